Context: an optimization exercise on an open-source flow, tuned for small area and a short achievable clock period. The choices shown serve that exercise and are no tape-out recipe. Only simulation tests tie the RTL to the original design; equivalence was not proved. Runs are listed by start time; runs that overlapped did not see each other's results, and the first one shown may already differ from the original design. The series may have gaps, and a smaller design here may also do less where the tests do not look.

==> flow/config.mk <==
export PLATFORM = sky130hd
export DESIGN_NAME = riscv32_cpu
export DESIGN_NICKNAME = riscv32_cpu
export VERILOG_FILES = /design/flow/design.v
export SDC_FILE = /design/flow/constraint.sdc
export NUM_CORES = 4
export LEC_CHECK = 0
export CAP_MARGIN = 20
export CORE_MARGIN = 2
export CORE_UTILIZATION = 30
export SLEW_MARGIN = 20
==> flow/constraint.sdc <==
create_clock -name core_clock -period 220.0 [get_ports {iCLK}]
set_input_delay 44.0000 -clock core_clock [delete_from_list [all_inputs] [get_ports {iCLK}]]
set_output_delay 44.0000 -clock core_clock [all_outputs]
set_load 0.01 [all_outputs]
==> flow/design.v <==
module x_register_file (
    input           iCLK,
    input           iRST,
    input   [4:0]   iRD,
    input   [4:0]   iRS1,
    input   [4:0]   iRS2,
    input   [4:0]   iRS3,
    output  [31:0]  oALU_IN1,
    output  [31:0]  oALU_IN2,
    output  [31:0]  oALU_IN3,
    input   [31:0]  iALU_OUT
);
    integer i;
    reg [31:0] regfile [0:31];
    assign oALU_IN1 = regfile[iRS1];
    assign oALU_IN2 = regfile[iRS2];
    assign oALU_IN3 = regfile[iRS3];
    always @(posedge iCLK) begin
        if (iRST) begin
            for (i = 0; i < 32; i = i + 1) begin
                regfile[i] <= 32'b0;
            end
        end else if (iRD != 5'b00000) begin
            regfile[iRD] <= iALU_OUT;
        end
    end
endmodule
module instruction_mux(
    input           iCLK,
    input   [6:0]   OPCODE,
    input   [15:0]  iIR_C,
    input   [31:0]  iIR,
    input   [4:0]   iRD_R, iRD_I, iRD_S, iRD_U, iRD_J, iRD_M, iRD_A, iRD_F,
    input   [4:0]   iRS1_R, iRS1_I, iRS1_S, iRS1_B, iRS1_M, iRS1_A, iRS1_F,
    input   [4:0]   iRS2_R, iRS2_I, iRS2_S, iRS2_B, iRS2_M, iRS2_A,
    output  [31:0]  oALU_IN1_R, oALU_IN1_I, oALU_IN1_S, oALU_IN1_B, oALU_IN1_M, oALU_IN1_A, oALU_IN1_F, 
    output  [31:0]  oALU_IN2_R, oALU_IN2_I, oALU_IN2_S, oALU_IN2_B, oALU_IN2_M, oALU_IN2_A,
    input   [31:0]  iALU_OUT_R, iALU_OUT_I, iALU_OUT_S, iALU_OUT_U, iALU_OUT_J, iALU_OUT_M, iALU_OUT_A, iALU_OUT_F,
    input   [4:0]   iRD_CR, iRD_CI, iRD_CIW, iRD_CL, iRD_CS, iRD_CB, iRD_CJ,
    input   [4:0]   iRS1_CR, iRS1_CI, iRS1_CSS, iRS1_CS, 
    input   [4:0]   iRS2_CR, iRS2_CI, iRS2_CSS, iRS2_CS,
    input   [4:0]   iRS_CIW, iRS_CL, iRS_CB,
    output  [31:0]  oALU_IN1_CR, oALU_IN1_CI, oALU_IN1_CSS, oALU_IN1_CS, 
    output  [31:0]  oALU_IN2_CR, oALU_IN2_CI, oALU_IN2_CSS, oALU_IN2_CS, 
    output  [31:0]  oALU_IN_CIW, oALU_IN_CL, oALU_IN_CB, 
    input   [31:0]  iALU_OUT_CR, iALU_OUT_CI, iALU_OUT_CIW, iALU_OUT_CL, 
    input   [31:0]  iALU_OUT_CS, iALU_OUT_CB, iALU_OUT_CJ,
    output  [4:0]   oRD, oRS1, oRS2,
    input   [31:0]  iALU_IN1, iALU_IN2,
    output  [31:0]  oALU_OUT
);
    function opcode_r_m;
        input [31:0] iIR;
        begin
            opcode_r_m = 1'b0;
            if ((iIR[14:12] == 3'h0 && iIR[31:25] == 7'h01) ||
                (iIR[14:12] == 3'h1 && iIR[31:25] == 7'h01) ||
                (iIR[14:12] == 3'h2 && iIR[31:25] == 7'h01) ||
                (iIR[14:12] == 3'h3 && iIR[31:25] == 7'h01) ||
                (iIR[14:12] == 3'h4 && iIR[31:25] == 7'h01) ||
                (iIR[14:12] == 3'h5 && iIR[31:25] == 7'h01) ||
                (iIR[14:12] == 3'h6 && iIR[31:25] == 7'h01) ||
                (iIR[14:12] == 3'h7 && iIR[31:25] == 7'h01))
            begin
                opcode_r_m = 1'b1;
            end
        end
    endfunction
    function [2:0] c_mux;
        input [15:0] iIR;
        begin
            c_mux = 3'b000;
            case (iIR[1:0])
                2'b00: begin
                    case (iIR[15:13])
                        3'b010: c_mux = 3'b100;
                        3'b110: c_mux = 3'b101;
                        3'b000: c_mux = 3'b011;
                        default: ;
                    endcase
                end
                2'b01: begin
                    case (iIR[15:13])
                        3'b101, 3'b001: c_mux = 3'b111;
                        3'b110, 3'b111: c_mux = 3'b110;
                        3'b010, 3'b011, 3'b000: c_mux = 3'b001;
                        default: ;
                    endcase
                    casez (iIR[15:10])
                        6'b100?00, 6'b100?01, 6'b100?10: c_mux = 3'b110;
                        default: ;
                    endcase
                    casez ({iIR[15:10], iIR[6:5]})
                        8'b10001111, 8'b10001110, 8'b10001101, 8'b10001100: c_mux = 3'b101;
                        default: ;
                    endcase
                end
                2'b10: begin
                    case (iIR[15:13])
                        3'b010, 3'b000: c_mux = 3'b001;
                        3'b110: c_mux = 3'b010;
                        default: ;
                    endcase
                    case (iIR[15:12])
                        4'b1000, 4'b1001: c_mux = 3'b000;
                        default: ;
                    endcase
                end
                default: ;
            endcase
        end
    endfunction
    wire   OPCODE_R_M;
    assign OPCODE_R_M = opcode_r_m(iIR);
    wire    [6:0]  OFFSET7;
    assign OFFSET7      = iIR[31:25];
    wire [2:0]  C_MUX;
    assign C_MUX = c_mux(iIR_C);
    assign oRD          =   (iIR[1:0] == 2'b11) ? 
                                ((OPCODE == 7'b0110011) ? 
                                    ((OPCODE_R_M == 1'b0) ? iRD_R                                                        : 
                                     (OPCODE_R_M == 1'b1) ? iRD_M                                                        :
                                     5'h0)                                                                               :
                                 (OPCODE == 7'b0010011) || (OPCODE == 7'b0000011) || (OPCODE == 7'b1100111) ? iRD_I      :
                                 (OPCODE == 7'b0100011) ? iRD_S                                                          :
                                 (OPCODE == 7'b0110111) || (OPCODE == 7'b0010111) ? iRD_U                                :
                                 (OPCODE == 7'b1101111) ? iRD_J                                                          :
                                 (OPCODE == 7'b0101111) ? iRD_A                                                          :
                                 (OPCODE == 7'b1010011) && ((OFFSET7 == 7'b1100000)   || 
                                                            (OFFSET7 == 7'b1110000)   || 
                                                            (OFFSET7 == 7'b1010000))   ? iRD_F                           :  
                                 5'h0)                                                                                   :
                            (iIR_C[1:0] != 2'b11) ?
                                ((C_MUX == 3'b000) ? iRD_CR                                                              :
                                 (C_MUX == 3'b001) ? iRD_CI                                                              :
                                 (C_MUX == 3'b011) ? iRD_CIW                                                             :
                                 (C_MUX == 3'b100) ? iRD_CL                                                              :
                                 (C_MUX == 3'b101) ? iRD_CS                                                              :
                                 (C_MUX == 3'b110) ? iRD_CB                                                              :
                                 (C_MUX == 3'b111) ? iRD_CJ                                                              :
                                 5'h0)                                                                                   :
                            5'h0;
    assign oRS1         =   (iIR[1:0] == 2'b11) ?
                                ((OPCODE == 7'b0110011) ?
                                    ((OPCODE_R_M == 1'b0) ? iRS1_R                                                      : 
                                     (OPCODE_R_M == 1'b1) ? iRS1_M                                                      :
                                     5'h0)                                                                              :
                                 (OPCODE == 7'b0010011) || (OPCODE == 7'b0000011) || (OPCODE == 7'b1100111) ? iRS1_I    :
                                 (OPCODE == 7'b0100011) ? iRS1_S                                                        :
                                 (OPCODE == 7'b1100011) ? iRS1_B                                                        :
                                 (OPCODE == 7'b0101111) ? iRS1_A                                                        :
                                 ((OPCODE == 7'b0000111) || 
                                  (OPCODE == 7'b0100111) || 
                                  ((OPCODE == 7'b1010011) && ((OFFSET7 == 7'b1101000)      || 
                                                              (OFFSET7 == 7'b1111000))))    ? iRS1_F                    :
                                 5'h0)                                                                                  :
                            (iIR_C[1:0] != 2'b11) ?
                                ((C_MUX == 3'b000) ? iRS1_CR                                                            :
                                 (C_MUX == 3'b001) ? iRS1_CI                                                            :
                                 (C_MUX == 3'b010) ? iRS1_CSS                                                           :
                                 (C_MUX == 3'b011) ? iRS_CIW                                                            :
                                 (C_MUX == 3'b100) ? iRS_CL                                                             :
                                 (C_MUX == 3'b101) ? iRS1_CS                                                            :
                                 (C_MUX == 3'b110) ? iRS_CB                                                             :
                                 5'h0)                                                                                  :
                            5'h0;
    assign oRS2         =   (iIR[1:0] == 2'b11) ?
                                ((OPCODE == 7'b0110011) ? 
                                    ((OPCODE_R_M == 1'b0) ? iRS2_R                                                      : 
                                     (OPCODE_R_M == 1'b1) ? iRS2_M                                                      :
                                     5'h0)                                                                              :
                                 (OPCODE == 7'b0010011) || (OPCODE == 7'b0000011) || (OPCODE == 7'b1100111) ? iRS2_I    :
                                 (OPCODE == 7'b0100011) ? iRS2_S                                                        :
                                 (OPCODE == 7'b1100011) ? iRS2_B                                                        :
                                 (OPCODE == 7'b0101111) ? iRS2_A                                                        :
                                 5'h0)                                                                                  :
                            (iIR_C[1:0] != 2'b11) ?
                                ((C_MUX == 3'b000) ? iRS2_CR                                                            :
                                 (C_MUX == 3'b001) ? iRS2_CI                                                            :
                                 (C_MUX == 3'b010) ? iRS2_CSS                                                           :
                                 (C_MUX == 3'b101) ? iRS2_CS                                                            :
                                 5'h0)                                                                                  :
                            5'h0;
    assign oALU_OUT     =   (iIR[1:0] == 2'b11) ?
                                ((OPCODE == 7'b0110011) ?
                                    ((OPCODE_R_M == 1'b0) ? iALU_OUT_R                                                   : 
                                     (OPCODE_R_M == 1'b1) ? iALU_OUT_M                                                   : 
                                     5'h0)                                                                               :
                                 (OPCODE == 7'b0010011) || (OPCODE == 7'b0000011) || (OPCODE == 7'b1100111) ? iALU_OUT_I :
                                 (OPCODE == 7'b0100011) ? iALU_OUT_S                                                     :
                                 (OPCODE == 7'b0110111) || (OPCODE == 7'b0010111) ? iALU_OUT_U                           :
                                 (OPCODE == 7'b1101111) ? iALU_OUT_J                                                     :
                                 (OPCODE == 7'b0101111) ? iALU_OUT_A                                                     :
                                 (OPCODE == 7'b1010011) && ((OFFSET7 == 7'b1100000)   || 
                                                            (OFFSET7 == 7'b1110000)   || 
                                                            (OFFSET7 == 7'b1010000))   ? iALU_OUT_F                      :
                                 5'h0)                                                                                   :   
                            (iIR_C[1:0] != 2'b11) ?
                                ((C_MUX == 3'b000) ? iALU_OUT_CR                                                         :
                                 (C_MUX == 3'b001) ? iALU_OUT_CI                                                         :
                                 (C_MUX == 3'b011) ? iALU_OUT_CIW                                                        :
                                 (C_MUX == 3'b100) ? iALU_OUT_CL                                                         :
                                 (C_MUX == 3'b101) ? iALU_OUT_CS                                                         :
                                 (C_MUX == 3'b110) ? iALU_OUT_CB                                                         :
                                 (C_MUX == 3'b111) ? iALU_OUT_CJ                                                         :
                                 5'h0)                                                                                   :
                            5'h0;                     
    assign oALU_IN1_R   =   ((iIR[1:0] == 2'b11) && ((OPCODE == 7'b0110011) && (OPCODE_R_M == 1'b0))) ? iALU_IN1 : 32'h0;
    assign oALU_IN1_I   =   ((iIR[1:0] == 2'b11) && ((OPCODE == 7'b0010011) || (OPCODE == 7'b0000011) || (OPCODE == 7'b1100111))) ? iALU_IN1 : 32'h0;
    assign oALU_IN1_S   =   ((iIR[1:0] == 2'b11) && (OPCODE == 7'b0100011)) ? iALU_IN1 : 32'h0;
    assign oALU_IN1_B   =   ((iIR[1:0] == 2'b11) && (OPCODE == 7'b1100011)) ? iALU_IN1 : 32'h0;
    assign oALU_IN1_M   =   ((iIR[1:0] == 2'b11) && ((OPCODE == 7'b0110011) && (OPCODE_R_M == 1'b1))) ? iALU_IN1 : 32'h0;
    assign oALU_IN1_A   =   ((iIR[1:0] == 2'b11) && (OPCODE == 7'b0101111)) ? iALU_IN1 : 32'h0;
    assign oALU_IN1_F   =   ((OPCODE == 7'b0000111) || 
                             (OPCODE == 7'b0100111) || 
                             ((OPCODE == 7'b1010011) && ((OFFSET7 == 7'b1101000)      || 
                                                         (OFFSET7 == 7'b1111000))))    ? iALU_IN1 : 32'h0;
    assign oALU_IN2_R   =   ((iIR[1:0] == 2'b11) && ((OPCODE == 7'b0110011) && (OPCODE_R_M == 1'b0))) ? iALU_IN2 : 32'h0;
    assign oALU_IN2_I   =   ((iIR[1:0] == 2'b11) && ((OPCODE == 7'b0010011) || (OPCODE == 7'b0000011) || (OPCODE == 7'b1100111))) ? iALU_IN2 : 32'h0;
    assign oALU_IN2_S   =   ((iIR[1:0] == 2'b11) && (OPCODE == 7'b0100011)) ? iALU_IN2 : 32'h0;
    assign oALU_IN2_B   =   ((iIR[1:0] == 2'b11) && (OPCODE == 7'b1100011)) ? iALU_IN2 : 32'h0;
    assign oALU_IN2_M   =   ((iIR[1:0] == 2'b11) && ((OPCODE == 7'b0110011) && (OPCODE_R_M == 1'b1))) ? iALU_IN2 : 32'h0;
    assign oALU_IN2_A   =   ((iIR[1:0] == 2'b11) && (OPCODE == 7'b0101111)) ? iALU_IN2 : 32'h0;
    assign oALU_IN1_CR  =   ((iIR_C[1:0] != 2'b11) && (C_MUX == 3'b000)) ? iALU_IN1 : 32'h0;
    assign oALU_IN1_CI  =   ((iIR_C[1:0] != 2'b11) && (C_MUX == 3'b001)) ? iALU_IN1 : 32'h0;
    assign oALU_IN1_CSS =   ((iIR_C[1:0] != 2'b11) && (C_MUX == 3'b010)) ? iALU_IN1 : 32'h0;
    assign oALU_IN1_CS  =   ((iIR_C[1:0] != 2'b11) && (C_MUX == 3'b101)) ? iALU_IN1 : 32'h0;
    assign oALU_IN2_CR  =   ((iIR_C[1:0] != 2'b11) && (C_MUX == 3'b000)) ? iALU_IN2 : 32'h0;
    assign oALU_IN2_CI  =   ((iIR_C[1:0] != 2'b11) && (C_MUX == 3'b001)) ? iALU_IN2 : 32'h0;
    assign oALU_IN2_CSS =   ((iIR_C[1:0] != 2'b11) && (C_MUX == 3'b010)) ? iALU_IN2 : 32'h0;
    assign oALU_IN2_CS  =   ((iIR_C[1:0] != 2'b11) && (C_MUX == 3'b101)) ? iALU_IN2 : 32'h0;
    assign oALU_IN_CIW  =   ((iIR_C[1:0] != 2'b11) && (C_MUX == 3'b011)) ? iALU_IN1 : 32'h0;
    assign oALU_IN_CL   =   ((iIR_C[1:0] != 2'b11) && (C_MUX == 3'b100)) ? iALU_IN1 : 32'h0;
    assign oALU_IN_CB   =   ((iIR_C[1:0] != 2'b11) && (C_MUX == 3'b110)) ? iALU_IN1 : 32'h0;
endmodule
module instruction_r (
    input           iCLK,
    input   [31:0]  iIR,
    input   [31:0]  iALU_IN1,
    input   [31:0]  iALU_IN2,
    output  [4:0]   oRD,
    output  [4:0]   oRS1,
    output  [4:0]   oRS2,
    output  [31:0]  oALU_OUT
);
    wire    [2:0]   func3;
    wire    [6:0]   func7;
    wire    [9:0]   func37;
    wire    [31:0]  alu_in1, alu_in2, alu_out;
    assign oRD      = iIR[11:7];
    assign oRS1     = iIR[19:15];
    assign oRS2     = iIR[24:20];
    assign func3    = iIR[14:12];
    assign func7    = iIR[31:25];
    assign alu_in1  = iALU_IN1;
    assign alu_in2  = iALU_IN2;
    assign func37   = {func3, func7};
    assign alu_out  = (func37 == {3'h0, 7'h00}) ? alu_in1 + alu_in2                             :        
                      (func37 == {3'h0, 7'h20}) ? alu_in1 - alu_in2                             :        
                      (func37 == {3'h4, 7'h00}) ? alu_in1 ^ alu_in2                             :        
                      (func37 == {3'h6, 7'h00}) ? alu_in1 | alu_in2                             :        
                      (func37 == {3'h7, 7'h00}) ? alu_in1 & alu_in2                             :        
                      (func37 == {3'h1, 7'h00}) ? alu_in1 << alu_in2                            :        
                      (func37 == {3'h5, 7'h00}) ? alu_in1 >> alu_in2                            :        
                      (func37 == {3'h5, 7'h20}) ? alu_in1 >>> alu_in2                           :        
                      (func37 == {3'h2, 7'h00}) ? $signed(alu_in1) < $signed(alu_in2) ? 1 : 0   :        
                      (func37 == {3'h3, 7'h00}) ? alu_in1 < alu_in2 ? 1 : 0                     :        
                      32'h00000000;
    assign oALU_OUT = alu_out;
endmodule
module instruction_i (
    input           iCLK,
    input   [31:0]  iIR,
    input   [31:0]  iREG_OUT1,
    input   [31:0]  iREG_OUT2,
    input   [7:0]   iPC,
    output          oRAM_CE,
    output          oRAM_RD,
    output          oRAM_WR,
    output  [7:0]   oRAM_ADDR,
    input   [31:0]  iRAM_DATA,
    output  [4:0]   oRD,
    output  [4:0]   oRS1,
    output  [4:0]   oRS2,
    output  [31:0]  oREG_IN,
    output  [31:0]  oPC
);
    wire    [2:0]   func3;
    wire    [6:0]   opcode;
    wire    [11:0]  imm;
    wire    [31:0]  alu_in1, alu_in2, alu_out;
    wire    [31:0]  ram_address, ram_data;
    wire    [7:0]   ram_data_byte;
    wire    [15:0]  ram_data_half;
    assign opcode       = iIR[6:0];
    assign oRD          = iIR[11:7];
    assign oRS1         = iIR[19:15];
    assign oRS2         = 5'h00;
    assign imm          = iIR[31:20];
    assign func3        = iIR[14:12];
    assign alu_in1      = iREG_OUT1;
    assign alu_in2      = imm;
    assign ram_address  = alu_in1 + alu_in2;
    assign oRAM_ADDR    = ram_address >> 2;
    assign ram_data     = iRAM_DATA;
    assign ram_data_byte    = (ram_address[1:0] == 2'b00) ? ram_data[7:0]   :
                              (ram_address[1:0] == 2'b01) ? ram_data[15:8]  :
                              (ram_address[1:0] == 2'b10) ? ram_data[23:16] :
                              (ram_address[1:0] == 2'b11) ? ram_data[31:24] :
                              8'h00;
    assign ram_data_half    = (ram_address[1] == 1'b0) ? ram_data[15:0]  :
                              (ram_address[1] == 1'b1) ? ram_data[31:16] :
                              16'h0000;
    assign alu_out  = (opcode == 7'b0010011) ?                                                    
                        ((func3 == 3'h0) ? alu_in1 + alu_in2                                    :        
                         (func3 == 3'h4) ? alu_in1 ^ alu_in2                                    :        
                         (func3 == 3'h6) ? alu_in1 | alu_in2                                    :        
                         (func3 == 3'h7) ? alu_in1 & alu_in2                                    :        
                         (func3 == 3'h1) ? alu_in1 << alu_in2[4:0]                              :        
                         (func3 == 3'h5 && alu_in2[11:5] == 7'h00) ? alu_in1 >> alu_in2[4:0]    :        
                         (func3 == 3'h5 && alu_in2[11:5] == 7'h20) ? alu_in1 >>> alu_in2[4:0]   :        
                         (func3 == 3'h2) ? ($signed(alu_in1) < $signed(alu_in2[4:0]) ? 1 : 0)   :        
                         (func3 == 3'h3) ? (alu_in1 < alu_in2[4:0] ? 1 : 0)                     :        
                         32'h00000000) :
                     (opcode == 7'b0000011) ?                                                    
                        ((func3 == 3'h0) ? $signed(ram_data_byte)                               :        
                         (func3 == 3'h1) ? $signed(ram_data_half)                               :        
                         (func3 == 3'h2) ? ram_data                                             :        
                         (func3 == 3'h4) ? ram_data_byte                                        :        
                         (func3 == 3'h5) ? ram_data_half                                        :        
                         32'h00000000) :
                     (opcode == 7'b1100111) ?                                                    
                        ((func3 == 3'h0) ? alu_in1 + alu_in2 : 32'h00000000) :
                         32'h00000000;
    assign oREG_IN  = (opcode == 7'b1100111 && func3 == 3'h0) ? iPC + 4 : alu_out;
    assign oPC      = (opcode == 7'b1100111 && func3 == 3'h0) ? alu_in1 + alu_in2 : 32'h00000000;
    assign oRAM_CE  = (opcode == 7'b0000011) ? 1'b1 : 1'b0;
    assign oRAM_RD  = (opcode == 7'b0000011) ? 1'b1 : 1'b0;
    assign oRAM_WR  = 1'b0;
endmodule
module instruction_s (
    input           iCLK,
    input   [31:0]  iIR,
    input   [31:0]  iREG_OUT1,
    input   [31:0]  iREG_OUT2,
    output  [4:0]   oRD,
    output  [4:0]   oRS1,
    output  [4:0]   oRS2,
    output  [31:0]  oREG_IN,
    output          oRAM_CE,
    output          oRAM_RD,
    output          oRAM_WR,
    output  [7:0]   oRAM_ADDR,
    input   [31:0]  iRAM_DATA,
    output  [31:0]  oRAM_DATA
);
    wire    [2:0]   func3;
    wire    [11:0]  imm;
    wire    [31:0]  alu_in1, alu_in2, alu_out, ram_address, ram_data_rd;
    wire    [31:0]  ram_data_byte_wr, ram_data_half_wr, ram_data_word_wr;
    wire    [15:0]  ram_data_half;
    wire            ram_wr;
    assign oRD          = 5'h00;
    assign oRS1         = iIR[19:15];
    assign oRS2         = iIR[24:20];
    assign imm          = {iIR[31:25], iIR[11:7]};
    assign func3        = iIR[14:12];
    assign alu_in1      = iREG_OUT1;
    assign alu_in2      = iREG_OUT2;
    assign oRAM_WR      = 1'b1;
    assign oRAM_CE      = 1'b1;
    assign oRAM_RD      = 1'b1;
    assign ram_address  = alu_in1 + imm;
    assign oRAM_ADDR    = ram_address >> 2;
    assign ram_data_rd  = iRAM_DATA;
    assign ram_data_byte_wr = (ram_address[1:0] == 2'b00) ? (alu_in2[7:0]           | (ram_data_rd & 32'hffffff00)) :
                              (ram_address[1:0] == 2'b01) ? ((alu_in2[7:0] << 8)    | (ram_data_rd & 32'hffff00ff)) :
                              (ram_address[1:0] == 2'b10) ? ((alu_in2[7:0] << 16)   | (ram_data_rd & 32'hff00ffff)) :
                              (ram_address[1:0] == 2'b11) ? ((alu_in2[7:0] << 24)   | (ram_data_rd & 32'h00ffffff)) :
                              32'h00;
    assign ram_data_half_wr = (ram_address[1] == 1'b0) ? ((alu_in2[15:0])           | (ram_data_rd & 32'hffff0000)) :
                              (ram_address[1] == 1'b1) ? ((alu_in2[15:0] << 16)     | (ram_data_rd & 32'h0000ffff)) :
                              32'h00;
    assign ram_data_word_wr = alu_in2;
    assign oRAM_DATA    = (func3 == 3'h0) ? ram_data_byte_wr :        
                          (func3 == 3'h1) ? ram_data_half_wr :        
                          (func3 == 3'h2) ? ram_data_word_wr :        
                          32'h00000000;
    assign oREG_IN      = 32'h00;
endmodule
module instruction_b (
    input           iCLK,
    input   [31:0]  iIR,
    input   [7:0]   iPC,
    input   [31:0]  iREG_OUT1,
    input   [31:0]  iREG_OUT2,
    output  [4:0]   oRS1,
    output  [4:0]   oRS2,
    output  [31:0]  oPCBR
);
	wire    [2:0]   func3;
	wire    [31:0]  alu_in1, alu_in2, alu_out;
    wire signed	[31:0] imm;
	assign func3    = iIR[14:12];
	assign oRS1     = iIR[19:15];
	assign oRS2     = iIR[24:20];
	assign imm      = {{19{iIR[31]}}, iIR[31], iIR[7], iIR[30:25], iIR[11:8], 1'b0};
	assign alu_in1  = iREG_OUT1;
	assign alu_in2  = iREG_OUT2;
    assign alu_out  = (func3 == 3'h0) ? (alu_in1 == alu_in2 ? iPC + imm : iPC + 4) :         
                      (func3 == 3'h1) ? (alu_in1 != alu_in2 ? iPC + imm : iPC + 4) :         
                      (func3 == 3'h4) ? (alu_in1 <  alu_in2 ? iPC + imm : iPC + 4) :         
                      (func3 == 3'h5) ? (alu_in1 >= alu_in2 ? iPC + imm : iPC + 4) :         
                      (func3 == 3'h6) ? (alu_in1 <  alu_in2 ? iPC + imm : iPC + 4) :         
                      (func3 == 3'h7) ? (alu_in1 >= alu_in2 ? iPC + imm : iPC + 4) :         
                      32'h0;
	assign oPCBR    = alu_out;
endmodule
module instruction_u (
    input           iCLK,
    input   [31:0]  iIR,
    input   [7:0]   iPC,
    output  [4:0]   oRD,
    output  [31:0]  oREG_IN
);
    wire    [6:0]   opcode;
    wire    [19:0]  imm;
    wire    [31:0]  alu_out;
    assign opcode   = iIR[6:0];
    assign oRD      = iIR[11:7];
    assign imm      = iIR[31:12];
    assign alu_out  = (opcode == {7'b0110111}) ? imm << 12    :           
                      (opcode == {7'h17}) ? iPC + (imm << 12) :           
                      32'h0;
    assign oREG_IN  = alu_out;
endmodule
module instruction_j (
    input           iCLK,
    input   [31:0]  iIR,
    input   [7:0]   iPC,
    output  [4:0]   oRD,
    output  [31:0]  oREG_IN,
    output  [31:0]  oPCBR
);
    wire        [6:0]   opcode;
    wire        [31:0]  imm;
    wire        [31:0]  jump;
    assign opcode   = iIR[6:0];
    assign oRD      = iIR[11:7];
    assign imm      = {{11{iIR[31]}}, iIR[31], iIR[19:12], iIR[20], iIR[30:21], 1'b0};
    assign oREG_IN  = iPC + 4;
    assign oPCBR    = iPC+ imm;
endmodule
module rv32m_multiply (
    input           iCLK,
    input   [31:0]  iIR,
    input   [31:0]  iALU_IN1,
    input   [31:0]  iALU_IN2,
    output  [4:0]   oRD,
    output  [4:0]   oRS1,
    output  [4:0]   oRS2,
    output  [31:0]  oALU_OUT
);
    wire    [2:0]   func3;
    wire    [6:0]   func7;
    wire    [9:0]   func37;
    wire    [31:0]  alu_in1, alu_in2, alu_out;
    wire    [63:0]  mul_res;
    assign oRD      = iIR[11:7];
    assign oRS1     = iIR[19:15];
    assign oRS2     = iIR[24:20];
    assign func3    = iIR[14:12];
    assign func7    = iIR[31:25];
    assign alu_in1  = iALU_IN1;
    assign alu_in2  = iALU_IN2;
    assign mul_res  = alu_in1 * alu_in2;
    wire    [31:0]  div_res, rem_res;
    assign div_res  = (alu_in2 == 32'h0) ? 32'hffffffff : alu_in1 / alu_in2;
    assign rem_res  = (alu_in2 == 32'h0) ? alu_in1      : alu_in1 % alu_in2;
    assign func37   = {func3, func7};
    assign alu_out  = (func37 == {3'h0, 7'h01}) ? mul_res[31:0]         :            
                      (func37 == {3'h1, 7'h01}) ? mul_res[63:32]        :            
                      (func37 == {3'h2, 7'h01}) ? mul_res[63:32]        :            
                      (func37 == {3'h3, 7'h01}) ? mul_res[63:32]        :            
                      (func37 == {3'h4, 7'h01}) ? div_res               :            
                      (func37 == {3'h5, 7'h01}) ? div_res               :            
                      (func37 == {3'h6, 7'h01}) ? rem_res               :            
                      (func37 == {3'h7, 7'h01}) ? rem_res               :            
                      32'h00000000;
    assign oALU_OUT = alu_out;
endmodule
module instruction_cr (
    input           iCLK,
    input   [15:0]  iIR,
    input   [7:0]   iPC,
    input   [31:0]  iRS1, iRS2,   
    output  [31:0]  oALU_OUT,
    output  [4:0]   oRS1, oRS2,
    output  [4:0]   oRD,
    output  [31:0]  oPC
);
    wire    [2:0]   FUNC4;
    assign oRD      = ((FUNC4 == 4'b1001) && (oRS1 != 5'b00000) && (oRS2 == 5'b00000)) ? 5'h1 : iIR[11:7];
    assign oRS1     = iIR[11:7];
    assign oRS2     = iIR[6:2];
    assign FUNC4    = iIR[15:12];
    assign oALU_OUT     = ((FUNC4 == 4'b1001) && (oRS1 != 5'b00000) && (oRS2 == 5'b00000)) ? iPC + 2        :        
                          ((FUNC4 == 4'b1000) && (oRD != 5'b00000)  && (oRS2 != 5'b00000)) ? iRS2           :        
                          ((FUNC4 == 4'b1001) && (oRD != 5'b00000)  && (oRS2 != 5'b00000)) ? iRS1 + iRS2    :        
                          32'h0;
    assign oPC          = ((FUNC4 == 4'b1000) && (oRS1 != 5'b00000) && (oRS2 == 5'b00000))                  ||       
                          ((FUNC4 == 4'b1001) && (oRS1 != 5'b00000) && (oRS2 == 5'b00000))                  ?        
                          iRS1 : 32'h0;
endmodule
module instruction_ci (
    input           iCLK,
    input   [15:0]  iIR,
    input   [31:0]  iRS1, iRS2,
    output  [4:0]   oRD, oRS1, oRS2,
    output  [31:0]  oALU_OUT,
    output          oRAM_CE,
    output          oRAM_RD,
    output          oRAM_WR,
    output  [7:0]   oRAM_ADDR,
    input   [31:0]  iRAM_DATA
);
    wire    [1:0]   OP;
    wire    [2:0]   FUNC3;
    wire    [31:0]  RAM_ADDR, RAM_DATA;
    assign oRD          = iIR[11:7];
    assign oRS1         = iIR[11:7];
    assign oRS2         = 5'h2;
    assign OP           = iIR[1:0];
    assign FUNC3        = iIR[15:13];
    assign RAM_ADDR     = iRS2 + {iIR[3:2], iIR[12], iIR[6:4], 2'b00};
    assign oRAM_ADDR    = RAM_ADDR >> 2;
    assign RAM_DATA     = iRAM_DATA;
    assign oRAM_CE      = 1'b1;
    assign oRAM_RD      = 1'b1;
    assign oRAM_WR      = 1'b0;
    assign oALU_OUT = ((OP == 2'b10) && (FUNC3 == 3'b010) && (oRD != 5'h0))                     
                            ? RAM_DATA                                                                                              :    
                      ((OP == 2'b01) && (FUNC3 == 3'b010) && (oRD != 5'h0))                     
                            ? {{26{iIR[12]}}, {iIR[12], iIR[6:2]}}                                                                  :    
                      ((OP == 2'b01) && (FUNC3 == 3'b011) && (oRD != 5'h0) && (oRD != 5'h2) && ({iIR[12], iIR[6:2]} != 6'h0))    
                            ? {{18{iIR[12]}}, iIR[12], iIR[6:2], 12'h0}                                                             :    
                      ((OP == 2'b01) && (FUNC3 == 3'b000) && (oRD != 5'h0) && ({iIR[12], iIR[6:2]} != 6'h0))    
                            ? iRS1 + {{26{iIR[12]}}, iIR[12], iIR[6:2]}                                                             :    
                      ((OP == 2'b01) && (FUNC3 == 3'b011) && (oRD != 5'h2) && ({iIR[12], iIR[4:3], iIR[5], iIR[2], iIR[4]} != 6'h0))                     
                            ? iRS1 + ({{26{iIR[12]}}, iIR[12], iIR[4:3], iIR[5], iIR[2], iIR[4]} * 16)                              :    
                      ((OP == 2'b10) && (FUNC3 == 3'b000) && (oRD != 5'h0))                                      
                            ? iRS1 << {iIR[12], iIR[6:2]}                                                                           :    
                      32'h0;
endmodule
module instruction_css (
    input           iCLK,
    input   [15:0]  iIR,
    input   [31:0]  iRS1, iRS2,
    output  [4:0]   oRS1, oRS2,
    output          oRAM_CE,
    output          oRAM_RD,
    output          oRAM_WR,
    output  [7:0]   oRAM_ADDR,
    output  [31:0]  oRAM_DATA
);
    wire    [1:0]   OP;
    wire    [2:0]   FUNC3;
    wire    [5:0]   IMM;
    wire    [31:0]  RAM_ADDR, RAM_DATA;
    assign OP           = iIR[1:0];
    assign oRS1         = 5'h2;
    assign oRS2         = iIR[6:2];
    assign IMM          = {iIR[8:7], iIR[12:9], 2'b00};
    assign FUNC3        = iIR[15:13];
    assign RAM_ADDR     = iRS1 + IMM;
    assign oRAM_ADDR    = RAM_ADDR >> 2;
    assign oRAM_CE      = 1'b1;
    assign oRAM_RD      = 1'b0;
    assign oRAM_WR      = 1'b1;
    assign oRAM_DATA    = ((OP == 2'b10) && (FUNC3 == 3'b110)) ? iRS2 :          
                          32'h0;
endmodule
module instruction_ciw (
    input           iCLK,
    input   [15:0]  iIR,
    input   [31:0]  iRS,
    output  [4:0]   oRS, oRD,
    output  [31:0]  oALU_OUT
);
    wire    [1:0]   OP;
    wire    [2:0]   FUNC3;
    wire    [9:0]   IMM;
    wire    [31:0]  RAM_ADDR, RAM_DATA;
    assign OP           = iIR[1:0];
    assign oRS          = 5'h2;
    assign oRD          = 5'h8 + iIR[4:2];
    assign IMM          = {iIR[10:7], iIR[12:11], iIR[5], iIR[4], 2'b00};
    assign FUNC3        = iIR[15:13];
    assign oALU_OUT     = ((OP == 2'b0) && (FUNC3 == 3'b000) && (IMM != 6'h0)) ? iRS + IMM :             
                          32'h0;
endmodule
module instruction_cl (
    input           iCLK,
    input   [15:0]  iIR,
    input   [31:0]  iRS,
    output  [4:0]   oRS, oRD,
    output  [31:0]  oALU_OUT,
    output          oRAM_CE,
    output          oRAM_RD,
    output          oRAM_WR,
    output  [7:0]   oRAM_ADDR,
    input   [31:0]  iRAM_DATA
);
    wire    [1:0]   OP;
    wire    [2:0]   FUNC3;
    wire    [9:0]   IMM;
    wire    [31:0]  RAM_ADDR, RAM_DATA;
    assign OP           = iIR[1:0];
    assign oRS          = 5'h8 + iIR[9:7];
    assign oRD          = 5'h8 + iIR[4:2];
    assign IMM          = {iIR[5], iIR[12:10], iIR[6], 2'b00};
    assign FUNC3        = iIR[15:13];
    assign RAM_ADDR     = iRS + IMM;
    assign oRAM_ADDR    = RAM_ADDR >> 2;
    assign RAM_DATA     = iRAM_DATA;
    assign oRAM_CE      = 1'b1;
    assign oRAM_RD      = 1'b1;
    assign oRAM_WR      = 1'b0;
    assign oALU_OUT     = ((OP == 2'b00) && (FUNC3 == 3'b010)) ? RAM_DATA :          
                          32'h0;
endmodule
module instruction_cs (
    input           iCLK,
    input   [15:0]  iIR,
    input   [31:0]  iRS1, iRS2,
    output  [4:0]   oRS1, oRS2, oRD,
    output  [31:0]  oALU_OUT,
    output          oRAM_CE,
    output          oRAM_RD,
    output          oRAM_WR,
    output  [7:0]   oRAM_ADDR,
    output  [31:0]  oRAM_DATA
);
    wire    [1:0]   OP;
    wire    [2:0]   FUNC3;
    wire    [5:0]   IMM;
    wire    [7:0]   FUNC8;
    wire    [31:0]  RAM_ADDR, RAM_DATA;
    assign OP           = iIR[1:0];
    assign oRD          = 5'h8 + iIR[9:7];
    assign oRS1         = 5'h8 + iIR[9:7];
    assign oRS2         = 5'h8 + iIR[4:2];
    assign IMM          = {iIR[5], iIR[12:10], iIR[6], 2'b00};
    assign FUNC3        = iIR[15:13];
    assign FUNC8        = {iIR[15:10], iIR[6:5]};
    assign RAM_ADDR     = iRS1 + IMM;
    assign oRAM_ADDR    = RAM_ADDR >> 2;
    assign oRAM_CE      = 1'b1;
    assign oRAM_RD      = 1'b0;
    assign oRAM_WR      = 1'b1;
    assign oALU_OUT     = ((OP == 2'b01) && (FUNC8 == 8'b10001111)) ? iRS1 & iRS2 :          
                          ((OP == 2'b01) && (FUNC8 == 8'b10001110)) ? iRS1 | iRS2 :          
                          ((OP == 2'b01) && (FUNC8 == 8'b10001101)) ? iRS1 ^ iRS2 :          
                          ((OP == 2'b01) && (FUNC8 == 8'b10001100)) ? iRS1 - iRS2 :          
                          32'h0; 
    assign oRAM_DATA    = ((OP == 2'b00) && (FUNC3 == 3'b110)) ? iRS2 :                      
                          32'h0;
endmodule
module instruction_cb (
    input           iCLK,
    input   [15:0]  iIR,
    input   [7:0]   iPC,
    input   [31:0]  iRS,
    output  [4:0]   oRD, oRS,
    output  [31:0]  oALU_OUT,
    output  [31:0]  oPC
);
    wire    [1:0]   OP;
    wire    [2:0]   FUNC3;
    wire    [4:0]   FUNC5;
    wire    [5:0]   IMM;
    wire    [7:0]   OFFSET;
    assign oRD          = 5'h8 + iIR[9:7];
    assign oRS          = 5'h8 + iIR[9:7];
    assign IMM          = {iIR[12], iIR[6:2]};
    assign OP           = iIR[1:0];
    assign FUNC3        = iIR[15:13];
    assign FUNC5        = {iIR[15:13], iIR[11:10]};
    assign oALU_OUT = ((OP == 2'b01) && (FUNC5 == 5'b10000) && (IMM[5] != 0)) ? iRS >> IMM   :            
                      ((OP == 2'b01) && (FUNC5 == 5'b10001) && (IMM[5] != 0)) ? iRS >>> IMM  :            
                      ((OP == 2'b01) && (FUNC5 == 5'b10010)) ? iRS & {{26{IMM[5]}}, IMM}     :            
                      32'h0;                      
    assign oPC      = ((OP == 2'b01) && (FUNC3 == 3'b110) && (iRS == 0))
                            ? iPC + OFFSET                                                   :            
                      ((OP == 2'b01) && (FUNC3 == 3'b111) && (iRS != 0))
                            ? iPC + OFFSET                                                   :            
                      32'h0;
endmodule
module instruction_cj (
    input           iCLK,
    input   [15:0]  iIR,
    input   [7:0]   iPC,
    output  [4:0]   oRD,
    output  [31:0]  oALU_OUT, oPC
);
    wire    [1:0]   OP;
    wire    [2:0]   FUNC3;
    wire    [10:0]  OFFSET;
    assign oRD          = 5'h1;
    assign OFFSET       = {iIR[5:3], iIR[11], iIR[2], iIR[7], iIR[6], iIR[10:9], iIR[8], iIR[12]};
    assign OP           = iIR[1:0];
    assign FUNC3        = iIR[15:13];
    assign oALU_OUT = ((OP == 2'b01) && (FUNC3 == 3'b001)) ? iPC + 2                    :            
                      32'h0;
    assign oPC      = ((OP == 2'b01) && (FUNC3 == 3'b101)) ? iPC + OFFSET               :            
                      ((OP == 2'b01) && (FUNC3 == 3'b001)) ? iPC + OFFSET               :            
                      32'h0;
endmodule
module alu (
    input           iCLK,
    input           iRST,
    input   [6:0]   OPCODE,
    input   [7:0]   PC,
    input   [15:0]  IR_C,
    input   [31:0]  IR,
    input   [31:0]  X_ALU_IN1, X_ALU_IN2,
    input   [31:0]  F_ALU_IN1, F_ALU_IN2, F_ALU_IN3,
    output  [31:0]  X_ALU_OUT, F_ALU_OUT,
    output  [31:0]  BR_B, BR_J, BR_I, BR_CR, BR_CB, BR_CJ,
    output  [4:0]   X_RD, X_RS1, X_RS2,
    output  [4:0]   F_RD, F_RS1, F_RS2, F_RS3,
    output          RAM_CE_I, RAM_RD_I, RAM_WR_I,
    output          RAM_CE_S, RAM_RD_S, RAM_WR_S,
    output          RAM_CE_A, RAM_RD_A, RAM_WR_A,
    output          RAM_CE_F, RAM_RD_F, RAM_WR_F,
    output          RAM_CE_CI, RAM_RD_CI, RAM_WR_CI,
    output          RAM_CE_CSS, RAM_RD_CSS, RAM_WR_CSS,
    output          RAM_CE_CL, RAM_RD_CL, RAM_WR_CL,
    output          RAM_CE_CS, RAM_RD_CS, RAM_WR_CS,
    output  [7:0]   RAM_ADDR_I, RAM_ADDR_S, RAM_ADDR_A, RAM_ADDR_F, RAM_ADDR_CI, RAM_ADDR_CSS, RAM_ADDR_CL, RAM_ADDR_CS,
    output  [31:0]  RAM_DATA_WR_I, RAM_DATA_WR_S, RAM_DATA_WR_A, RAM_DATA_WR_F, RAM_DATA_WR_CSS, RAM_DATA_WR_CS, oRAM_DATA,
    input   [31:0]  RAM_DATA_RD_I, RAM_DATA_RD_S, RAM_DATA_RD_A, RAM_DATA_RD_F, RAM_DATA_RD_CI, RAM_DATA_RD_CL
);
    function opcode_r_m;
        input [31:0] iIR;
        begin
            opcode_r_m = 1'b0;
            if ((iIR[14:12] == 3'h0 && iIR[31:25] == 7'h01) ||
                (iIR[14:12] == 3'h1 && iIR[31:25] == 7'h01) ||
                (iIR[14:12] == 3'h2 && iIR[31:25] == 7'h01) ||
                (iIR[14:12] == 3'h3 && iIR[31:25] == 7'h01) ||
                (iIR[14:12] == 3'h4 && iIR[31:25] == 7'h01) ||
                (iIR[14:12] == 3'h5 && iIR[31:25] == 7'h01) ||
                (iIR[14:12] == 3'h6 && iIR[31:25] == 7'h01) ||
                (iIR[14:12] == 3'h7 && iIR[31:25] == 7'h01))
            begin
                opcode_r_m = 1'b1;
            end
        end
    endfunction
    function [2:0] c_mux;
        input [15:0] iIR;
        begin
            c_mux = 3'b000;
            case (iIR[1:0])
                2'b00: begin
                    case (iIR[15:13])
                        3'b010: c_mux = 3'b100;
                        3'b110: c_mux = 3'b101;
                        3'b000: c_mux = 3'b011;
                        default: ;
                    endcase
                end
                2'b01: begin
                    case (iIR[15:13])
                        3'b101, 3'b001: c_mux = 3'b111;
                        3'b110, 3'b111: c_mux = 3'b110;
                        3'b010, 3'b011, 3'b000: c_mux = 3'b001;
                        default: ;
                    endcase
                    casez (iIR[15:10])
                        6'b100?00, 6'b100?01, 6'b100?10: c_mux = 3'b110;
                        default: ;
                    endcase
                    casez ({iIR[15:10], iIR[6:5]})
                        8'b10001111, 8'b10001110, 8'b10001101, 8'b10001100: c_mux = 3'b101;
                        default: ;
                    endcase
                end
                2'b10: begin
                    case (iIR[15:13])
                        3'b010, 3'b000: c_mux = 3'b001;
                        3'b110: c_mux = 3'b010;
                        default: ;
                    endcase
                    case (iIR[15:12])
                        4'b1000, 4'b1001: c_mux = 3'b000;
                        default: ;
                    endcase
                end
                default: ;
            endcase
        end
    endfunction
    wire    [4:0]   RD, RS1, RS2, RS3;                                    
    wire    [31:0]  ALU_IN1, ALU_IN2, ALU_IN3, ALU_OUT;
    wire    [4:0]   RD_R, RS1_R, RS2_R;                              
    wire    [31:0]  ALU_IN1_R, ALU_IN2_R, ALU_OUT_R;
    wire    [4:0]   RD_I, RS1_I, RS2_I;                              
    wire    [31:0]  ALU_IN1_I, ALU_IN2_I, ALU_OUT_I;
    wire    [4:0]   RD_S, RS1_S, RS2_S;                              
    wire    [31:0]  ALU_IN1_S, ALU_IN2_S, ALU_OUT_S;
    wire    [4:0]   RS1_B, RS2_B;                                    
    wire    [31:0]  ALU_IN1_B, ALU_IN2_B;
    wire    [4:0]   RD_U, RD_J;                                      
    wire    [31:0]  ALU_OUT_U, ALU_OUT_J;
    wire    [4:0]   RD_M, RS1_M, RS2_M;                              
    wire    [31:0]  ALU_IN1_M, ALU_IN2_M, ALU_OUT_M;
    wire    [4:0]   RD_A, RS1_A, RS2_A;                              
    wire    [31:0]  ALU_IN1_A, ALU_IN2_A, ALU_OUT_A;
    wire    [4:0]   RD_F, RS1_F;                                     
    wire    [31:0]  ALU_IN1_F, ALU_OUT_F;
    wire    [4:0]   RD_CR, RS1_CR, RS2_CR;                           
    wire    [31:0]  ALU_IN1_CR, ALU_IN2_CR, ALU_OUT_CR;
    wire    [4:0]   RD_CI, RS1_CI, RS2_CI;                           
    wire    [31:0]  ALU_IN1_CI, ALU_IN2_CI, ALU_OUT_CI;
    wire    [4:0]   RS1_CSS, RS2_CSS;                                
    wire    [31:0]  ALU_IN1_CSS, ALU_IN2_CSS;
    wire    [4:0]   RD_CIW, RS_CIW;                                  
    wire    [31:0]  ALU_IN_CIW, ALU_OUT_CIW;
    wire    [4:0]   RD_CL, RS_CL;                                    
    wire    [31:0]  ALU_IN_CL, ALU_OUT_CL;
    wire    [4:0]   RD_CS, RS1_CS, RS2_CS;                           
    wire    [31:0]  ALU_IN1_CS, ALU_IN2_CS, ALU_OUT_CS;
    wire    [4:0]   RD_CB, RS_CB;                                    
    wire    [31:0]  ALU_IN_CB, ALU_OUT_CB;
    wire    [4:0]   RD_CJ;                                           
    wire    [31:0]  ALU_OUT_CJ;
    wire [2:0]  C_MUX;
    assign C_MUX = c_mux(IR_C);
    instruction_mux u1 (
        .iCLK(iCLK),
        .iIR_C(IR_C), .iIR(IR), .OPCODE(OPCODE),
        .iRD_R(RD_R), .iRD_I(RD_I), .iRD_S(RD_S), .iRD_U(RD_U), .iRD_J(RD_J),
        .iRD_M(RD_M), .iRD_A(RD_A), .iRD_F(RD_F),
        .iRS1_R(RS1_R), .iRS1_I(RS1_I), .iRS1_S(RS1_S), .iRS1_B(RS1_B), 
        .iRS1_M(RS1_M), .iRS1_A(RS1_A), .iRS1_F(RS1_F),
        .iRS2_R(RS2_R), .iRS2_I(RS2_I), .iRS2_S(RS2_S), .iRS2_B(RS2_B),
        .iRS2_M(RS2_M), .iRS2_A(RS2_A),
        .oALU_IN1_R(ALU_IN1_R), .oALU_IN1_I(ALU_IN1_I), .oALU_IN1_S(ALU_IN1_S), .oALU_IN1_B(ALU_IN1_B),
        .oALU_IN1_M(ALU_IN1_M), .oALU_IN1_A(ALU_IN1_A), .oALU_IN1_F(ALU_IN1_F),
        .oALU_IN2_R(ALU_IN2_R), .oALU_IN2_I(ALU_IN2_I), .oALU_IN2_S(ALU_IN2_S), .oALU_IN2_B(ALU_IN2_B), 
        .oALU_IN2_M(ALU_IN2_M), .oALU_IN2_A(ALU_IN2_A),
        .iALU_OUT_R(ALU_OUT_R), .iALU_OUT_I(ALU_OUT_I), .iALU_OUT_S(ALU_OUT_S), .iALU_OUT_U(ALU_OUT_U), .iALU_OUT_J(ALU_OUT_J),
        .iALU_OUT_M(ALU_OUT_M), .iALU_OUT_A(ALU_OUT_A), .iALU_OUT_F(ALU_OUT_F),
        .iRD_CR(RD_CR), .iRD_CI(RD_CI), .iRD_CIW(RD_CIW), .iRD_CL(RD_CL), 
        .iRD_CS(RD_CS), .iRD_CB(RD_CB), .iRD_CJ(RD_CJ),
        .iRS1_CR(RS1_CR), .iRS1_CI(RS1_CI), .iRS1_CSS(RS1_CSS), .iRS1_CS(RS1_CS), 
        .iRS2_CR(RS2_CR), .iRS2_CI(RS2_CI), .iRS2_CSS(RS2_CSS), .iRS2_CS(RS2_CS),
        .iRS_CIW(RS_CIW), .iRS_CL(RS_CL), .iRS_CB(RS_CB),
        .oALU_IN1_CR(ALU_IN1_CR), .oALU_IN1_CI(ALU_IN1_CI), .oALU_IN1_CSS(ALU_IN1_CSS), .oALU_IN1_CS(ALU_IN1_CS), 
        .oALU_IN2_CR(ALU_IN2_CR), .oALU_IN2_CI(ALU_IN2_CI), .oALU_IN2_CSS(ALU_IN2_CSS), .oALU_IN2_CS(ALU_IN2_CS), 
        .oALU_IN_CIW(ALU_IN_CIW), .oALU_IN_CL(ALU_IN_CL), .oALU_IN_CB(ALU_IN_CB), 
        .iALU_OUT_CR(ALU_OUT_CR), .iALU_OUT_CI(ALU_OUT_CI), .iALU_OUT_CIW(ALU_OUT_CIW), .iALU_OUT_CL(ALU_OUT_CL), 
        .iALU_OUT_CS(ALU_OUT_CS), .iALU_OUT_CB(ALU_OUT_CB), .iALU_OUT_CJ(ALU_OUT_CJ),
        .oRD(X_RD), .oRS1(X_RS1), .oRS2(X_RS2),
        .iALU_IN1(X_ALU_IN1), .iALU_IN2(X_ALU_IN2),
        .oALU_OUT(X_ALU_OUT)
    );
    instruction_r u2 (
        .iCLK(iCLK), .iIR(IR),
        .iALU_IN1(ALU_IN1_R), .iALU_IN2(ALU_IN2_R),
        .oRD(RD_R), .oRS1(RS1_R), .oRS2(RS2_R),
        .oALU_OUT(ALU_OUT_R)
    );
    instruction_i u3 (
        .iCLK(iCLK), .iIR(IR),
        .oRAM_CE(RAM_CE_I), .oRAM_RD(RAM_RD_I), .oRAM_WR(RAM_WR_I), 
        .oRAM_ADDR(RAM_ADDR_I), .iRAM_DATA(RAM_DATA_RD_I),
        .iREG_OUT1(ALU_IN1_I), .iREG_OUT2(ALU_IN2_I),
        .oRD(RD_I), .oRS1(RS1_I), .oRS2(RS2_I),
        .oREG_IN(ALU_OUT_I),
        .iPC(PC), .oPC(BR_I)
    );
    instruction_s u4 (
        .iCLK(iCLK), .iIR(IR),
        .iREG_OUT1(ALU_IN1_S), .iREG_OUT2(ALU_IN2_S),
        .oRD(RD_S), .oRS1(RS1_S), .oRS2(RS2_S),
        .oREG_IN(ALU_OUT_S),
        .oRAM_CE(RAM_CE_S), .oRAM_RD(RAM_RD_S), .oRAM_WR(RAM_WR_S), 
        .oRAM_ADDR(RAM_ADDR_S), .iRAM_DATA(RAM_DATA_RD_S),
        .oRAM_DATA(RAM_DATA_WR_S)        
    );
    instruction_b u5 (
        .iCLK(iCLK), .iIR(IR), .iPC(PC),
        .iREG_OUT1(ALU_IN1_B), .iREG_OUT2(ALU_IN2_B),
        .oRS1(RS1_B), .oRS2(RS2_B),
        .oPCBR(BR_B)
    );
    instruction_u u7 (
        .iCLK(iCLK), .iIR(IR),
        .iPC(PC),
        .oRD(RD_U), .oREG_IN(ALU_OUT_U)
    );
    instruction_j u8 (
        .iCLK(iCLK), .iIR(IR),
        .iPC(PC),
        .oRD(RD_J), .oREG_IN(ALU_OUT_J),
        .oPCBR(BR_J)
    );
    rv32m_multiply u9 (
        .iCLK(iCLK), .iIR(IR),
        .iALU_IN1(ALU_IN1_M), .iALU_IN2(ALU_IN2_M),
        .oRD(RD_M), .oRS1(RS1_M), .oRS2(RS2_M),
        .oALU_OUT(ALU_OUT_M)
    );
    assign RD_A = 5'h0;  assign RS1_A = 5'h0;  assign RS2_A = 5'h0;  assign ALU_OUT_A = 32'h0;
    assign RAM_CE_A = 1'b0;  assign RAM_RD_A = 1'b0;  assign RAM_WR_A = 1'b0;
    assign RAM_ADDR_A = 8'h0;  assign RAM_DATA_WR_A = 32'h0;
    assign F_RD = 5'h0;  assign F_RS1 = 5'h0;  assign F_RS2 = 5'h0;  assign F_RS3 = 5'h0;  assign F_ALU_OUT = 32'h0;
    assign RD_F = 5'h0;  assign RS1_F = 5'h0;  assign ALU_OUT_F = 32'h0;
    assign RAM_CE_F = 1'b0;  assign RAM_RD_F = 1'b0;  assign RAM_WR_F = 1'b0;
    assign RAM_ADDR_F = 8'h0;  assign RAM_DATA_WR_F = 32'h0;
    instruction_cr u12 (
        .iCLK(iCLK), .iIR(IR_C),
        .iPC(PC),
        .oRS1(RS1_CR), .oRS2(RS2_CR),
        .oRD(RD_CR),
        .iRS1(ALU_IN1_CR), .iRS2(ALU_IN2_CR),   
        .oALU_OUT(ALU_OUT_CR),
        .oPC(BR_CR)
    );
    instruction_ci u13 (
        .iCLK(iCLK), .iIR(IR_C),
        .iRS1(ALU_IN1_CI), .iRS2(ALU_IN2_CI),
        .oRD(RD_CI), .oRS1(RS1_CI), .oRS2(RS2_CI),
        .oALU_OUT(ALU_OUT_CI),
        .oRAM_CE(RAM_CE_CI), .oRAM_RD(RAM_RD_CI), .oRAM_WR(RAM_WR_CI),
        .oRAM_ADDR(RAM_ADDR_CI), .iRAM_DATA(RAM_DATA_RD_CI)
    );
    instruction_css u14 (
        .iCLK(iCLK), .iIR(IR_C),
        .iRS1(ALU_IN1_CSS), .iRS2(ALU_IN2_CSS),
        .oRS1(RS1_CSS), .oRS2(RS2_CSS),
        .oRAM_CE(RAM_CE_CSS), .oRAM_RD(RAM_RD_CSS), .oRAM_WR(RAM_WR_CSS),
        .oRAM_ADDR(RAM_ADDR_CSS), .oRAM_DATA(RAM_DATA_WR_CSS)
    );
    instruction_ciw u15 (
        .iCLK(iCLK), .iIR(IR_C),
        .oRS(RS_CIW), .oRD(RD_CIW),
        .iRS(ALU_IN_CIW),
        .oALU_OUT(ALU_OUT_CIW)
    );
    instruction_cl u16 (
        .iCLK(iCLK), .iIR(IR_C),
        .oRS(RS_CL), .oRD(RD_CL),
        .iRS(ALU_IN_CL),
        .oALU_OUT(ALU_OUT_CL),
        .oRAM_CE(RAM_CE_CL), .oRAM_RD(RAM_RD_CL), .oRAM_WR(RAM_WR_CL),
        .oRAM_ADDR(RAM_ADDR_CL), .iRAM_DATA(RAM_DATA_RD_CL)
    );
    instruction_cs u17 (
        .iCLK(iCLK), .iIR(IR_C),
        .iRS1(ALU_IN1_CS), .iRS2(ALU_IN2_CS),
        .oRS1(RS1_CS), .oRS2(RS2_CS), .oRD(RD_CS),
        .oALU_OUT(ALU_OUT_CS),
        .oRAM_CE(RAM_CE_CS), .oRAM_RD(RAM_RD_CS), .oRAM_WR(RAM_WR_CS),
        .oRAM_ADDR(RAM_ADDR_CS), .oRAM_DATA(RAM_DATA_WR_CS)
    );
    instruction_cb u18 (
        .iCLK(iCLK), .iIR(IR_C),
        .iPC(PC),
        .iRS(ALU_IN_CB),
        .oRD(RD_CB), .oRS(RS_CB),
        .oALU_OUT(ALU_OUT_CB),
        .oPC(BR_CB)
    );
    instruction_cj u19 (
        .iCLK(iCLK), .iIR(IR_C),
        .iPC(PC),
        .oRD(RD_CJ),
        .oALU_OUT(ALU_OUT_CJ), .oPC(BR_CJ)
    );
    assign oRAM_DATA    = (IR[1:0] == 2'b11) ?
                            ((OPCODE == 7'b0100011) ? RAM_DATA_WR_S :
                             (OPCODE == 7'b0101111) ? RAM_DATA_WR_A :
                             (OPCODE == 7'b0100111) ? RAM_DATA_WR_F :
                             32'h0)                                 :
                          (IR_C[1:0] != 2'b11) ?
							((C_MUX == 3'b010) ? RAM_DATA_WR_CSS	:
                             (C_MUX == 3'b101) ? RAM_DATA_WR_CS     :
					   		 32'h0) 								:
						  32'h0;
endmodule
module ram_mux (
	input			iCLK,
    input   [6:0]   OPCODE,    
	input   [15:0]  iIR_C,
    input   [31:0]  iIR,
	input 			iRAM_CE_I, iRAM_RD_I, iRAM_WR_I,
	input 	[7:0]	iRAM_ADDR_I, 
	input 	[31:0]  iRAM_DATA_WR_I,
	output	[31:0]	oRAM_DATA_RD_I,
	input 			iRAM_CE_S, iRAM_RD_S, iRAM_WR_S,
	input 	[7:0]	iRAM_ADDR_S, 
	input 	[31:0]  iRAM_DATA_WR_S,
	output	[31:0]	oRAM_DATA_RD_S,
	input 			iRAM_CE_A, iRAM_RD_A, iRAM_WR_A,
	input 	[7:0]	iRAM_ADDR_A, 
	input 	[31:0]  iRAM_DATA_WR_A,
	output	[31:0]	oRAM_DATA_RD_A,
	input 			iRAM_CE_F, iRAM_RD_F, iRAM_WR_F,
	input 	[7:0]	iRAM_ADDR_F, 
	input 	[31:0]  iRAM_DATA_WR_F,
	output	[31:0]	oRAM_DATA_RD_F,
	input 			iRAM_CE_CI, iRAM_RD_CI, iRAM_WR_CI,
	input 	[7:0]	iRAM_ADDR_CI,
	output	[31:0]	oRAM_DATA_RD_CI,
	input 			iRAM_CE_CSS, iRAM_RD_CSS, iRAM_WR_CSS,
	input 	[7:0]	iRAM_ADDR_CSS, 
	input 	[31:0]  iRAM_DATA_WR_CSS,
	input 			iRAM_CE_CL, iRAM_RD_CL, iRAM_WR_CL,
	input 	[7:0]	iRAM_ADDR_CL,
	output	[31:0]	oRAM_DATA_RD_CL,
	input 			iRAM_CE_CS, iRAM_RD_CS, iRAM_WR_CS,
	input 	[7:0]	iRAM_ADDR_CS, 
	input 	[31:0]  iRAM_DATA_WR_CS,
	output			oRAM_CE, oRAM_RD, oRAM_WR,
	output	[7:0]	oRAM_ADDR, 
	output	[31:0] 	oRAM_DATA_WR,
	input	[31:0]	iRAM_DATA_RD
);
    function opcode_r_m;
        input [31:0] iIR;
        begin
            opcode_r_m = 1'b0;
            if ((iIR[14:12] == 3'h0 && iIR[31:25] == 7'h01) ||
                (iIR[14:12] == 3'h1 && iIR[31:25] == 7'h01) ||
                (iIR[14:12] == 3'h2 && iIR[31:25] == 7'h01) ||
                (iIR[14:12] == 3'h3 && iIR[31:25] == 7'h01) ||
                (iIR[14:12] == 3'h4 && iIR[31:25] == 7'h01) ||
                (iIR[14:12] == 3'h5 && iIR[31:25] == 7'h01) ||
                (iIR[14:12] == 3'h6 && iIR[31:25] == 7'h01) ||
                (iIR[14:12] == 3'h7 && iIR[31:25] == 7'h01))
            begin
                opcode_r_m = 1'b1;
            end
        end
    endfunction
    function [2:0] c_mux;
        input [15:0] iIR;
        begin
            c_mux = 3'b000;
            case (iIR[1:0])
                2'b00: begin
                    case (iIR[15:13])
                        3'b010: c_mux = 3'b100;
                        3'b110: c_mux = 3'b101;
                        3'b000: c_mux = 3'b011;
                        default: ;
                    endcase
                end
                2'b01: begin
                    case (iIR[15:13])
                        3'b101, 3'b001: c_mux = 3'b111;
                        3'b110, 3'b111: c_mux = 3'b110;
                        3'b010, 3'b011, 3'b000: c_mux = 3'b001;
                        default: ;
                    endcase
                    casez (iIR[15:10])
                        6'b100?00, 6'b100?01, 6'b100?10: c_mux = 3'b110;
                        default: ;
                    endcase
                    casez ({iIR[15:10], iIR[6:5]})
                        8'b10001111, 8'b10001110, 8'b10001101, 8'b10001100: c_mux = 3'b101;
                        default: ;
                    endcase
                end
                2'b10: begin
                    case (iIR[15:13])
                        3'b010, 3'b000: c_mux = 3'b001;
                        3'b110: c_mux = 3'b010;
                        default: ;
                    endcase
                    case (iIR[15:12])
                        4'b1000, 4'b1001: c_mux = 3'b000;
                        default: ;
                    endcase
                end
                default: ;
            endcase
        end
    endfunction
    wire [2:0]  C_MUX;
    assign C_MUX = c_mux(iIR_C);
	assign oRAM_CE 			= (iIR[1:0] == 2'b11) ? 
							  	((OPCODE == 7'b0000011) ? iRAM_CE_I       							:
					             (OPCODE == 7'b0100011) ? iRAM_CE_S       							:
							     (OPCODE == 7'b0101111) ? iRAM_CE_A       							:
							     (OPCODE == 7'b0000111) || (OPCODE == 7'b0100111) ? iRAM_CE_F 		:
					   		     1'b0) 																: 
							  (iIR_C[1:0] != 2'b11) ?
							  	((C_MUX == 3'b001) ? iRAM_CE_CI										:
								 (C_MUX == 3'b010) ? iRAM_CE_CSS									:
								 (C_MUX == 3'b100) ? iRAM_CE_CL                                     :
                                 (C_MUX == 3'b101) ? iRAM_CE_CS                                     :
					   		     1'b0) 								  								:
							  1'b0;  
	assign oRAM_RD 			= (iIR[1:0] == 2'b11) ? 
							  	((OPCODE == 7'b0000011) ? iRAM_RD_I       							:
					             (OPCODE == 7'b0100011) ? iRAM_RD_S       							:
							     (OPCODE == 7'b0101111) ? iRAM_RD_A       							:
							     (OPCODE == 7'b0000111) || (OPCODE == 7'b0100111) ? iRAM_RD_F 		:
					   		     1'b0) 																: 
							  (iIR_C[1:0] != 2'b11) ?
							  	((C_MUX == 3'b001) ? iRAM_RD_CI										:
								 (C_MUX == 3'b010) ? iRAM_RD_CSS									:
								 (C_MUX == 3'b100) ? iRAM_RD_CL                                     :
                                 (C_MUX == 3'b101) ? iRAM_RD_CS                                     :
					   		     1'b0) 								  								:
							  1'b0;    
	assign oRAM_WR 			= (iIR[1:0] == 2'b11) ? 
							  	((OPCODE == 7'b0000011) ? iRAM_WR_I       							:
					             (OPCODE == 7'b0100011) ? iRAM_WR_S       							:
							     (OPCODE == 7'b0101111) ? iRAM_WR_A       							:
							     (OPCODE == 7'b0000111) || (OPCODE == 7'b0100111) ? iRAM_WR_F 		:
					   		     1'b0) 																: 
							  (iIR_C[1:0] != 2'b11) ?
							  	((C_MUX == 3'b001) ? iRAM_WR_CI										:
								 (C_MUX == 3'b010) ? iRAM_WR_CSS									:
								 (C_MUX == 3'b100) ? iRAM_WR_CL                                     :
                                 (C_MUX == 3'b101) ? iRAM_WR_CS                                     :
					   		     1'b0) 								  								:
							  1'b0;  
	assign oRAM_ADDR 		= (iIR[1:0] == 2'b11) ? 
							  	((OPCODE == 7'b0000011) ? iRAM_ADDR_I       					   	:
					             (OPCODE == 7'b0100011) ? iRAM_ADDR_S       					   	:
							     (OPCODE == 7'b0101111) ? iRAM_ADDR_A       					   	:
							     (OPCODE == 7'b0000111) || (OPCODE == 7'b0100111) ? iRAM_ADDR_F    	:
					   		     8'h0) 																: 
							  (iIR_C[1:0] != 2'b11) ?
							  	((C_MUX == 3'b001) ? iRAM_ADDR_CI								    :
								 (C_MUX == 3'b010) ? iRAM_ADDR_CSS									:
								 (C_MUX == 3'b100) ? iRAM_ADDR_CL                                   :
                                 (C_MUX == 3'b101) ? iRAM_ADDR_CS                                   :
					   		     8'h0) 								  								:
							  8'h0;     
	assign oRAM_DATA_WR 	= (iIR[1:0] == 2'b11) ? 
							  	((OPCODE == 7'b0100011) ? iRAM_DATA_WR_S  							: 
							     (OPCODE == 7'b0101111) ? iRAM_DATA_WR_A  							: 
							     (OPCODE == 7'b0100111) ? iRAM_DATA_WR_F 							:
					   		     32'h0) 															: 
							  (iIR_C[1:0] != 2'b11) ?
							  	((C_MUX == 3'b010) ? iRAM_DATA_WR_CSS								:
                                 (C_MUX == 3'b101) ? iRAM_DATA_WR_CS                                :
					   		     32'h0) 								  							:
							  32'h0;
	assign oRAM_DATA_RD_I	= ((iIR[1:0] == 2'b11) && (OPCODE == 7'b0000011)) ? iRAM_DATA_RD : 32'h0;
	assign oRAM_DATA_RD_S	= ((iIR[1:0] == 2'b11) && (OPCODE == 7'b0100011)) ? iRAM_DATA_RD : 32'h0;
	assign oRAM_DATA_RD_A	= ((iIR[1:0] == 2'b11) && (OPCODE == 7'b0101111)) ? iRAM_DATA_RD : 32'h0;
	assign oRAM_DATA_RD_F	= ((iIR[1:0] == 2'b11) && (OPCODE == 7'b0000111)) || (OPCODE == 7'b0100111) ? iRAM_DATA_RD : 32'h0;
	assign oRAM_DATA_RD_CI	= ((iIR_C[1:0] != 2'b11) && (C_MUX == 3'b001)) ? iRAM_DATA_RD : 32'h0;
	assign oRAM_DATA_RD_CL	= ((iIR_C[1:0] != 2'b11) && (C_MUX == 3'b100)) ? iRAM_DATA_RD : 32'h0;
endmodule
module riscv32_cpu (
    input           iRST,
    input           iCLK,
    output          oROM_CE, oROM_RD,
    output  [7:0]   oROM_ADDR,
    input   [31:0]  iROM_DATA,
    output          oRAM_CE, oRAM_RD, oRAM_WR,
    output  [31:0]  oRAM_DATA,
    output  [7:0]   oRAM_ADDR,
    input   [31:0]  iRAM_DATA,
    input   [1:0]   iMODE,
    input   [7:0]   iSW,
    output  [31:0]  oREG32
);
    reg     [7:0]   PC;
    reg             C_BUFFER;
    wire    [4:0]   X_RD, X_RS1, X_RS2, X_RS3;                       
    assign X_RS3 = 5'h0;
    wire    [31:0]  X_ALU_IN1, X_ALU_IN2, X_ALU_IN3, X_ALU_OUT;
    wire    [4:0]   F_RD, F_RS1, F_RS2, F_RS3;                       
    wire    [31:0]  F_ALU_IN1, F_ALU_IN2, F_ALU_IN3, F_ALU_OUT;
    wire    [31:0]  BR_B, BR_J, BR_I;
    wire            ROM_CE, ROM_RD;
    wire    [1:0]   OP;
    wire    [6:0]   OPCODE;
    wire    [15:0]  IR_C;
    wire    [31:0]  CURRENT_INSTRUCTION, IR, BR;
    assign ROM_CE = 1;
    assign ROM_RD = 1;
    assign oROM_CE = ROM_CE;
    assign oROM_RD = ROM_RD;
    assign oROM_ADDR            = (PC >> 2);
    assign CURRENT_INSTRUCTION  = iROM_DATA;
    assign IR                   = (CURRENT_INSTRUCTION[1:0] == 2'b11) ? CURRENT_INSTRUCTION                         : 32'h0;
    assign OPCODE               = (CURRENT_INSTRUCTION[1:0] == 2'b11) ? IR[6:0]                                     : 6'h0;
    assign IR_C                 = (CURRENT_INSTRUCTION[1:0] != 2'b11) ? 
                                  (C_BUFFER ? CURRENT_INSTRUCTION[31:16] : CURRENT_INSTRUCTION[15:0])               : 16'h0;
    assign OP                   = (CURRENT_INSTRUCTION[1:0] != 2'b11) ? IR_C[1:0]                                   : 2'b11;
    wire            RAM_CE_I, RAM_RD_I, RAM_WR_I;            
    wire    [31:0]  RAM_DATA_WR_I, RAM_DATA_RD_I;
    wire    [7:0]   RAM_ADDR_I;
    wire            RAM_CE_S, RAM_RD_S, RAM_WR_S;            
    wire    [31:0]  RAM_DATA_WR_S, RAM_DATA_RD_S;
    wire    [7:0]   RAM_ADDR_S;
    wire            RAM_CE_A, RAM_RD_A, RAM_WR_A;            
    wire    [31:0]  RAM_DATA_WR_A, RAM_DATA_RD_A;
    wire    [7:0]   RAM_ADDR_A;
    wire            RAM_CE_F, RAM_RD_F, RAM_WR_F;            
    wire    [31:0]  RAM_DATA_WR_F, RAM_DATA_RD_F;
    wire    [7:0]   RAM_ADDR_F;
    wire            RAM_CE_CI, RAM_RD_CI, RAM_WR_CI;         
    wire    [31:0]  RAM_DATA_RD_CI;
    wire    [7:0]   RAM_ADDR_CI;
    wire            RAM_CE_CSS, RAM_RD_CSS, RAM_WR_CSS;      
    wire    [31:0]  RAM_DATA_WR_CSS;
    wire    [7:0]   RAM_ADDR_CSS;
    wire            RAM_CE_CL, RAM_RD_CL, RAM_WR_CL;         
    wire    [31:0]  RAM_DATA_RD_CL;
    wire    [7:0]   RAM_ADDR_CL;
    wire            RAM_CE_CS, RAM_RD_CS, RAM_WR_CS;         
    wire    [31:0]  RAM_DATA_WR_CS;
    wire    [7:0]   RAM_ADDR_CS;
    x_register_file u1 (
        .iCLK(iCLK), .iRST(iRST),
        .iRD(X_RD), .iRS1(X_RS1), .iRS2(X_RS2), .iRS3(X_RS3),
        .oALU_IN1(X_ALU_IN1), .oALU_IN2(X_ALU_IN2), .oALU_IN3(X_ALU_IN3), .iALU_OUT(X_ALU_OUT)
    );
    assign F_ALU_IN1 = 32'h0;
    assign F_ALU_IN2 = 32'h0;
    assign F_ALU_IN3 = 32'h0;
    alu u3 (
        .iCLK(iCLK), .iRST(iRST), 
        .PC(PC), .OPCODE(OPCODE), .IR_C(IR_C), .IR(IR),
        .X_ALU_IN1(X_ALU_IN1), .X_ALU_IN2(X_ALU_IN2), .X_ALU_OUT(X_ALU_OUT), 
        .F_ALU_IN1(F_ALU_IN1), .F_ALU_IN2(F_ALU_IN2), .F_ALU_IN3(F_ALU_IN3), .F_ALU_OUT(F_ALU_OUT), 
        .BR_B(BR_B), .BR_J(BR_J), .BR_I(BR_I),
        .X_RD(X_RD), .X_RS1(X_RS1), .X_RS2(X_RS2),
        .F_RD(F_RD), .F_RS1(F_RS1), .F_RS2(F_RS2), .F_RS3(F_RS3),
        .RAM_CE_I(RAM_CE_I), .RAM_RD_I(RAM_RD_I), .RAM_WR_I(RAM_WR_I),
        .RAM_ADDR_I(RAM_ADDR_I), .RAM_DATA_WR_I(RAM_DATA_WR_I),
        .RAM_CE_S(RAM_CE_S), .RAM_RD_S(RAM_RD_S), .RAM_WR_S(RAM_WR_S),
        .RAM_ADDR_S(RAM_ADDR_S), .RAM_DATA_WR_S(RAM_DATA_WR_S),
        .RAM_CE_A(RAM_CE_A), .RAM_RD_A(RAM_RD_A), .RAM_WR_A(RAM_WR_A),
        .RAM_ADDR_A(RAM_ADDR_A), .RAM_DATA_WR_A(RAM_DATA_WR_A),
        .RAM_CE_F(RAM_CE_F), .RAM_RD_F(RAM_RD_F), .RAM_WR_F(RAM_WR_F),
        .RAM_ADDR_F(RAM_ADDR_F), .RAM_DATA_WR_F(RAM_DATA_WR_F),
        .RAM_CE_CI(RAM_CE_CI), .RAM_RD_CI(RAM_RD_CI), .RAM_WR_CI(RAM_WR_CI),
        .RAM_ADDR_CI(RAM_ADDR_CI),
        .RAM_CE_CSS(RAM_CE_CSS), .RAM_RD_CSS(RAM_RD_CSS), .RAM_WR_CSS(RAM_WR_CSS),
        .RAM_ADDR_CSS(RAM_ADDR_CSS), .RAM_DATA_WR_CSS(RAM_DATA_WR_CSS),
        .RAM_CE_CL(RAM_CE_CL), .RAM_RD_CL(RAM_RD_CL), .RAM_WR_CL(RAM_WR_CL),
        .RAM_ADDR_CL(RAM_ADDR_CL),
        .RAM_CE_CS(RAM_CE_CS), .RAM_RD_CS(RAM_RD_CS), .RAM_WR_CS(RAM_WR_CS),
        .RAM_ADDR_CS(RAM_ADDR_CS), .RAM_DATA_WR_CS(RAM_DATA_WR_CS),
        .RAM_DATA_RD_I(iRAM_DATA), .RAM_DATA_RD_S(iRAM_DATA), .RAM_DATA_RD_A(iRAM_DATA), .RAM_DATA_RD_F(iRAM_DATA),
        .RAM_DATA_RD_CI(iRAM_DATA), .RAM_DATA_RD_CL(iRAM_DATA),
        .oRAM_DATA()
    );
    ram_mux u4 (
        .iCLK(iCLK), .OPCODE(OPCODE),
        .iIR_C(IR_C), .iIR(IR),   
        .iRAM_CE_I(RAM_CE_I), .iRAM_RD_I(RAM_RD_I), .iRAM_WR_I(RAM_WR_I),
        .iRAM_ADDR_I(RAM_ADDR_I), .iRAM_DATA_WR_I(RAM_DATA_WR_I),
        .oRAM_DATA_RD_I(RAM_DATA_RD_I),
        .iRAM_CE_S(RAM_CE_S), .iRAM_RD_S(RAM_RD_S), .iRAM_WR_S(RAM_WR_S),
        .iRAM_ADDR_S(RAM_ADDR_S), .iRAM_DATA_WR_S(RAM_DATA_WR_S),
        .oRAM_DATA_RD_S(RAM_DATA_RD_S),
        .iRAM_CE_A(RAM_CE_A), .iRAM_RD_A(RAM_RD_A), .iRAM_WR_A(RAM_WR_A),
        .iRAM_ADDR_A(RAM_ADDR_A), .iRAM_DATA_WR_A(RAM_DATA_WR_A),
        .oRAM_DATA_RD_A(RAM_DATA_RD_A),
        .iRAM_CE_F(RAM_CE_F), .iRAM_RD_F(RAM_RD_F), .iRAM_WR_F(RAM_WR_F),
        .iRAM_ADDR_F(RAM_ADDR_F), .iRAM_DATA_WR_F(RAM_DATA_WR_F),
        .oRAM_DATA_RD_F(RAM_DATA_RD_F),
        .iRAM_CE_CI(RAM_CE_CI), .iRAM_RD_CI(RAM_RD_CI), .iRAM_WR_CI(RAM_WR_CI),
        .iRAM_ADDR_CI(RAM_ADDR_CI), .oRAM_DATA_RD_CI(RAM_DATA_RD_CI),
        .iRAM_CE_CSS(RAM_CE_CSS), .iRAM_RD_CSS(RAM_RD_CSS), .iRAM_WR_CSS(RAM_WR_CSS),
        .iRAM_ADDR_CSS(RAM_ADDR_CSS), .iRAM_DATA_WR_CSS(RAM_DATA_WR_CSS),
        .iRAM_CE_CL(RAM_CE_CL), .iRAM_RD_CL(RAM_RD_CL), .iRAM_WR_CL(RAM_WR_CL),
        .iRAM_ADDR_CL(RAM_ADDR_CL), .oRAM_DATA_RD_CL(RAM_DATA_RD_CL),
        .iRAM_CE_CS(RAM_CE_CS), .iRAM_RD_CS(RAM_RD_CS), .iRAM_WR_CS(RAM_WR_CS),
        .iRAM_ADDR_CS(RAM_ADDR_CS), .iRAM_DATA_WR_CS(RAM_DATA_WR_CS),
        .oRAM_CE(oRAM_CE), .oRAM_RD(oRAM_RD), .oRAM_WR(oRAM_WR),
        .oRAM_ADDR(oRAM_ADDR), .oRAM_DATA_WR(oRAM_DATA),
        .iRAM_DATA_RD(iRAM_DATA)
    );
    always @(posedge iCLK or posedge iRST) begin
        if (iRST) begin
            PC          <= 8'b0;
            C_BUFFER    <= 1'b0;
        end else begin
            if (CURRENT_INSTRUCTION[1:0] != 2'b11)
                C_BUFFER <= ~C_BUFFER;
            else
                C_BUFFER <= 1'b0;
            PC  <= (OPCODE == 7'b1100011)                ? (BR_B) :
                   (OPCODE == 7'b1101111)                ? (BR_J) :
                   (OPCODE == 7'b1100111)                ? (BR_I) :
                   (CURRENT_INSTRUCTION[1:0] == 2'b11)   ? PC + 4 :
                   (CURRENT_INSTRUCTION[1:0] != 2'b11)   ? PC + 2 :
                   0;
        end
    end
    assign oREG32 = X_ALU_OUT;
endmodule
==> flow/run.sh <==
#!/bin/bash
# synth_recipe.tcl (not shown) runs the flow's synth.tcl, then flattens the netlist and writes it again
# the make line also repeats each setting of config.mk as NAME=value (left out here)
make -C /OpenROAD-flow-scripts/flow DESIGN_CONFIG=/design/flow/config.mk WORK_HOME=/design/flow/orfs CLKGATE_MAP_FILE= SYNTH_SCRIPT=/design/flow/synth_recipe.tcl finish
==> results_dict.tcl, run 1 <==
set metrics [dict create \
    syn2layout_area_growth_pct 10.0 \
    fin_ws_ns 6.85 \
    synthesis.area_mm2 0.150 \
    finish.net_count 20900 \
    detailroute.via_count 159000 \
    cts.clk_slew.worst_paths_ns 0.08 \
    rsz0062_at_grt "no" \
    met3WireLength_mm 112 \
    rrSetupSlack_ns 95.06 \
    critical-path-slowest-cell "sky130_fd_sc_hd__o41ai_1" \
    drcViolationCount 0 \
    top_cells_by_area_synth "sky130_fd_sc_hd__edfxtp_1 (21%), sky130_fd_sc_hd__fa_1 (12%), sky130_fd_sc_hd__ha_1 (9.7%), sky130_fd_sc_hd__nand2_1 (8.2%), sky130_fd_sc_hd__nor2_1 (4.5%)" \
    grt_remaining_overflow 0 \
    final-instance-count-excl-fill 25600 \
    initialDrtViolationCount 24600 \
    crit_arrival_ns 169.15 \
    yosys_warnings 5 \
    leading_cell_types_by_count_after_synthesis "sky130_fd_sc_hd__nand2_1 (3281), sky130_fd_sc_hd__nor2_1 (1802), sky130_fd_sc_hd__inv_1 (1508), sky130_fd_sc_hd__ha_1 (1157), sky130_fd_sc_hd__a21oi_1 (1033)" \
    synth.yosys.seq_area_share_pct 20.7 \
    hold-path-endpoint "C_BUFFER$_DFF_PP0_" \
    nFillCells 53000 \
    max_slew.worst_pin.slew_ns 1.34 \
    timing.critical_path.buf_inv 35 \
    floorplan.initialDensity_pct 30.1 \
    syn_inst 19200 \
    hold_violations 0 \
    ys.flop_type "sky130_fd_sc_hd__edfxtp_1" \
    path_delay_family "compound AO/OA/AOI/OAI gates" \
    antenna_found_initial 106 \
    timing.final.max_slew_violations 0 \
    antenna_violating_nets_post_route 0 \
    gp_routability_congestion 1.06 \
    totalNegativeSetupSlack_ns 0 \
    avgRoutedWirePerCell_um 33.9 \
    worstPathRequired_ns 176.00 \
    route.layer.met1.wl_mm 317 \
    synth.lib_cells_used.distinct 130 \
    skew_ns 0.0783 \
    drtPass1Iterations 10 \
    postSynthRegisterBits 1033 \
    post_cts_hold_buffer_count 0 \
    category_of_the_critical_setup_timing_path "input port to output port" \
    relSlewSlack_pct 10.4 \
    clk_root_buffer_cell "sky130_fd_sc_hd__clkbuf_16" \
    port_buffers 146 \
    chipHeight_um 711 \
    synth-edff-count 1024 \
    die_w_um 711 \
    grt_start_max_net_pins 146 \
    highest_metal_used "met5" \
    min_path_cells 1 \
    worstSkewPairLatency_ns 0.92 \
    cts.sink_count 1033 \
    cap_violations 0 \
    wl_met2_mm 359 \
    final_hpwl_from_detailed_placement_mm 626 \
    period_needed_ns 213.15 \
    synthDominantAreaCellType "sky130_fd_sc_hd__edfxtp_1" \
    status "timing/DRC/antenna clean" \
    timing.rr.start "C_BUFFER$_DFF_PP0_" \
    htree_levels 3 \
    final-setup-viol-count 0 \
    design.portCount 161 \
    post-synth-top-area-fraction_pct 20.5 \
    worst_setup_path_end_kind "output port" \
    worstRegToRegCells 478 \
    cts_max_path_buffers 4 \
    grt_pass1_vias 149000 \
    clock.fmax_mhz 4.69 \
    dominant_cell_by_count_in_the_synthesized_netlist "sky130_fd_sc_hd__nand2_1" \
    ys_async_sr_fraction_pct 0.871 \
    critPathMaxStageDelay_ns 1.08 \
    grt.total_usage_pct 32.8 \
    timing.hold.ws_ns 0.586 \
    worst_hold_startpoint "C_BUFFER$_DFF_PP0_" \
    min_period_over_period_pct 96.9 \
    grt_pass1_wl_mm 1190 \
    cpMostUsedCell "sky130_fd_sc_hd__o21a_1" \
    start_kind "input port" \
    numCtsBuffers 115 \
    cts_tree "yes" \
    detail_route.vias_per_cell 6.24 \
    floorplan.core_area_mm2 0.498 \
    worst-path-max-fanout 113 \
    place.detailed.instances 25300 \
    drt_wl_total_mm 867 \
    hold_path.class "register to register" \
    dp_slack_ns 6.34 \
    worstReg2RegEnd "u1.regfile[31][30]$_SDFFCE_PN0P_" \
    die_area_mm2 0.506 \
    syn-mean-instance-area_um2 7.83 \
    core.rowCount 259 \
    fraction_of_final_layout_cells_with_drive_strength_greater_than_1_pct 8.19 \
]
## kinds of logic after synthesis
family / after synthesis / synth area share (%)
fa+ha+maj: 2072 / 21.8
xor+xnor: 489 / 2.86
other cells: 2 / 0.00501
compound gates: 4459 / 19.9
simple gates: 7687 / 23.1
mux: 500 / 3.86
buf+inv: 2910 / 7.78
flops: 1033 / 20.7
## flip-flops by register name (all words and copies together), names as in the netlist
signal	cells
PC	8
u1.regfile	1024
C_BUFFER	1
## layer usage
metal | global-route usage, % | vias to the layer above
met2 | 48.1 | 12200
met1 | 40.6 | 77900
met3 | 9.57 | 3023
met4 | 24.6 | 52
met5 | 0 | -
li1 | - | 66300
## how the worst max path moves through the flow
stage | start | to | slack (ns) | cells past startpoint
6_report | iROM_DATA[1] | oREG32[8] | 6.85 | 478
4_1_cts | iROM_DATA[1] | oREG32[8] | 5.89 | 476
3_5_place_dp | iROM_DATA[1] | oREG32[8] | 6.34 | 476
3_3_place_gp | iROM_DATA[1] | oREG32[8] | 6.99 | 476
2_1_floorplan | iROM_DATA[1] | oREG32[4] | 34.30 | 500
## cell type report
class                   instances  area, um^2  share of cell area [%]
diodes                         70         175                   0.106
clock buffers                 130        2930                    1.78
clock inverters                75         702                   0.425
inverters                    1521        5720                    3.47
multi-input cells           15200      109000                    66.3
flip-flops and latches       1033       31000                    18.8
well taps                    6655        8330                    5.05
repair buffers                840        6850                    4.15
## layout by cell type (no fill, tap or decap), types with 59 or more instances in the layout
cell type	count
sky130_fd_sc_hd__a211oi_1	291
sky130_fd_sc_hd__a21o_1	214
sky130_fd_sc_hd__a21oi_1	1024
sky130_fd_sc_hd__a221oi_1	97
sky130_fd_sc_hd__a22oi_1	95
sky130_fd_sc_hd__a311oi_1	212
sky130_fd_sc_hd__a31oi_1	200
sky130_fd_sc_hd__and2_1	153
sky130_fd_sc_hd__and3_1	509
sky130_fd_sc_hd__buf_4	674
sky130_fd_sc_hd__clkbuf_16	115
sky130_fd_sc_hd__clkdlybuf4s50_1	145
sky130_fd_sc_hd__diode_2	70
sky130_fd_sc_hd__edfxtp_1	1024
sky130_fd_sc_hd__fa_1	909
sky130_fd_sc_hd__ha_1	1157
sky130_fd_sc_hd__inv_1	1493
sky130_fd_sc_hd__mux2_2	144
sky130_fd_sc_hd__mux2i_1	298
sky130_fd_sc_hd__nand2_1	3204
sky130_fd_sc_hd__nand2b_1	120
sky130_fd_sc_hd__nand3_1	486
sky130_fd_sc_hd__nand4_1	114
sky130_fd_sc_hd__nor2_1	1774
sky130_fd_sc_hd__nor2b_1	351
sky130_fd_sc_hd__nor3_1	399
sky130_fd_sc_hd__o211ai_1	213
sky130_fd_sc_hd__o21a_1	229
sky130_fd_sc_hd__o21ai_0	862
sky130_fd_sc_hd__o21bai_1	104
sky130_fd_sc_hd__o22ai_1	92
sky130_fd_sc_hd__o311ai_0	71
sky130_fd_sc_hd__o31ai_1	59
sky130_fd_sc_hd__or2_2	76
sky130_fd_sc_hd__or3_1	144
sky130_fd_sc_hd__xnor2_1	319
sky130_fd_sc_hd__xor2_1	169
## repair_timing
item	4_1_cts	5_1_grt
setup buffers	0	1
setup endpoints to repair	0	32
resized for setup	0	28
## through the flow
stage / instance area [um^2] / util, %
6_report: 165000 / 33.1
4_1_cts: 165000 / 33.1
3_3_place_gp: 161000 / 32.3
2_1_floorplan: 150000 / -
3_5_place_dp: 161000 / 32.3
5_1_grt: 165000 / 33.1
Power of run 1 is not shown: default switching activity piles up to over one toggle a cycle in this logic, so the estimate is an artifact.
## Run 2: large edit since run 1, in outline
flow/design.v: 1308 -> 2173 lines; modules unchanged: 0
  x_register_file: edited, 27 -> 29 lines
  rv32m_multiply: edited, 38 -> 14 lines
  divu: new, 45 lines
  mulu: new, 1890 lines, shown in part
  riscv32_cpu: edited, 144 -> 195 lines
  removed: instruction_mux, instruction_r, instruction_i, instruction_s, instruction_b, instruction_u, instruction_j, instruction_cr, instruction_ci, instruction_css, instruction_ciw, instruction_cl, instruction_cs, instruction_cb, instruction_cj, alu, ram_mux
==> module x_register_file as of run 2 <==
module x_register_file (
    input           iCLK,
    input           iRST,
    input   [4:0]   iRD,
    input   [4:0]   iRS1,
    input   [4:0]   iRS2,
    input   [31:0]  iWD,
    output  [31:0]  oRS1,
    output  [31:0]  oRS2
);
    wire    [31:0]  wd = iRST ? 32'h0 : iWD;
    wire    [31:0]  rd1 [0:31];
    wire    [31:0]  rd2 [0:31];
    assign rd1[0] = 32'h0;
    assign rd2[0] = 32'h0;
    genvar i;
    generate
        for (i = 1; i < 32; i = i + 1) begin : x
            reg [31:0] q;
            always @(posedge iCLK)
                if (iRST || (iRD == i))
                    q <= wd;
            assign rd1[i] = rd1[i-1] | ({32{iRS1 == i}} & q);
            assign rd2[i] = rd2[i-1] | ({32{iRS2 == i}} & q);
        end
    endgenerate
    assign oRS1 = rd1[31];
    assign oRS2 = rd2[31];
endmodule
==> module rv32m_multiply as of run 2 <==
module rv32m_multiply (
    input   [2:0]   iF3,
    input   [31:0]  iA,
    input   [31:0]  iB,
    output  [31:0]  oOUT
);
    wire    [63:0]  prod;
    wire    [31:0]  q, r;
    mulu u_mul (.iA(iA), .iB(iB), .oP(prod));
    divu u_div (.iA(iA), .iB(iB), .oQ(q), .oR(r));
    assign oOUT = (iF3 == 3'h0) ? prod[31:0]  :
                  (iF3[2] == 1'b0) ? prod[63:32] :
                  (iF3[1] == 1'b0) ? q : r;
endmodule
==> module divu as of run 2 <==
module divu (
    input   [31:0]  iA,
    input   [31:0]  iB,
    output  [31:0]  oQ,
    output  [31:0]  oR
);
    wire    [33:0]  b3 = {2'b00, iB} + {1'b0, iB, 1'b0};
    wire    [31:0]  rem [0:16];
    assign rem[0] = 32'h0;
    genvar j;
    generate
        for (j = 0; j < 16; j = j + 1) begin : d
            localparam W = 2*j + 2;
            wire [W-1:0] x;
            if (j == 0) begin : x0
                assign x = iA[31:30];
            end else begin : xn
                assign x = {rem[j][W-3:0], iA[31-2*j:30-2*j]};
            end
            wire [W:0] d1 = {1'b0, x} - {1'b0, iB[W-1:0]};
            wire [W:0] d2 = {1'b0, x} - {1'b0, iB[W-2:0], 1'b0};
            wire [W:0] d3 = {1'b0, x} - {1'b0, b3[W-1:0]};
            wire hz1, hz2, hz3;
            if (j == 15) begin : h1
                assign hz1 = 1'b1;
            end else begin : hn
                assign hz1 = ~|iB[31:W];
            end
            assign hz2 = ~|iB[31:W-1];
            assign hz3 = ~|b3[33:W];
            wire ge1 = hz1 & ~d1[W];
            wire ge2 = hz2 & ~d2[W];
            wire ge3 = hz3 & ~d3[W];
            assign oQ[31-2*j] = ge2;
            assign oQ[30-2*j] = ge3 | (ge1 & ~ge2);
            wire [W-1:0] rn = ge3 ? d3[W-1:0] : ge2 ? d2[W-1:0] : ge1 ? d1[W-1:0] : x;
            if (j == 15) begin : r1
                assign rem[j+1] = rn;
            end else begin : rr
                assign rem[j+1] = {{(32-W){1'b0}}, rn};
            end
        end
    endgenerate
    assign oR = rem[16];
endmodule
==> module mulu as of run 2, first 37 of 1890 lines <==
module mulu (
    input   [31:0]  iA,
    input   [31:0]  iB,
    output  [63:0]  oP
);
    wire one0 = iB[0] ^ 1'b0;
    wire two0 = (iB[1] & ~iB[0] & ~1'b0) | (~iB[1] & iB[0] & 1'b0);
    wire neg0 = iB[1] & ~(iB[0] & 1'b0);
    wire [32:0] ax0 = {1'b0, iA} ^ {33{neg0}};
    wire pp0_0 = (one0 & ax0[0]) | (two0 & neg0);
    wire pp0_1 = (one0 & ax0[1]) | (two0 & ax0[0]);
    wire pp0_2 = (one0 & ax0[2]) | (two0 & ax0[1]);
    wire pp0_3 = (one0 & ax0[3]) | (two0 & ax0[2]);
    wire pp0_4 = (one0 & ax0[4]) | (two0 & ax0[3]);
    wire pp0_5 = (one0 & ax0[5]) | (two0 & ax0[4]);
    wire pp0_6 = (one0 & ax0[6]) | (two0 & ax0[5]);
    wire pp0_7 = (one0 & ax0[7]) | (two0 & ax0[6]);
    wire pp0_8 = (one0 & ax0[8]) | (two0 & ax0[7]);
    wire pp0_9 = (one0 & ax0[9]) | (two0 & ax0[8]);
    wire pp0_10 = (one0 & ax0[10]) | (two0 & ax0[9]);
    wire pp0_11 = (one0 & ax0[11]) | (two0 & ax0[10]);
    wire pp0_12 = (one0 & ax0[12]) | (two0 & ax0[11]);
    wire pp0_13 = (one0 & ax0[13]) | (two0 & ax0[12]);
    wire pp0_14 = (one0 & ax0[14]) | (two0 & ax0[13]);
    wire pp0_15 = (one0 & ax0[15]) | (two0 & ax0[14]);
    wire pp0_16 = (one0 & ax0[16]) | (two0 & ax0[15]);
    wire pp0_17 = (one0 & ax0[17]) | (two0 & ax0[16]);
    wire pp0_18 = (one0 & ax0[18]) | (two0 & ax0[17]);
    wire pp0_19 = (one0 & ax0[19]) | (two0 & ax0[18]);
    wire pp0_20 = (one0 & ax0[20]) | (two0 & ax0[19]);
    wire pp0_21 = (one0 & ax0[21]) | (two0 & ax0[20]);
    wire pp0_22 = (one0 & ax0[22]) | (two0 & ax0[21]);
    wire pp0_23 = (one0 & ax0[23]) | (two0 & ax0[22]);
    wire pp0_24 = (one0 & ax0[24]) | (two0 & ax0[23]);
    wire pp0_25 = (one0 & ax0[25]) | (two0 & ax0[24]);
    wire pp0_26 = (one0 & ax0[26]) | (two0 & ax0[25]);
    wire pp0_27 = (one0 & ax0[27]) | (two0 & ax0[26]);
==> module riscv32_cpu as of run 2 <==
module riscv32_cpu (
    input           iRST,
    input           iCLK,
    output          oROM_CE, oROM_RD,
    output  [7:0]   oROM_ADDR,
    input   [31:0]  iROM_DATA,
    output          oRAM_CE, oRAM_RD, oRAM_WR,
    output  [31:0]  oRAM_DATA,
    output  [7:0]   oRAM_ADDR,
    input   [31:0]  iRAM_DATA,
    input   [1:0]   iMODE,
    input   [7:0]   iSW,
    output  [31:0]  oREG32
);
    reg     [7:0]   PC;
    reg             C_BUFFER;
    assign oROM_CE   = 1'b1;
    assign oROM_RD   = 1'b1;
    assign oROM_ADDR = {2'b00, PC[7:2]};
    wire    [31:0]  I    = iROM_DATA;
    wire            is32 = I[1] & I[0];
    wire    [6:0]   opc  = I[6:0];
    wire    [2:0]   f3   = I[14:12];
    wire    [6:0]   f7   = I[31:25];
    wire            oR   = is32 & (opc[6:2] == 5'b01100);
    wire            isM  = oR & (f7 == 7'b0000001);
    wire            isR  = oR & ~isM;
    wire            isIA = is32 & (opc[6:2] == 5'b00100);
    wire            isLD = is32 & (opc[6:2] == 5'b00000);
    wire            isJR = is32 & (opc[6:2] == 5'b11001);
    wire            isS  = is32 & (opc[6:2] == 5'b01000);
    wire            isLU = is32 & (opc[6:2] == 5'b01101);
    wire            isAU = is32 & (opc[6:2] == 5'b00101);
    wire            isJ  = is32 & (opc[6:2] == 5'b11011);
    wire            isB  = is32 & (opc[6:2] == 5'b11000);
    wire    [15:0]  h    = C_BUFFER ? I[31:16] : I[15:0];
    wire            cv   = ~is32 & ~(h[1] & h[0]);
    wire    [2:0]   cf3  = h[15:13];
    wire            q0   = cv & (h[1:0] == 2'b00);
    wire            q1   = cv & (h[1:0] == 2'b01);
    wire            q2   = cv & (h[1:0] == 2'b10);
    wire            cCL  = q0 & (cf3 == 3'b010);
    wire            cSW  = q0 & (cf3 == 3'b110);
    wire            cIW  = q0 & (cf3 == 3'b000);
    wire            cJ   = q1 & (cf3[1:0] == 2'b01);
    wire            c100 = q1 & (cf3 == 3'b100);
    wire            cB   = (q1 & (cf3[2:1] == 2'b11)) | (c100 & (h[11:10] != 2'b11));
    wire            cSA  = c100 & (h[11:10] == 2'b11) & ~h[12];
    wire            cI1  = q1 & ((cf3 == 3'b000) | (cf3 == 3'b010) | (cf3 == 3'b011));
    wire            cI2  = q2 & ((cf3 == 3'b000) | (cf3 == 3'b010));
    wire            cI   = cI1 | cI2;
    wire            cSS  = q2 & (cf3 == 3'b110);
    wire            cS   = cSW | cSA;
    wire            cR   = cv & ~(cCL | cS | cIW | cJ | cB | cI | cSS);
    wire    [4:0]   hrd  = h[11:7];
    wire    [4:0]   hp97 = {2'b01, h[9:7]};
    wire    [4:0]   hp42 = {2'b01, h[4:2]};
    wire    [4:0]   rs1  = is32            ? I[19:15] :
                           (cR | cI)       ? hrd      :
                           (cSS | cIW)     ? 5'd2     : hp97;
    wire    [4:0]   rs2  = is32            ? I[24:20] :
                           cI              ? 5'd2     :
                           cSS             ? h[6:2]   : hp42;
    wire    [4:0]   rd   = (isR | isM | isIA | isLD | isJR | isLU | isAU | isJ) ? I[11:7] :
                           (cR | cI)       ? hrd      :
                           (cIW | cCL)     ? hp42     :
                           (cS | cB)       ? hp97     :
                           cJ              ? 5'd1     : 5'd0;
    wire    [31:0]  rA, rB, wval;
    x_register_file u_rf (
        .iCLK(iCLK), .iRST(iRST),
        .iRD(rd), .iRS1(rs1), .iRS2(rs2),
        .iWD(wval),
        .oRS1(rA), .oRS2(rB)
    );
    wire    [11:0]  immI  = I[31:20];
    wire    [31:0]  imm6s = {{26{h[12]}}, h[12], h[6:2]};
    wire    [9:0]   immIW = {h[10:7], h[12:11], h[5], h[4], 2'b00};
    wire            iaSlt = isIA & (f3[2:1] == 2'b01);
    wire            sub   = (isR & ((f7[5] & (f3 == 3'h0)) | (f3[2:1] == 2'b01))) | isB | iaSlt | (cSA & (h[6:5] == 2'b00));
    wire    [31:0]  bop   = (isR | isB | cSA) ? rB :
                            iaSlt           ? {{27{~f3[0] & I[24]}}, I[24:20]} :
                            isIA | isJR     ? {20'h0, immI} :
                            cIW             ? {22'h0, immIW} : imm6s;
    wire    [32:0]  sum   = {1'b0, rA} + {1'b0, bop ^ {32{sub}}} + {32'h0, sub};
    wire            ltu   = ~sum[32];
    wire            lts   = (rA[31] ^ bop[31]) ? rA[31] : sum[31];
    wire            slt   = f3[0] ? ltu : lts;
    wire            eq    = (sum[31:0] == 32'h0);
    wire            shl   = (isR | isIA) ? ~f3[2] : 1'b1;
    wire    [5:0]   shamt = isR  ? {|rB[31:5], rB[4:0]} :
                            isIA ? {1'b0, I[24:20]}     : {h[12], h[6:2]};
    wire    [31:0]  rArev, shres, shrev;
    genvar gi;
    generate
        for (gi = 0; gi < 32; gi = gi + 1) begin : rv
            assign rArev[gi] = rA[31-gi];
            assign shrev[gi] = shres[31-gi];
        end
    endgenerate
    wire    [31:0]  shin  = shl ? rArev : rA;
    assign shres = shamt[5] ? 32'h0 : (shin >> shamt[4:0]);
    wire    [31:0]  shout = shl ? shrev : shres;
    wire    [31:0]  mout;
    rv32m_multiply u_m (.iF3(f3), .iA(rA), .iB(rB), .oOUT(mout));
    wire    [9:0]   abase = cI ? rB[9:0] : rA[9:0];
    wire    [9:0]   aoff  = isLD ? immI[9:0] :
                            isS  ? {I[29:25], I[11:7]} :
                            cI   ? {2'b00, h[3:2], h[12], h[6:4], 2'b00} :
                            cSS  ? {4'b0000, h[12:9], 2'b00} :
                            cCL  ? {3'b000, h[5], h[12:10], h[6], 2'b00} :
                                   {4'b0000, h[12:10], h[6], 2'b00};
    wire    [9:0]   addr  = abase + aoff;
    assign oRAM_ADDR = addr[9:2];
    assign oRAM_CE   = isLD | isS | cI | cSS | cCL | cS;
    assign oRAM_RD   = isLD | isS | cI | cCL;
    assign oRAM_WR   = isS | cSS | cS;
    wire    [31:0]  M     = iRAM_DATA;
    wire    [7:0]   lbyte = addr[1] ? (addr[0] ? M[31:24] : M[23:16]) : (addr[0] ? M[15:8] : M[7:0]);
    wire    [15:0]  lhalf = addr[1] ? M[31:16] : M[15:0];
    wire    [31:0]  ldval = (f3[1:0] == 2'b00) ? {24'h0, lbyte} :
                            (f3[1:0] == 2'b01) ? {16'h0, lhalf} :
                            (f3 == 3'h2)       ? M : 32'h0;
    wire    [31:0]  sbyte = {addr[1:0] == 2'b11 ? rB[7:0] : M[31:24],
                             addr[1:0] == 2'b10 ? rB[7:0] : M[23:16],
                             addr[1:0] == 2'b01 ? rB[7:0] : M[15:8],
                             addr[1:0] == 2'b00 ? rB[7:0] : M[7:0]};
    wire    [31:0]  shalf = addr[1] ? {rB[15:0], M[15:0]} : {M[31:16], rB[15:0]};
    assign oRAM_DATA = isS ? ((f3 == 3'h0) ? sbyte :
                              (f3 == 3'h1) ? shalf :
                              (f3 == 3'h2) ? rB : 32'h0) :
                       (cSS | cSW) ? rB : 32'h0;
    wire    [8:0]   pc4   = {1'b0, PC} + 9'd4;
    wire    [8:0]   pc2   = {1'b0, PC} + 9'd2;
    wire    [31:0]  rres  = (f3 == 3'h0) ? ((f7 == 7'h00 || f7 == 7'h20) ? sum[31:0] : 32'h0) :
                            (f7 != 7'h00) ? ((f3 == 3'h5 && f7 == 7'h20) ? shout : 32'h0) :
                            (f3 == 3'h4) ? (rA ^ rB) :
                            (f3 == 3'h6) ? (rA | rB) :
                            (f3 == 3'h7) ? (rA & rB) :
                            (f3[2:1] == 2'b01) ? {31'h0, slt} : shout;
    wire    [31:0]  iimm  = {20'h0, immI};
    wire    [31:0]  iares = (f3 == 3'h0) ? sum[31:0] :
                            (f3 == 3'h4) ? (rA ^ iimm) :
                            (f3 == 3'h6) ? (rA | iimm) :
                            (f3 == 3'h7) ? (rA & iimm) :
                            (f3 == 3'h1) ? shout :
                            (f3 == 3'h5) ? (((I[31:25] == 7'h00) || (I[31:25] == 7'h20)) ? shout : 32'h0) :
                            {31'h0, slt};
    wire            hrdz  = (hrd == 5'd0);
    wire    [5:0]   imm6  = {h[12], h[6:2]};
    wire    [31:0]  cires = (q2 & (cf3 == 3'b010) & ~hrdz) ? M :
                            (q1 & (cf3 == 3'b010) & ~hrdz) ? imm6s :
                            (q1 & (cf3 == 3'b011) & ~hrdz & (hrd != 5'd2) & (imm6 != 6'h0)) ? {imm6s[19:0], 12'h0} :
                            (q1 & (cf3 == 3'b000) & ~hrdz & (imm6 != 6'h0)) ? sum[31:0] :
                            (q1 & (cf3 == 3'b011) & hrdz & ({h[12], h[4:3], h[5], h[2], h[4]} != 6'h0)) ?
                                {{22{h[12]}}, h[12], h[4:3], h[5], h[2], h[4], 4'h0} :
                            (q2 & (cf3 == 3'b000) & ~hrdz) ? shout : 32'h0;
    wire    [31:0]  csres = (h[6:5] == 2'b11) ? (rA & rB) :
                            (h[6:5] == 2'b10) ? (rA | rB) :
                            (h[6:5] == 2'b01) ? (rA ^ rB) : sum[31:0];
    wire    [31:0]  other = isR  ? rres :
                            isIA ? iares :
                            isLD ? ldval :
                            isJR ? ((f3 == 3'h0) ? {23'h0, pc4} : 32'h0) :
                            isLU ? {I[31:12], 12'h0} :
                            isAU ? {I[31:12], 4'h0, PC} :
                            isJ  ? {23'h0, pc4} :
                            cI   ? cires :
                            cIW  ? ((immIW != 10'h0) ? sum[31:0] : 32'h0) :
                            cCL  ? M :
                            cSA  ? csres :
                            (cB & (cf3 == 3'b100) & (h[11:10] == 2'b10)) ? (rA & imm6s) :
                            (cJ & ~cf3[2]) ? {23'h0, pc2} : 32'h0;
    assign wval   = isM ? mout : other;
    assign oREG32 = wval;
    wire            btake = (f3 == 3'h0) ? eq :
                            (f3 == 3'h1) ? ~eq :
                            f3[0] ? ~ltu : ltu;
    wire    [7:0]   pcb   = (f3[2:1] == 2'b01) ? 8'h0 :
                            btake ? (PC + {I[27:25], I[11:8], 1'b0}) : pc4[7:0];
    wire    [7:0]   pcj   = PC + {I[27:21], 1'b0};
    wire    [7:0]   pcn   = isB  ? pcb :
                            isJ  ? pcj :
                            isJR ? ((f3 == 3'h0) ? sum[7:0] : 8'h0) :
                            is32 ? pc4[7:0] : pc2[7:0];
    always @(posedge iCLK or posedge iRST) begin
        if (iRST) begin
            PC          <= 8'b0;
            C_BUFFER    <= 1'b0;
        end else begin
            C_BUFFER    <= ~is32 & ~C_BUFFER;
            PC          <= pcn;
        end
    end
endmodule
--- a/flow/config.mk
+++ b/flow/config.mk
@@ -5,7 +5,9 @@
 export SDC_FILE = /design/flow/constraint.sdc
 export NUM_CORES = 4
 export LEC_CHECK = 0
+export ABC_AREA = 1
 export CAP_MARGIN = 20
 export CORE_MARGIN = 2
-export CORE_UTILIZATION = 30
+export CORE_UTILIZATION = 50
+export PLACE_DENSITY = 0.6
 export SLEW_MARGIN = 20
==> run 2 against run 1 <==
Synthesized area down 18%. Register-to-register slack improved by 47 ns. Cell count down 25%. Die area shrank 50%. Worst setup slack improved by 48 ns. Non-clock buffer count fell by 169. Critical path depth down 99. Fmax up 29%. Synthesized cell count down 18%. Clock-buffer cell count decreased by 26. Wire length decreased by 20%. Sequential cell count shrank 32. Critical path type unchanged. Critical endpoint is now oREG32[20]. Largest cell class unchanged.
==> results_dict.tcl, run 2 <==
set metrics [dict create \
    cts_tree "yes" \
    post_cts_hold_buffer_count 0 \
    worstRegToRegCells 371 \
    final_core_utilization_pct 54.8 \
    final-setup-viol-count 0 \
    finish.net_count 17600 \
    grt_pass1_wl_mm 946 \
    synth.yosys.seq_area_share_pct 24.3 \
    hold_violations 0 \
    ys_async_sr_fraction_pct 0.899 \
    clk_root_buffer_cell "sky130_fd_sc_hd__clkbuf_16" \
    timing.final.max_slew_violations 0 \
    totalNegativeSetupSlack_ns 0 \
    htree_levels 3 \
    syn_inst 15800 \
    critPathMaxStageDelay_ns 0.81 \
    yosys_warnings 3 \
    min_path_cells 2 \
    mostFrequentLayoutCells "sky130_fd_sc_hd__nand2_1 (3006), sky130_fd_sc_hd__inv_1 (1869), sky130_fd_sc_hd__a21oi_1 (1111)" \
    grt_pass1_vias 122000 \
    max_flop_register "u_rf.x.q" \
    drcViolationCount 0 \
    nFillCells 24100 \
    ys.flop_type "sky130_fd_sc_hd__edfxtp_1" \
    worst_setup_path_end_kind "output port" \
    post-synth-top-area-fraction_pct 24.1 \
    critical-path-slowest-cell "sky130_fd_sc_hd__o21ai_2" \
    drt_wl_total_mm 697 \
    worstSkewPairLatency_ns 0.77 \
    cts.sink_count 1001 \
    status "timing/DRC/antenna clean" \
    hold-path-endpoint "PC[0]$_DFFE_PP0P_" \
    max_ffs_per_register 992 \
    rsz0062_at_grt "no" \
    drtPass1Iterations 7 \
    worst_hold_startpoint "PC[0]$_DFFE_PP0P_" \
    post_cts_resized 0 \
    max_slew.worst_pin.slew_ns 1.35 \
    cts.clk_slew.worst_paths_ns 0.09 \
    category_of_the_critical_setup_timing_path "input port to output port" \
    final_hpwl_from_detailed_placement_mm 497 \
    cts_max_path_buffers 3 \
    crit_arrival_ns 121.05 \
    skew_ns 0.0846 \
    timing.rr.start "C_BUFFER$_DFF_PP0_" \
    synth-edff-count 992 \
    core.rowCount 182 \
    avgRoutedWirePerCell_um 36.2 \
    worst-path-max-fanout 40 \
    dominant_cell_by_count_in_the_synthesized_netlist "sky130_fd_sc_hd__nand2_1" \
    area.sequential_mm2 0.0300 \
    floorplan.core_area_mm2 0.246 \
    clock.fmax_mhz 6.06 \
    cap_violations 0 \
    numCtsBuffers 89 \
    die_w_um 501 \
    top_cells_by_area_synth "sky130_fd_sc_hd__edfxtp_1 (24%), sky130_fd_sc_hd__ha_1 (11%), sky130_fd_sc_hd__fa_1 (9.4%), sky130_fd_sc_hd__nand2_1 (9.2%), sky130_fd_sc_hd__inv_1 (5.7%)" \
    start_kind "input port" \
    chipHeight_um 501 \
    final-instance-count-excl-fill 19300 \
    timing.critical_path.buf_inv 55 \
    floorplan.initialDensity_pct 50.3 \
    cts_setup_buffers 0 \
    port_buffers 146 \
    worstPathRequired_ns 176.00 \
    antenna_violating_nets_post_route 0 \
    design.portCount 161 \
    gp_routability_congestion 1.10 \
    syn2layout_area_growth_pct 8.95 \
    syn-mean-instance-area_um2 7.82 \
    detail_route.vias_per_cell 6.88 \
    commonest_non_fill_non_tap_cell_in_the_layout "sky130_fd_sc_hd__nand2_1" \
    place.detailed.instances 19000 \
    worstReg2RegEnd "u_rf.x[2].q[9]$_DFFE_PP_" \
    leading_cell_types_by_count_after_synthesis "sky130_fd_sc_hd__nand2_1 (3030), sky130_fd_sc_hd__inv_1 (1891), sky130_fd_sc_hd__a21oi_1 (1126), sky130_fd_sc_hd__o21ai_0 (1121), sky130_fd_sc_hd__ha_1 (1077)" \
    grt_remaining_overflow 0 \
    die_area_mm2 0.251 \
    grt.total_usage_pct 53.8 \
    path_delay_family "compound AO/OA/AOI/OAI gates" \
    grt_start_max_net_pins 66 \
    period_needed_ns 165.05 \
    multi_input_comb_area_mm2 0.0845 \
    min_period_over_period_pct 75.0 \
    postSynthRegisterBits 1001 \
    synth.lib_cells_used.distinct 90 \
    cpMostUsedCell "sky130_fd_sc_hd__nand2_1" \
    synthesis.area_mm2 0.123 \
    synthDominantAreaCellType "sky130_fd_sc_hd__edfxtp_1" \
    antenna_found_initial 104 \
    top_regs "u_rf.x.q x992, PC x8, C_BUFFER x1" \
    initialDrtViolationCount 22100 \
    relSlewSlack_pct 9.55 \
    detailroute.via_count 132000 \
    fraction_of_final_layout_cells_with_drive_strength_greater_than_1_pct 7.38 \
    rrSetupSlack_ns 142.36 \
    hold_path.class "register to register" \
]
run 2: logic make-up (layout without fill, tap and decap cells):
family	count (synthesis)	after routing	share of synthesized area [%]
AO/OA/AOI/OAI	4348	4348	21.5
XOR/XNOR	1165	1165	8.26
adder cells (fa/ha/maj)	1655	1655	20.3
buffers and inverters	2668	2826	8.43
flip-flops	1001	1001	24.3
multiplexers	25	25	0.203
other	2	101	0.00608
AND/OR/NAND/NOR	4918	4918	17.0
run 2: worst max path at each step:
stage | start | end | slack (ns) | depth (start not counted)
after global routing | iROM_DATA[14] | oREG32[20] | 49.99 | 377
after floorplan | iROM_DATA[1] | oREG32[10] | 81.26 | 366
final | iROM_DATA[14] | oREG32[20] | 54.95 | 379
after detailed placement | iROM_DATA[14] | oREG32[20] | 57.53 | 374
after global placement | iROM_DATA[1] | oREG32[20] | 57.88 | 371
after CTS | iROM_DATA[1] | oREG32[20] | 57.30 | 374
run 2: cell type report:
class / instances / area share, %
timing repair buffer: 671 / 4.02
multi-input combinational: 12100 / 62.8
tap: 3220 / 2.99
inverter: 1992 / 5.57
antenna: 97 / 0.180
clock inverter: 59 / 0.415
sequential: 1001 / 22.3
clock buffer: 104 / 1.70
run 2: through the flow:
| step | hold slack (ns) | setup slack (ns) | instance area (um^2) |
|---|---|---|---|
| 2_1_floorplan | 0.537 | 81.26 | 123000 |
| 3_3_place_gp | 0.667 | 57.88 | 131000 |
| 3_5_place_dp | 0.665 | 57.53 | 131000 |
| 4_1_cts | 0.685 | 57.30 | 134000 |
| 5_1_grt | 0.755 | 49.99 | 134000 |
| 6_report | 0.710 | 54.95 | 135000 |
run 2: layer usage:
layer,up-vias,track usage (%),share of wire [%]
met5,-,0.405,0.078
met4,69,49.7,12
met3,3540,24.3,16
met2,11200,74.3,39
met1,62300,61.5,34
li1,55400,-,-
run 2: tightest hold or removal path, delay by kind of cell, from the launching register on:
| kind | cells | cell delay (ns) |
|---|---|---|
| AOI/OAI and AO/OA | 2 | 0.19 |
| DFF | 1 | 0.49 |
Power of run 2 is left out for the same reason.

re-timing with driven ports:
Ports are ideal in the flow. The routed layouts listed here were re-timed in OpenROAD. Step 1 sets driving cells, clkbuf_16 on the clock port and buf_2 on the other inputs (assumed; they add their load-dependent delay and slew). Step 2 also shifts input and output timing later by t, the mid clock arrival at the registers, as if the neighbouring blocks saw the same clock. a / b / c = ideal / step 1 / step 2; a / b = the first two.
run | t, ns | setup slack, ns | worst setup path at the end | worst data-port slew with drivers (ns) | pins driven straight from the clock port
run 1 | 0.976 | 6.851 / 6.805 / 6.805 | input to output | 0.22 | 1
run 2 | 0.782 | 54.952 / 54.756 / 54.756 | input to output | 0.55 | 1
After both steps setup and hold are still met in every run listed. For run 2, which loses most, drivers alone change the setup slack by -0.196 ns; drivers and shift together by -0.196 ns.
